Background: an optimization exercise with open tools, aiming at small area and a short achievable clock period. Do not read the settings as production practice. Where RTL was checked, it was by simulation tests only, not by an equivalence proof against the original. The runs stand in the order in which they began. Some may have run side by side, so a run need not build on the results above it, and the first need not be the original design. The series may have gaps, and a smaller design here may also do less where the tests do not look. Only the layout flow was run in run 3; the RTL was not checked for function there.

==> flow/design.v <==
module LMS (
    input Clk, Rst,
    input signed [15:0] x_in,  
    output signed [15:0] y_out,  
    output signed [15:0] w0, w1, w2, w3,  
    output signed [15:0] err  
);
  parameter signed [15:0] gamma = 16'b0000001100110011;  
reg signed [15:0] wn[0:3], x[0:3] ;
wire signed [15:0] wn_u[0:3];
wire signed [15:0] fir_out, m1,m2,m3,m4, m12,m22,m32,m42;
wire signed [31:0] m11,m21,m31,m41, m13,m23,m33,m43, y_out1;
reg signed [15:0] d_in;
FIR_Filter fir(
    .Clk(Clk),
    .Rst(Rst),
    .x(x_in),
    .d(fir_out)
  );
  always@(*)
    begin
      if(Rst)
        d_in <= 0;
      else
        d_in <= fir_out;
    end
always@(posedge Clk or posedge Rst)
    if(Rst)
    begin
        x[3]<=16'b0;
        x[2]<=16'b0;
        x[1]<=16'b0;
        x[0]<=16'b0;
    end
    else
    begin
        x[3]<=x[2]; 
        x[2]<=x[1];
        x[1]<=x[0];
        x[0]<=x_in;
    end
    assign y_out1 = $signed(wn[0])*$signed(x[0]) + $signed(wn[1])*$signed(x[1]) + $signed(wn[2])*$signed(x[2]) + $signed(wn[3])*$signed(x[3]);
    assign y_out = y_out1[27:12];
assign m11 = $signed(err)*$signed(x[0]);
assign m12 = m11[27:12];
assign m13 = $signed(gamma)*$signed(m12);
assign m1 = m13[27:12];
assign m21 = $signed(err)*$signed(x[1]);
assign m22 = m21[27:12];
assign m23 = $signed(gamma)*$signed(m22);
assign m2 = m23[27:12];
assign m31 = $signed(err)*$signed(x[2]);
assign m32 = m31[27:12];
assign m33 = $signed(gamma)*$signed(m32);
assign m3 = m33[27:12];
assign m41 = $signed(err)*$signed(x[3]);
assign m42 = m41[27:12];
assign m43 = $signed(gamma)*$signed(m42);
assign m4 = m43[27:12];
assign wn_u[0] = wn[0] + m1;
assign wn_u[1] = wn[1] + m2;
assign wn_u[2] = wn[2] + m3;
assign wn_u[3] = wn[3] + m4;
always@( posedge Clk or posedge Rst)
    begin
    if(Rst)
        begin
         wn[0] <= 16'b0000000000000000;
         wn[1] <= 16'b0000000000000000;
         wn[2] <= 16'b0000000000000000;
         wn[3] <= 16'b0000000000000000;
        end
     else
        begin	
         wn[0] <= wn_u[0];
         wn[1] <= wn_u[1];
         wn[2] <= wn_u[2];
         wn[3] <= wn_u[3];  
        end
    end
    assign w0 = wn[0];
    assign w1 = wn[1];
    assign w2 = wn[2];
    assign w3 = wn[3];
    assign err = d_in - y_out;
endmodule
module FIR_Filter (
  input Clk,
  input Rst,
  input signed [15:0] x,
  output signed [15:0] d
);
  localparam signed [15:0] w0 = 16'b0000100000000000;
  localparam signed [15:0] w1 = 16'b0000100000000000;
  localparam signed [15:0] w2 = 16'b0000100000000000;
  localparam signed [15:0] w3 = 16'b0000100000000000;
  reg signed [15:0] xn_0, xn_1, xn_2, xn_3;
  reg signed [31:0] d1;
  always @(posedge Clk) 
  begin
    if (Rst) 
	    begin
	      xn_0 <= 0;
	      xn_1 <= 0;
	      xn_2 <= 0;
	      xn_3 <= 0;
	      d1 <= 0;
	    end 
    else 
	    begin
	      xn_3 <= xn_2;
	      xn_2 <= xn_1;
	      xn_1 <= xn_0;
	      xn_0 <= x;
	      d1 <= w0*xn_0 + w1*xn_1 + w2*xn_2 + w3*xn_3;
	    end
  end
  assign d = d1[27:12];
endmodule
==> flow/run.sh <==
#!/bin/bash
# synth_recipe.tcl (not shown) runs the flow's synth.tcl, then flattens the netlist and writes it again
# the make line also repeats each setting of config.mk as NAME=value (left out here)
make -C /OpenROAD-flow-scripts/flow DESIGN_CONFIG=/design/flow/config.mk WORK_HOME=/design/flow/orfs CLKGATE_MAP_FILE= SYNTH_SCRIPT=/design/flow/synth_recipe.tcl finish
==> flow/config.mk <==
export PLATFORM = sky130hd
export DESIGN_NAME = LMS
export DESIGN_NICKNAME = LMS
export VERILOG_FILES = /design/flow/design.v
export SDC_FILE = /design/flow/constraint.sdc
export NUM_CORES = 4
export LEC_CHECK = 0
export CAP_MARGIN = 20
export CORE_MARGIN = 2
export CORE_UTILIZATION = 40
export SLEW_MARGIN = 20
==> flow/constraint.sdc <==
create_clock -name core_clock -period 22.0 [get_ports {Clk}]
set_input_delay 4.4000 -clock core_clock [delete_from_list [all_inputs] [get_ports {Clk}]]
set_output_delay 4.4000 -clock core_clock [all_outputs]
set_load 0.01 [all_outputs]
==> results of run 1 <==
-- worst max-delay path: cells and delay by family, from the launching register on --
kind,cells,cell delay [ps]
DFF,1,630
xor gates and xnor gates,6,1660
buffers and inverters,9,740
adders and majority gates,24,11100
and+or+nand+nor,12,2060
AOI/OAI and AO/OA,24,4840
-- metal layers --
layer  wire length [um]  vias up  track usage, %
met1             110300    32190           32.29
met2             119900     1832           38.10
li1                   -    27020               -
met5                 29        -               0
met4               7626        4           5.915
met3              18330      294           3.912
-- flip-flops by register name, summed over array words and instances, names as in the netlist --
register  count
fir.xn_2     16
fir.xn_1     16
fir.d1       16
wn           64
fir.xn_3     16
x            64
fir.xn_0     16
-- how the worst max path moves through the flow --
| stage | end | slack, ps | depth (start not counted) |
|---|---|---|---|
| detailed placement | wn[2][15] | -500 | 85 |
| global route | wn[3][15] | -90 | 87 |
| global placement | wn[2][15] | -120 | 85 |
| CTS | wn[2][15] | -2 | 82 |
| finish | wn[3][15] | 820 | 75 |
| floorplan | wn[3][15] | 1410 | 84 |
-- cell usage after synthesis (4+ instances only) --
cell type	instances	area share, %
sky130_fd_sc_hd__o22ai_1	4	0.028
sky130_fd_sc_hd__o21a_1	38	0.32
sky130_fd_sc_hd__a21oi_1	150	0.84
sky130_fd_sc_hd__or2_2	4	0.028
sky130_fd_sc_hd__fa_1	2199	49
sky130_fd_sc_hd__o31a_1	6	0.059
sky130_fd_sc_hd__buf_1	7	0.029
sky130_fd_sc_hd__inv_1	2225	9.4
sky130_fd_sc_hd__nor2_1	195	0.82
sky130_fd_sc_hd__clkbuf_1	358	1.5
sky130_fd_sc_hd__a31o_2	7	0.069
sky130_fd_sc_hd__mux2i_1	10	0.11
sky130_fd_sc_hd__nor2b_1	200	1.4
sky130_fd_sc_hd__nand2b_1	51	0.36
sky130_fd_sc_hd__xnor2_1	322	3.2
sky130_fd_sc_hd__nand2_1	907	3.8
sky130_fd_sc_hd__dfrtp_1	128	3.6
sky130_fd_sc_hd__nand3_1	20	0.11
sky130_fd_sc_hd__a211oi_1	8	0.067
sky130_fd_sc_hd__or3_1	6	0.042
sky130_fd_sc_hd__a2111oi_0	4	0.039
sky130_fd_sc_hd__dfxtp_1	80	1.8
sky130_fd_sc_hd__ha_1	882	12
sky130_fd_sc_hd__a41o_1	5	0.056
sky130_fd_sc_hd__a21o_1	71	0.60
sky130_fd_sc_hd__o21ai_0	65	0.36
sky130_fd_sc_hd__o211ai_1	8	0.067
sky130_fd_sc_hd__buf_2	4	0.022
sky130_fd_sc_hd__o31ai_1	10	0.084
sky130_fd_sc_hd__a31oi_1	7	0.049
sky130_fd_sc_hd__o21bai_1	42	0.35
sky130_fd_sc_hd__a21boi_0	6	0.051
sky130_fd_sc_hd__and3_1	18	0.13
sky130_fd_sc_hd__xor2_1	117	1.1
sky130_fd_sc_hd__nor4_1	5	0.035
sky130_fd_sc_hd__nor3_1	37	0.21
sky130_fd_sc_hd__nand4_1	11	0.077
sky130_fd_sc_hd__and2_1	975	6.8
-- timing repair --
action / CTS / global route
gates resized for setup: 19 / 168
buffers inserted: 1 / 24
endpoints found under the hold margin: 0 / 0
pin swaps: 1 / 33
cloned: 0 / 1
setup endpoints to repair: 7 / 35
-- cells by family (layout without fill, tap and decap cells) --
kind of cell | after synthesis | after routing | share of synthesized area, %
DFF | 208 | 208 | 5.387
and+or+nand+nor | 2439 | 2439 | 13.96
xor gates and xnor gates | 445 | 445 | 4.464
AOI/OAI and AO/OA | 459 | 459 | 3.371
muxes | 12 | 12 | 0.1375
other | 0 | 6 | 0
buffers and inverters | 2599 | 2711 | 10.95
adders and majority gates | 3081 | 3081 | 61.73
-- through the flow --
stage,setup slack [ps],instances,util (%)
after floorplan,1412,9243,-
after global placement,-124.4,12250,42.83
after detailed placement,-496.1,12250,42.83
after CTS,-1.638,12310,43.35
after global routing,-89.29,12330,43.70
final,823.7,12340,43.71
-- cell type report --
type                    instances  area share, %
diodes                          6        0.01548
clock buffers                  41         0.9122
clock inverters                17         0.1922
inverters                    2229          8.633
multi-input cells            6436          77.59
flip-flops and latches        208          5.024
well taps                    2975          3.838
repair buffers                424          3.791
==> flow_summary.yaml, run 1 <==
worst_setup_path:
  cp_data_arrival_time_ps: 21730
  worst_path_max_delay_cell: "sky130_fd_sc_hd__fa_1"
  timing.setup.critical_path_class: "flop to flop"
  r2r_end: "wn[3][15]"
  worst_ep_required_time_ps: 22560
  r2r_cells: 75
  setup.worst_path.start_class: "flop"
  endpoint_kind: "flop"
  r2r_setup_slack_ps: 820
  critPathMaxFanout: 9
  worstReg2RegStart: "x[3][0]"
  critical_path.startpoint: "x[3][0]"
  cp_common_cell: "sky130_fd_sc_hd__fa_1"
  crit_path_max_incr_delay_ps: 640
timing:
  finalSetupViolations: 0
  relSlewSlack_pct: 36.98
  fin_crit_ps: 21180
  period_share_pct: 96.26
  hold_viol: 0
  finalMaxSlewViolations: 0
  setup_tns_ps: 0
  finalHoldWorstSlack_ps: 467.6
  maxClockFrequency_mhz: 47.22
  worst_pin_slew_ps: 938.6
  skew_ps: 35.98
routing:
  overall_via_count_from_detail_route: 61340
  first_pass_iters: 6
  via_density: 4.972
  antenna_left: 0
  wl_per_cell_um: 20.77
  drt_iter0_markers: 3933
  route.detailed.drc: 0
  finalWirelength_um: 256200
logic_synthesis:
  synth_top_flop_cell: "sky130_fd_sc_hd__dfrtp_1"
  number_of_flops_mapped_to_enable_cells_by_yosys: 0
  post_synth_inst_count: 9243
  yosys_register_bits: 208
  syn_area_um2: 89190
  syn_nets: 12340
  yosysUniqueCellTypes: 74
  postSynthAreaPerCell_um2: 9.649
  synth-warning-count: 4
  synth_async_sr_flop_share_pct: 61.54
  ys_seq_area_share_pct: 5.387
cts:
  clock-root-buffer: "sky130_fd_sc_hd__clkbuf_16"
  numCtsBuffers: 31
  clkLatencyLatePin_ps: 670
  clock_path_buffers: 3
  cts.sinks: 208
  postCtsHoldBufs: 0
  cts_tree: "done"
  htreeDepth: 1
  clk_pin_slew_ps: 70
grt:
  grt.total_usage_pct: 23.35
  wire_length_of_the_first_global_routing_pass_um: 408200
  antenna_found_initial: 8
  grt_pass1_vias: 69010
  grt-ovfl-total: 0
  grt_max_degree: 50
finish:
  final_layout_size_suffix_gt1_share_pct: 5.783
  final_cell_area_um2: 96980
  commonest_cells_after_routing_fill_and_taps_aside: "sky130_fd_sc_hd__inv_1, sky130_fd_sc_hd__fa_1, sky130_fd_sc_hd__and2_1"
  area_taken_by_flip_flops_and_latches_um2: 4872
  number_of_filler_cells_placed_in_the_layout: 21320
  multiInputGateArea_um2: 75250
  commonest_non_fill_non_tap_cell_in_the_layout: "sky130_fd_sc_hd__inv_1"
  design.final.nets: 12430
  layout-area-overhead-vs-synth_pct: 8.736
placement:
  io_buffers: 113
  placed_standard_cell_area_um2: 95030
  finalWeightedCongestion: 0.9512
  dp_hpwl_um: 216600
floorplan:
  placeableCoreArea_um2: 221900
  rows: 173
  io_count: 114
  die_height_um: 476.2
  starting_density_of_the_core_pct: 40.20
  die_w_um: 476.2
  die_area_um2: 226800
flow_run:
  max-cap-violations: 0
hold_path:
  holdCritPathClass: "flop to flop"
  min_delay_worst_endpoint: "fir.xn_1[0]"
  min-delay-start: "fir.xn_0[0]"
  min_path_cells: 1
outcome:
  outcome: "timing/DRC/antenna clean"
Power of run 1 is not shown: default switching activity piles up to over one toggle a cycle in this logic, so the estimate is an artifact.
--- run 2: outline of the changes from run 1 ---
flow/design.v: 119 -> 7730 lines; modules unchanged: 0
  LMS: edited, 86 -> 7730 lines, shown in part
  removed: FIR_Filter
==> module LMS, changes in run 2, first 63 of 7813 lines <==
@@ -1,86 +1,7730 @@
 module LMS (
     input Clk, Rst,
-    input signed [15:0] x_in,  
-    output signed [15:0] y_out,  
-    output signed [15:0] w0, w1, w2, w3,  
-    output signed [15:0] err  
+    input signed [15:0] x_in,
+    output signed [15:0] y_out,
+    output signed [15:0] w0, w1, w2, w3,
+    output signed [15:0] err
 );
-  parameter signed [15:0] gamma = 16'b0000001100110011;  
-reg signed [15:0] wn[0:3], x[0:3] ;
-wire signed [15:0] wn_u[0:3];
-wire signed [15:0] fir_out, m1,m2,m3,m4, m12,m22,m32,m42;
-wire signed [31:0] m11,m21,m31,m41, m13,m23,m33,m43, y_out1;
-reg signed [15:0] d_in;
-FIR_Filter fir(
-    .Clk(Clk),
-    .Rst(Rst),
-    .x(x_in),
-    .d(fir_out)
-  );
-  always@(*)
-    begin
-      if(Rst)
-        d_in <= 0;
-      else
-        d_in <= fir_out;
-    end
-always@(posedge Clk or posedge Rst)
-    if(Rst)
-    begin
-        x[3]<=16'b0;
-        x[2]<=16'b0;
-        x[1]<=16'b0;
-        x[0]<=16'b0;
-    end
-    else
-    begin
-        x[3]<=x[2]; 
-        x[2]<=x[1];
-        x[1]<=x[0];
-        x[0]<=x_in;
-    end
-    assign y_out1 = $signed(wn[0])*$signed(x[0]) + $signed(wn[1])*$signed(x[1]) + $signed(wn[2])*$signed(x[2]) + $signed(wn[3])*$signed(x[3]);
-    assign y_out = y_out1[27:12];
-assign m11 = $signed(err)*$signed(x[0]);
-assign m12 = m11[27:12];
-assign m13 = $signed(gamma)*$signed(m12);
-assign m1 = m13[27:12];
-assign m21 = $signed(err)*$signed(x[1]);
-assign m22 = m21[27:12];
-assign m23 = $signed(gamma)*$signed(m22);
-assign m2 = m23[27:12];
-assign m31 = $signed(err)*$signed(x[2]);
-assign m32 = m31[27:12];
-assign m33 = $signed(gamma)*$signed(m32);
-assign m3 = m33[27:12];
-assign m41 = $signed(err)*$signed(x[3]);
-assign m42 = m41[27:12];
-assign m43 = $signed(gamma)*$signed(m42);
--- a/flow/config.mk
+++ b/flow/config.mk
@@ -6,4 +6,5 @@
 export NUM_CORES = 4
 export LEC_CHECK = 0
+export ABC_AREA = 1
 export CAP_MARGIN = 20
 export CORE_MARGIN = 2
==> run 2 against run 1 <==
Compared with the run above: highest routed layer unchanged; fmax rose by 10%; global-route usage rose by 8.3 points; hold slack improved by 7.7 ps; final area fell by 32%; core utilization fell by 0.72 points; cell count fell by 26%; synthesized cell count fell by 21%.
==> flow_summary.yaml, run 2 <==
finish:
  layout-area-overhead-vs-synth_pct: 6.435
  commonest_cells_after_routing_fill_and_taps_aside: "sky130_fd_sc_hd__inv_1, sky130_fd_sc_hd__xor2_1, sky130_fd_sc_hd__fa_1"
  number_of_filler_cells_placed_in_the_layout: 15240
  commonest_non_fill_non_tap_cell_in_the_layout: "sky130_fd_sc_hd__inv_1"
  finish.cell_count_without_fillers: 9179
  design.final.nets: 8665
  final_layout_size_suffix_gt1_share_pct: 4.338
cts:
  cts_repair_resize_count: 0
  clkLatencyLatePin_ps: 560
  clock-root-buffer: "sky130_fd_sc_hd__clkbuf_16"
  cts_tree: "done"
  numCtsBuffers: 17
  htreeDepth: 4
  post_cts_buffers: 0
  clock_path_buffers: 2
  postCtsHoldBufs: 0
  clk_pin_slew_ps: 90
  cts.sinks: 144
logic_synthesis:
  ys_seq_area_share_pct: 5.852
  synth.area.top_cells: "sky130_fd_sc_hd__fa_1, sky130_fd_sc_hd__xor2_1, sky130_fd_sc_hd__o22ai_1, sky130_fd_sc_hd__ha_1, sky130_fd_sc_hd__inv_1"
  postSynthAreaPerCell_um2: 8.435
  syn_area_um2: 61580
  yosysUniqueCellTypes: 60
  synth-adder-area-share_pct: 43.76
  synth_top_family_by_area: "adder cells"
  syn_nets: 8831
  yosys-top-cells-count: "sky130_fd_sc_hd__inv_1, sky130_fd_sc_hd__xor2_1, sky130_fd_sc_hd__fa_1, sky130_fd_sc_hd__o22ai_1, sky130_fd_sc_hd__nand2_1"
  post-synth-top-area-fraction_pct: 34.66
  synth-warning-count: 1
  number_of_flops_mapped_to_enable_cells_by_yosys: 0
  post_synth_inst_count: 7300
  synth_async_sr_flop_share_pct: 100.0
  synth-xor-area-share_pct: 16.89
  synthSimpleGateAreaFrac_pct: 7.046
  synth_top_flop_cell: "sky130_fd_sc_hd__dfrtp_1"
  yosys_register_bits: 144
  synth_largest_area_cell: "sky130_fd_sc_hd__fa_1"
  synth_compound_area_share_pct: 14.32
  synth_mux_area_share_pct: 0
  yosysMostFrequentCell: "sky130_fd_sc_hd__inv_1"
floorplan:
  die_area_um2: 157100
  die_height_um: 396.4
  io_count: 114
  starting_density_of_the_core_pct: 40.40
  die_w_um: 396.4
  rows: 143
  placeableCoreArea_um2: 152400
grt:
  grt_max_degree: 90
  grt_pass1_vias: 54230
  grt.total_usage_pct: 31.64
  antenna_found_initial: 13
  grt-ovfl-total: 0
  wire_length_of_the_first_global_routing_pass_um: 366700
placement:
  placedCellCount: 9145
  dp_hpwl_um: 193500
  finalWeightedCongestion: 1.085
  io_buffers: 113
flow_run:
  max-cap-violations: 0
routing:
  first_pass_iters: 6
  via_density: 5.843
  wl_per_cell_um: 27.21
  drt_iter0_markers: 6889
  finalWirelength_um: 249800
  overall_via_count_from_detail_route: 53630
  route.detailed.drc: 0
  antenna_left: 0
worst_setup_path:
  setup.worst_path.start_class: "flop"
  critPathMaxFanout: 24
  r2r_end: "wn0[15]"
  r2r_cells: 68
  endpoint_kind: "flop"
  cp_data_arrival_time_ps: 19600
  setup.worst_path.end: "wn0[15]"
  timing.setup.critical_path_class: "flop to flop"
  cp_common_cell: "sky130_fd_sc_hd__fa_1"
  worstReg2RegStart: "x1[11]"
  worst_path_max_delay_cell: "sky130_fd_sc_hd__nand2_2"
  critical_path.startpoint: "x1[11]"
  worst_ep_required_time_ps: 22420
  crit_path_max_incr_delay_ps: 780
  r2r_setup_slack_ps: 2820
hold_path:
  holdCritPathClass: "flop to flop"
  min_path_cells: 0
timing:
  finalMaxSlewViolations: 0
  finalHoldWorstSlack_ps: 475.2
  fin_crit_ps: 19180
  grt_setup_unrepaired: "false"
  maxClockFrequency_mhz: 52.13
  setup_tns_ps: 0
  hold_viol: 0
  worst_pin_slew_ps: 1125
  skew_ps: 33.26
  relSlewSlack_pct: 24.97
  period_share_pct: 87.19
  finalSetupViolations: 0
outcome:
  outcome: "timing/DRC/antenna clean"
==> run 2: cell type report <==
| type | instances | area [um^2] | share of cell area [%] |
|---|---|---|---|
| multi-input cells | 5193 | 50680 | 77.33 |
| inverters | 1493 | 5617 | 8.570 |
| flip-flops and latches | 144 | 3606 | 5.502 |
| well taps | 2030 | 2540 | 3.875 |
| repair buffers | 285 | 2472 | 3.772 |
| clock buffers | 18 | 429.2 | 0.6548 |
| clock inverters | 13 | 186.4 | 0.2844 |
| diodes | 3 | 7.507 | 0.01145 |
==> run 2: critical path: cells and delay by family (launching register included) <==
kind            cells  cell delay [ps]
flops               1              750
xor+xnor            5             1320
simple gates       18             3010
fa+ha+maj          19             9030
compound gates     14             2770
buf+inv            12             2110
==> run 2: worst min path at each step <==
stage | from | to | slack [ps]
after floorplan | x0[1] | x1[1] | 410
after global placement | x1[5] | x2[5] | 430
after detailed placement | x1[5] | x2[5] | 450
after CTS | x1[5] | x2[5] | 470
after global routing | x1[5] | x2[5] | 480
final | x1[5] | x2[5] | 480
==> run 2: routing by layer <==
metal	wire length [um]	GRT usage (%)
met5	68	0
met1	100100	42.42
met4	13460	14.18
met2	106700	47.03
met3	29480	9.361
==> run 2: cells by family after synthesis <==
| logic type | Yosys count |
|---|---|
| compound gates | 1457 |
| xor+xnor | 1186 |
| fa+ha+maj | 1514 |
| buf+inv | 1963 |
| flops | 144 |
| simple gates | 1036 |
==> run 2: per-stage QoR <==
step           area [um^2]  setup WS (ps)  util (%)
6_report             65540           2818     42.99
2_1_floorplan        61580           5674         -
3_5_place_dp         64900           3118     42.58
3_3_place_gp         64900           3165     42.58
5_1_grt              65530           1959     42.99
4_1_cts              65520           3076     42.98
Power of run 2 is left out for the same reason.
--- run 3: outline of the changes from run 2 ---
flow/design.v: 7730 -> 6614 lines; modules unchanged: 0
  LMS: edited, 7730 -> 6614 lines, shown in part
==> module LMS, changes in run 3, first 26 of 3633 lines <==
@@ -4515,1060 +4515,560 @@
 assign y3pp_639 = ((y3one_621 & wn3[15]) | (y3two_622 & wn3[14])) ^ y3neg_623;
 assign y3pp_640 = ((y3one_621 & wn3[15]) | (y3two_622 & wn3[15])) ^ y3neg_623;
-assign ys_641 = y0neg_123 ^ y1neg_283 ^ y2neg_443;
-assign yc_642 = (y0neg_123 & y1neg_283) | (y0neg_123 & y2neg_443) | (y1neg_283 & y2neg_443);
-assign ys_643 = y3neg_603 ^ y0pp_16 ^ y0pp_34;
-assign yc_644 = (y3neg_603 & y0pp_16) | (y3neg_603 & y0pp_34) | (y0pp_16 & y0pp_34);
-assign ys_645 = y0pp_17 ^ y0pp_35 ^ y0pp_53;
-assign yc_646 = (y0pp_17 & y0pp_35) | (y0pp_17 & y0pp_53) | (y0pp_35 & y0pp_53);
-assign ys_647 = y0neg_143 ^ y1neg_303 ^ y2neg_463;
-assign yc_648 = (y0neg_143 & y1neg_303) | (y0neg_143 & y2neg_463) | (y1neg_303 & y2neg_463);
-assign ys_649 = y3neg_623 ^ y0pp_18 ^ y0pp_36;
-assign yc_650 = (y3neg_623 & y0pp_18) | (y3neg_623 & y0pp_36) | (y0pp_18 & y0pp_36);
-assign ys_651 = y0pp_54 ^ y0pp_72 ^ y0pp_90;
-assign yc_652 = (y0pp_54 & y0pp_72) | (y0pp_54 & y0pp_90) | (y0pp_72 & y0pp_90);
-assign ys_653 = y0pp_108 ^ y0pp_126 ^ y0pp_144;
-assign yc_654 = (y0pp_108 & y0pp_126) | (y0pp_108 & y0pp_144) | (y0pp_126 & y0pp_144);
+assign {yc_642, ys_641} = {1'b0, y0neg_123} + {1'b0, y1neg_283} + {1'b0, y2neg_443};
+assign {yc_644, ys_643} = {1'b0, y3neg_603} + {1'b0, y0pp_16} + {1'b0, y0pp_34};
+assign {yc_646, ys_645} = {1'b0, y0pp_17} + {1'b0, y0pp_35} + {1'b0, y0pp_53};
+assign {yc_648, ys_647} = {1'b0, y0neg_143} + {1'b0, y1neg_303} + {1'b0, y2neg_463};
+assign {yc_650, ys_649} = {1'b0, y3neg_623} + {1'b0, y0pp_18} + {1'b0, y0pp_36};
+assign {yc_652, ys_651} = {1'b0, y0pp_54} + {1'b0, y0pp_72} + {1'b0, y0pp_90};
+assign {yc_654, ys_653} = {1'b0, y0pp_108} + {1'b0, y0pp_126} + {1'b0, y0pp_144};
 assign ys_655 = y1pp_178 ^ y1pp_196;
 assign yc_656 = y1pp_178 & y1pp_196;
--- a/flow/config.mk
+++ b/flow/config.mk
@@ -9,4 +9,5 @@
 export CAP_MARGIN = 20
 export CORE_MARGIN = 2
-export CORE_UTILIZATION = 40
+export CORE_UTILIZATION = 50
+export SETUP_SLACK_MARGIN = 5
 export SLEW_MARGIN = 20
==> run 3 against run 2 <==
Compared with the run above: global-route usage is 8.4 points higher; clock skew is 5.6 ps lower; flip-flop and latch count stayed put; hold slack better by 7.5 ps; via count is 4.8% higher; critical path depth is 7 lower; synthesized cell count is 3.5% higher; core utilization is 11 points higher; setup slack better by 2700 ps; final area is 3.6% higher; die area is 18% lower; first-iteration DRC count is 4.5% higher.
==> flow_summary.yaml, run 3 <==
logic_synthesis:
  yosys_register_bits: 144
  synth.area.top_cells: "sky130_fd_sc_hd__fa_1, sky130_fd_sc_hd__xor2_1, sky130_fd_sc_hd__ha_1, sky130_fd_sc_hd__o22ai_1, sky130_fd_sc_hd__inv_1"
  yosysUniqueCellTypes: 58
  synth-warning-count: 1
  number_of_flops_mapped_to_enable_cells_by_yosys: 0
  yosysMostFrequentCell: "sky130_fd_sc_hd__inv_1"
  synth_top_flop_cell: "sky130_fd_sc_hd__dfrtp_1"
  syn_nets: 9097
  synth_async_sr_flop_share_pct: 100.0
  ys_seq_area_share_pct: 5.740
  syn_area_um2: 62780
  synth_largest_area_cell: "sky130_fd_sc_hd__fa_1"
  postSynthAreaPerCell_um2: 8.313
  post-synth-top-area-fraction_pct: 34.82
  post_synth_inst_count: 7552
  yosys-top-cells-count: "sky130_fd_sc_hd__inv_1, sky130_fd_sc_hd__fa_1, sky130_fd_sc_hd__xor2_1, sky130_fd_sc_hd__nand2_1, sky130_fd_sc_hd__o22ai_1"
floorplan:
  io_count: 114
  die_area_um2: 128400
  starting_density_of_the_core_pct: 50.19
  die_height_um: 358.4
  placeableCoreArea_um2: 125100
  rows: 130
  die_w_um: 358.4
cts:
  clock_path_buffers: 2
  clock-root-buffer: "sky130_fd_sc_hd__clkbuf_16"
  cts_tree: "done"
  numCtsBuffers: 17
  clkLatencyLatePin_ps: 570
  clk_pin_slew_ps: 80
  cts.sinks: 144
  htreeDepth: 4
  postCtsHoldBufs: 0
worst_setup_path:
  setup.worst_path.end: "wn2[11]"
  setup.worst_path.start_class: "flop"
  critPathTopFamily: "adder cells"
  worstReg2RegStart: "wn1[9]"
  r2r_cells: 61
  critPathMaxFanout: 17
  worstPathBufferInverterCount: 10
  worst_ep_required_time_ps: 22470
  cp_num_cells: 61
  endpoint_kind: "flop"
  r2r_setup_slack_ps: 5470
  cp_common_cell: "sky130_fd_sc_hd__fa_1"
  r2r_end: "wn2[11]"
  worst_path_max_delay_cell: "sky130_fd_sc_hd__clkinv_1"
  timing.setup.critical_path_class: "flop to flop"
  crit_path_max_incr_delay_ps: 740
  cp_data_arrival_time_ps: 17000
  critical_path.startpoint: "wn1[9]"
timing:
  maxClockFrequency_mhz: 60.51
  setup_slack_ps: 5473
  relSlewSlack_pct: 32.75
  finalHoldWorstSlack_ps: 482.7
  finalSetupViolations: 0
  setup_tns_ps: 0
  grt_setup_unrepaired: "false"
  skew_ps: 27.66
  fin_crit_ps: 16530
  finalMaxSlewViolations: 0
  worst_pin_slew_ps: 1008
  hold_viol: 0
  period_share_pct: 75.12
finish:
  final_layout_size_suffix_gt1_share_pct: 7.377
  design.final.nets: 9001
  final_cell_area_um2: 67890
  commonest_non_fill_non_tap_cell_in_the_layout: "sky130_fd_sc_hd__inv_1"
  commonest_cells_after_routing_fill_and_taps_aside: "sky130_fd_sc_hd__inv_1, sky130_fd_sc_hd__fa_1, sky130_fd_sc_hd__xor2_1"
  layout-area-overhead-vs-synth_pct: 8.139
routing:
  overall_via_count_from_detail_route: 56230
  finalWirelength_um: 256500
  drt_iter0_markers: 7201
  via_density: 6.160
  antenna_left: 0
  wl_per_cell_um: 28.10
  first_pass_iters: 9
  route.detailed.drc: 0
grt:
  wire_length_of_the_first_global_routing_pass_um: 375900
  grt_max_degree: 59
  grt.total_usage_pct: 40.04
  global_route.usage.met3_pct: 13.61
  groute.layer.met2.usage_pct: 57.88
  most_used_routing_layer: "met2"
  met1_usage_in_global_routing_pct: 52.92
  antenna_found_initial: 11
  grt-ovfl-total: 0
  grt_pass1_vias: 56050
placement:
  worst_slack_after_detailed_placement_ps: 4027
  placed_standard_cell_area_um2: 65420
  dp_hpwl_um: 195600
  io_buffers: 113
  finalWeightedCongestion: 1.072
outcome:
  outcome: "timing/DRC/antenna clean"
flow_run:
  max-cap-violations: 0
hold_path:
  holdCritPathClass: "flop to flop"
  min_path_cells: 0
[run 3: cell types whose count changed in the layout (fill, tap and decap cells not counted), moves of 35 or more]
cell,delta
sky130_fd_sc_hd__nand2_1,+253
sky130_fd_sc_hd__inv_1,-168
sky130_fd_sc_hd__o21ai_0,+77
sky130_fd_sc_hd__o22ai_1,-76
sky130_fd_sc_hd__xor2_1,-74
sky130_fd_sc_hd__nor2_1,+53
sky130_fd_sc_hd__buf_6,+35
[run 3: timing repair]
item / CTS / global route
pin swaps: 4 / 23
buffers inserted: 10 / 64
endpoints found under the setup margin: 56 / 60
cloned: 4 / 3
hold endpoints to repair: 0 / 0
resized for setup: 82 / 241
[run 3: cell families (layout without fill, tap and decap cells)]
kind of cell	Yosys count	in the layout	share of synthesized area (%)
buffers and inverters	1841	1756	11.34
AOI/OAI and AO/OA	1536	1538	14.75
adders and majority gates	1527	1527	43.49
and+or+nand+nor	1386	1386	9.082
xor gates and xnor gates	1118	1118	15.60
DFF	144	144	5.740
other	0	9	0
[run 3: worst min path at each step]
stage | startpoint | to | slack, ps
2_1_floorplan | x2[15] | x3[15] | 390
3_3_place_gp | x1[12] | x2[12] | 530
3_5_place_dp | x1[12] | x2[12] | 550
4_1_cts | x1[12] | x2[12] | 560
5_1_grt | x0[11] | x1[11] | 500
6_report | x0[11] | x1[11] | 480
[run 3: through the flow]
step	util [%]	cells
after global placement	52.30	9006
final	54.28	9128
after detailed placement	52.30	9006
after global routing	54.26	9120
after CTS	53.13	9052
after floorplan	-	7552
[run 3: metal layers]
metal  wire, um  vias up
met5         83        -
li1           -    24030
met4      16610       12
met2     106700     3700
met3      33250      836
met1      99890    27660
[run 3: final cells by class]
type,instances,area (um^2)
clock buffer,17,425.4
sequential,144,3638
inverter,1370,5296
antenna,9,22.52
clock inverter,15,187.7
tap,1650,2064
multi-input combinational,5569,52830
timing repair buffer,352,3416
timing repair inverter,2,10.01
fill,11880,57190
Power of run 3 is left out for the same reason.
--- run 4: outline of the changes from run 3 ---
flow/design.v: 6614 -> 6253 lines; modules unchanged: 0
  LMS: edited, 6614 -> 6253 lines, shown in part
==> module LMS, changes in run 4, first 32 of 9686 lines <==
@@ -6,10 +6,25 @@
     output signed [15:0] err
 );
-reg [15:0] x0, x1, x2, x3;      
 reg [15:0] wn0, wn1, wn2, wn3;  
 reg [15:0] d;                   
-wire y0one_1;
-wire y0two_2;
-wire y0neg_3;
+reg [7:0] xneg0, xneg1, xneg2, xneg3;
+reg [7:0] xone0, xone1, xone2, xone3;
+reg [7:0] xtwo0, xtwo1, xtwo2, xtwo3;
+wire [15:0] x0, x1, x2, x3;    
+assign x0 = {xneg0[7], xone0[7] ^ xneg0[6], xneg0[6], xone0[6] ^ xneg0[5], xneg0[5], xone0[5] ^ xneg0[4], xneg0[4], xone0[4] ^ xneg0[3], xneg0[3], xone0[3] ^ xneg0[2], xneg0[2], xone0[2] ^ xneg0[1], xneg0[1], xone0[1] ^ xneg0[0], xneg0[0], xone0[0]};
+assign x1 = {xneg1[7], xone1[7] ^ xneg1[6], xneg1[6], xone1[6] ^ xneg1[5], xneg1[5], xone1[5] ^ xneg1[4], xneg1[4], xone1[4] ^ xneg1[3], xneg1[3], xone1[3] ^ xneg1[2], xneg1[2], xone1[2] ^ xneg1[1], xneg1[1], xone1[1] ^ xneg1[0], xneg1[0], xone1[0]};
+assign x2 = {xneg2[7], xone2[7] ^ xneg2[6], xneg2[6], xone2[6] ^ xneg2[5], xneg2[5], xone2[5] ^ xneg2[4], xneg2[4], xone2[4] ^ xneg2[3], xneg2[3], xone2[3] ^ xneg2[2], xneg2[2], xone2[2] ^ xneg2[1], xneg2[1], xone2[1] ^ xneg2[0], xneg2[0], xone2[0]};
+assign x3 = {xneg3[7], xone3[7] ^ xneg3[6], xneg3[6], xone3[6] ^ xneg3[5], xneg3[5], xone3[5] ^ xneg3[4], xneg3[4], xone3[4] ^ xneg3[3], xneg3[3], xone3[3] ^ xneg3[2], xneg3[2], xone3[2] ^ xneg3[1], xneg3[1], xone3[1] ^ xneg3[0], xneg3[0], xone3[0]};
+wire [16:0] xie = {x_in, 1'b0};
+wire [7:0] ineg, ione, itwo;
+genvar gj;
+generate for (gj = 0; gj < 8; gj = gj + 1) begin : enc
+  assign ineg[gj] = xie[2*gj+2];
+  assign ione[gj] = xie[2*gj+1] ^ xie[2*gj];
+  assign itwo[gj] = (xie[2*gj+2] & ~xie[2*gj+1] & ~xie[2*gj]) | (~xie[2*gj+2] & xie[2*gj+1] & xie[2*gj]);
+end endgenerate
+wire y0pp_1;
+wire y0pp_2;
+wire y0pp_3;
 wire y0pp_4;
 wire y0pp_5;
@@ -29,7 +44,7 @@
 wire y0pp_19;
removed: flow/run.sh
==> flow/flow/run.sh (new file) <==
#!/bin/bash
set -euo pipefail
bash standard.sh SYNTH_ARGS=-noabc SETUP_SLACK_MARGIN=6 finish > standard_flow.log 2>&1
==> flow/standard.sh (new file) <==
#!/bin/bash
# synth_recipe.tcl (not shown) runs the flow's synth.tcl, then flattens the netlist and writes it again
# the make line also repeats each setting of config.mk as NAME=value (left out here)
make -C /OpenROAD-flow-scripts/flow DESIGN_CONFIG=/design/flow/config.mk WORK_HOME=/design/flow/orfs CLKGATE_MAP_FILE= SYNTH_SCRIPT=/design/flow/synth_recipe.tcl "${@:-finish}"
--- a/flow/config.mk
+++ b/flow/config.mk
@@ -9,5 +9,4 @@
 export CAP_MARGIN = 20
 export CORE_MARGIN = 2
-export CORE_UTILIZATION = 50
-export SETUP_SLACK_MARGIN = 5
+export CORE_UTILIZATION = 40
 export SLEW_MARGIN = 20
==> run 4 against run 3 <==
Compared with the run above: still clean on timing, DRC and antenna; non-clock buffer count rose by 41; sequential share of layout area rose by 1.3 points; critical path depth fell by 4; hold slack got worse by 3.3 ps; critical endpoint is now wn1[11]; highest routed layer unchanged.
==> flow_summary.yaml, run 4 <==
outcome:
  outcome: "timing/DRC/antenna clean"
timing:
  finalMaxSlewViolations: 0
  setup_tns_ps: 0
  period_share_pct: 70.60
  fin_crit_ps: 15530
  maxClockFrequency_mhz: 64.38
  worst_pin_slew_ps: 1054
  skew_ps: 30.38
  relSlewSlack_pct: 29.66
  grt_setup_unrepaired: "true"
  finalSetupViolations: 0
  hold_viol: 0
grt:
  grt_max_degree: 82
  wire_length_of_the_first_global_routing_pass_um: 362800
  grt-ovfl-total: 0
  antenna_found_initial: 3
  grt_pass1_vias: 54430
  grt.total_usage_pct: 31.11
placement:
  dp_hpwl_um: 187700
  finalWeightedCongestion: 1.113
  io_buffers: 113
floorplan:
  starting_density_of_the_core_pct: 40.41
  die_w_um: 396.2
  die_area_um2: 157000
  die_height_um: 396.2
  io_count: 114
  placeableCoreArea_um2: 152300
  rows: 143
logic_synthesis:
  synth_largest_area_cell: "sky130_fd_sc_hd__fa_1"
  post-synth-top-area-fraction_pct: 35.59
  yosys-top-cells-count: "sky130_fd_sc_hd__xor2_1, sky130_fd_sc_hd__fa_1, sky130_fd_sc_hd__nand2_1, sky130_fd_sc_hd__o22ai_1, sky130_fd_sc_hd__inv_1"
  ys_seq_area_share_pct: 7.158
  synth.area.top_cells: "sky130_fd_sc_hd__fa_1, sky130_fd_sc_hd__xor2_1, sky130_fd_sc_hd__ha_1, sky130_fd_sc_hd__o22ai_1, sky130_fd_sc_hd__dfrtp_1"
  synth_top_flop_cell: "sky130_fd_sc_hd__dfrtp_1"
  synth_async_sr_flop_share_pct: 100.0
  yosysMostFrequentCell: "sky130_fd_sc_hd__xor2_1"
  yosys_register_bits: 176
  number_of_flops_mapped_to_enable_cells_by_yosys: 0
  syn_nets: 8522
  syn_area_um2: 61530
  postSynthAreaPerCell_um2: 8.843
  synth-warning-count: 1
  yosysUniqueCellTypes: 52
  post_synth_inst_count: 6958
cts:
  htreeDepth: 4
  postCtsHoldBufs: 0
  cts_tree: "done"
  clock_path_buffers: 2
  clkLatencyLatePin_ps: 600
  clk_pin_slew_ps: 110
  numCtsBuffers: 17
  cts.sinks: 176
  clock-root-buffer: "sky130_fd_sc_hd__clkbuf_16"
finish:
  commonest_non_fill_non_tap_cell_in_the_layout: "sky130_fd_sc_hd__xor2_1"
  multiInputGateArea_um2: 52930
  number_of_filler_cells_placed_in_the_layout: 14770
  design.final.nets: 8470
  commonest_cells_after_routing_fill_and_taps_aside: "sky130_fd_sc_hd__xor2_1, sky130_fd_sc_hd__fa_1, sky130_fd_sc_hd__nand2_1"
  final_layout_size_suffix_gt1_share_pct: 8.917
  area_taken_by_flip_flops_and_latches_um2: 4489
  layout-area-overhead-vs-synth_pct: 9.425
  fin_util_pct: 44.22
hold_path:
  holdCritPathClass: "flop to flop"
worst_setup_path:
  worst_ep_required_time_ps: 22510
  crit_path_max_incr_delay_ps: 730
  endpoint_kind: "flop"
  setup.worst_path.start_class: "flop"
  worstPathBufferInverterCount: 10
  worst_path_max_delay_cell: "sky130_fd_sc_hd__fa_1"
  critPathMaxFanout: 36
  critPathTopFamily: "adder cells"
  cp_data_arrival_time_ps: 16040
  cp_common_cell: "sky130_fd_sc_hd__fa_1"
  timing.setup.critical_path_class: "flop to flop"
routing:
  via_density: 6.077
  first_pass_iters: 9
  finalWirelength_um: 248300
  wl_per_cell_um: 27.73
  antenna_left: 0
  route.detailed.drc: 0
  overall_via_count_from_detail_route: 54410
  drt_iter0_markers: 7096
flow_run:
  max-cap-violations: 0
[run 4: cell types whose count changed after synthesis, moves of 30 or more]
| cell | previous run | this run |
|---|---|---|
| sky130_fd_sc_hd__inv_1 | 1287 | 659 |
| sky130_fd_sc_hd__xor2_1 | 1077 | 1151 |
| sky130_fd_sc_hd__nor2_1 | 233 | 192 |
| sky130_fd_sc_hd__dfrtp_1 | 144 | 176 |
| sky130_fd_sc_hd__buf_1 | 78 | 108 |
[run 4: worst paths after layout]
kind                            slack, ps  depth (start not counted)     start        to
worst max-delay path                 6470                         57  xone3[3]   wn1[11]
worst min-delay path                  480                          0  xtwo0[6]  xtwo1[6]
worst max register to register       6470                         57  xone3[3]   wn1[11]
worst min register to register        480                          0  xtwo0[6]  xtwo1[6]
max in group asynchronous           16240                          3       Rst  xone2[5]
min in group asynchronous            4340                          2       Rst  xneg0[6]
[run 4: area by class of cell]
| class | instances | area share [%] |
|---|---|---|
| Multi-Input combinational cell | 5584 | 78.62 |
| Clock buffer | 17 | 0.6318 |
| Tap cell | 2030 | 3.772 |
| Clock inverter | 15 | 0.2137 |
| Antenna cell | 4 | 0.01487 |
| Timing Repair Buffer | 393 | 5.513 |
| Sequential cell | 176 | 6.667 |
| Inverter | 726 | 4.512 |
| Timing Repair inverter | 8 | 0.05946 |
[run 4: through the flow]
step / hold WS [ps] / setup slack [ps] / std cells / area, um^2
global route: 482.8 / 5958 / 8949 / 67320
floorplan: 348.7 / 7463 / 6958 / 61530
CTS: 481.4 / 6005 / 8810 / 65320
global placement: 458.5 / 4484 / 8753 / 64290
detailed placement: 465.1 / 4495 / 8753 / 64290
finish: 479.5 / 6468 / 8953 / 67330
[run 4: timing repair]
item | 4_1_cts | 5_1_grt
pin swaps | 1 | 6
setup buffers | 21 | 133
resized for setup | 83 | 205
gates cloned | 4 | 6
setup endpoints to repair | 64 | 64
[run 4: logic make-up after synthesis]
logic type      count (synthesis)  share of synthesized area, %
compound gates               1494                         14.57
xor+xnor                     1183                         16.84
fa+ha+maj                    1546                         44.78
buf+inv                      1198                         7.578
flops                         176                         7.158
mux                             7                        0.1281
simple gates                 1354                         8.943
[run 4: layer usage]
layer | part of all wire (%) | up-vias | track usage [%]
met5 | 0.035 | - | 0
met4 | 6.7 | 12 | 17.48
met3 | 12 | 741 | 8.421
met2 | 43 | 3577 | 46.20
met1 | 39 | 27170 | 40.90
li1 | - | 22910 | -
[run 4: worst register-to-register path, delay by kind of cell, from the launching register on]
| family | cells | cell delay (ps) |
|---|---|---|
| compound gates | 5 | 720 |
| buf+inv | 10 | 1650 |
| flops | 1 | 590 |
| simple gates | 20 | 2730 |
| fa+ha+maj | 19 | 9270 |
| xor+xnor | 3 | 510 |
Power of run 4 is left out for the same reason.
==> run 5: changes to the inputs <==
==> flow/flow/run.sh (replaced) <==
#!/bin/bash
set -euo pipefail
bash standard.sh SYNTH_ARGS=-noabc SETUP_SLACK_MARGIN=5.5 finish > standard_flow.log 2>&1
==> run 5 against run 4 <==
Compared with the run above: critical endpoint is now wn2[13]; sequential share of layout area increased by 0.070 points; critical path type unchanged; synthesized area unchanged; setup slack worse by 400 ps; non-clock buffer count decreased by 49; flip-flop and latch count is the same; cell count shrank 0.52%; hold slack better by 4.4 ps; fmax fell by 2.5%; final area shrank 1.5%; first-iteration DRC count decreased by 5.9%.
==> flow_summary.yaml, run 5 <==
outcome:
  outcome: "timing/DRC/antenna clean"
worst_setup_path:
  critPathMaxFanout: 36
  worstReg2RegStart: "xneg2[4]"
  worst_ep_required_time_ps: 22480
  r2r_cells: 51
  cp_common_cell: "sky130_fd_sc_hd__fa_1"
  worstPathBufferInverterCount: 4
  worst_path_max_delay_cell: "sky130_fd_sc_hd__xor2_1"
  crit_path_max_incr_delay_ps: 690
  r2r_end: "wn2[13]"
  critPathTopFamily: "adder cells"
  critical_path.startpoint: "xneg2[4]"
  r2r_setup_slack_ps: 6070
  timing.setup.critical_path_class: "flop to flop"
  endpoint_kind: "flop"
  cp_data_arrival_time_ps: 16410
  setup.worst_path.start_class: "flop"
logic_synthesis:
  yosys-top-cells-count: "sky130_fd_sc_hd__xor2_1, sky130_fd_sc_hd__fa_1, sky130_fd_sc_hd__nand2_1, sky130_fd_sc_hd__o22ai_1, sky130_fd_sc_hd__inv_1"
  post-synth-top-area-fraction_pct: 35.59
  number_of_flops_mapped_to_enable_cells_by_yosys: 0
  synth_top_flop_cell: "sky130_fd_sc_hd__dfrtp_1"
  yosysMostFrequentCell: "sky130_fd_sc_hd__xor2_1"
  synth_largest_area_cell: "sky130_fd_sc_hd__fa_1"
  synth-warning-count: 1
  ys_seq_area_share_pct: 7.158
  postSynthAreaPerCell_um2: 8.843
  synth.area.top_cells: "sky130_fd_sc_hd__fa_1, sky130_fd_sc_hd__xor2_1, sky130_fd_sc_hd__ha_1, sky130_fd_sc_hd__o22ai_1, sky130_fd_sc_hd__dfrtp_1"
  post_synth_inst_count: 6958
  syn_nets: 8522
  syn_area_um2: 61530
  yosysUniqueCellTypes: 52
  synth_async_sr_flop_share_pct: 100.0
  yosys_register_bits: 176
routing:
  route.detailed.drc: 0
  via_density: 6.061
  drt_iter0_markers: 6676
  wl_per_cell_um: 27.56
  first_pass_iters: 8
  overall_via_count_from_detail_route: 53980
  antenna_left: 0
  finalWirelength_um: 245400
finish:
  design.final.nets: 8419
  final_layout_size_suffix_gt1_share_pct: 7.251
  commonest_non_fill_non_tap_cell_in_the_layout: "sky130_fd_sc_hd__xor2_1"
  layout-area-overhead-vs-synth_pct: 7.833
  commonest_cells_after_routing_fill_and_taps_aside: "sky130_fd_sc_hd__xor2_1, sky130_fd_sc_hd__fa_1, sky130_fd_sc_hd__nand2_1"
grt:
  grt-ovfl-total: 0
  antenna_found_initial: 4
  grt_pass1_vias: 54180
  grt_max_degree: 82
  grt.total_usage_pct: 31.05
  wire_length_of_the_first_global_routing_pass_um: 362300
hold_path:
  min-delay-start: "xtwo2[5]"
  holdCritPathClass: "flop to flop"
  min_path_cells: 0
  min_delay_worst_endpoint: "xtwo3[5]"
cts:
  numCtsBuffers: 17
  clkLatencyLatePin_ps: 600
  cts.sinks: 176
  clk_pin_slew_ps: 80
  clock-root-buffer: "sky130_fd_sc_hd__clkbuf_16"
  clock_path_buffers: 2
  cts_tree: "done"
  postCtsHoldBufs: 0
  htreeDepth: 4
floorplan:
  io_count: 114
  die_area_um2: 157000
  die_w_um: 396.2
  placeableCoreArea_um2: 152300
  die_height_um: 396.2
  starting_density_of_the_core_pct: 40.41
  rows: 143
timing:
  finalMaxSlewViolations: 0
  relSlewSlack_pct: 31.14
  grt_setup_unrepaired: "false"
  hold_viol: 0
  finalSetupViolations: 0
  setup_tns_ps: 0
  period_share_pct: 72.42
  fin_crit_ps: 15930
  maxClockFrequency_mhz: 62.76
  skew_ps: 31.40
  worst_pin_slew_ps: 1032
placement:
  finalWeightedCongestion: 1.113
  io_buffers: 113
  dp_hpwl_um: 187700
flow_run:
  max-cap-violations: 0
==> run 5: cell counts after synthesis <==
Identical to the previous run, type by type.
==> run 5: cell type report <==
class                           instances  area (um^2)
Antenna cell                            8        20.02
Clock buffer                           17        425.4
Clock inverter                         15        143.9
Fill cell                           14840        85910
Inverter                              726         2945
Multi-Input combinational cell       5584        52700
Sequential cell                       176         4471
Tap cell                             2030         2540
Timing Repair Buffer                  344         3079
Timing Repair inverter                  6        30.03
==> run 5: cell families (layout without fill, tap and decap cells) <==
| logic type | after synthesis | count (layout) | synth area share, % |
|---|---|---|---|
| xor gates and xnor gates | 1183 | 1183 | 16.84 |
| buffers and inverters | 1198 | 1108 | 7.578 |
| AOI/OAI and AO/OA | 1494 | 1494 | 14.57 |
| DFF | 176 | 176 | 7.158 |
| and+or+nand+nor | 1354 | 1354 | 8.943 |
| adders and majority gates | 1546 | 1546 | 44.78 |
| muxes | 7 | 7 | 0.1281 |
| other | 0 | 8 | 0 |
==> run 5: metrics by stage <==
stage	hold slack [ps]	instances	utilization (%)	area, um^2	setup slack, ps
floorplan	348.7	6958	-	61530	7463
global placement	458.5	8753	42.23	64290	4484
detailed placement	465.1	8753	42.23	64290	4495
CTS	481.4	8789	42.70	65010	5502
global route	494.8	8898	43.56	66330	5459
finish	483.9	8906	43.58	66350	6067
==> run 5: worst max-delay path by stage <==
stage	slack [ps]	cells past startpoint	to
finish	6070	51	wn2[13]
global route	5460	57	wn1[15]
CTS	5500	60	wn1[15]
detailed placement	4500	57	wn1[14]
global placement	4480	58	wn1[14]
floorplan	7460	51	wn3[15]
==> run 5: per-layer routing <==
layer | GRT usage (%) | wire length (um) | vias up
li1 | - | - | 22820
met1 | 41.03 | 95990 | 26950
met2 | 45.73 | 104700 | 3463
met3 | 8.273 | 27580 | 744
met4 | 17.94 | 17120 | 4
met5 | 0 | 26 | -
==> run 5: timing repair <==
| action | in CTS | in global routing |
|---|---|---|
| pin swaps | 0 | 3 |
| gates cloned | 3 | 3 |
| gates resized for setup | 35 | 122 |
| setup buffers | 1 | 105 |
| endpoints found under the hold margin | 0 | 0 |
| endpoints found under the setup margin | 62 | 64 |
Power of run 5 is left out for the same reason.
==> run 6: changes to the inputs <==
==> flow/flow/run.sh (replaced) <==
#!/bin/bash
set -euo pipefail
bash standard.sh SYNTH_ARGS=-noabc SETUP_SLACK_MARGIN=6 finish > standard_flow.log 2>&1
--- a/flow/config.mk
+++ b/flow/config.mk
@@ -10,3 +10,4 @@
 export CORE_MARGIN = 2
 export CORE_UTILIZATION = 40
+export PLACE_DENSITY = 0.7
 export SLEW_MARGIN = 20
==> run 6 against run 5 <==
Compared with the run above: routed wire length rose by 0.21%; critical path depth fell by 1; clock skew fell by 6.1 ps; synthesized area did not move; sequential share of layout area barely moved; cell count rose by 0.37%.
==> flow_summary.yaml, run 6 <==
timing:
  period_share_pct: 70.37
  finalMaxSlewViolations: 0
  relSlewSlack_pct: 19.74
  fin_crit_ps: 15480
  grt_setup_unrepaired: "false"
  skew_ps: 25.28
  finalSetupViolations: 0
  hold_viol: 0
  maxClockFrequency_mhz: 64.59
  setup_tns_ps: 0
  worst_pin_slew_ps: 1200
worst_setup_path:
  worst_ep_required_time_ps: 22430
  endpoint_kind: "flop"
  setup.worst_path.start_class: "flop"
  r2r_setup_slack_ps: 6520
  critical_path.startpoint: "xtwo1[3]"
  critPathMaxFanout: 38
  cp_common_cell: "sky130_fd_sc_hd__fa_1"
  crit_path_max_incr_delay_ps: 650
  worstReg2RegStart: "xtwo1[3]"
  cp_data_arrival_time_ps: 15920
  worst_path_max_delay_cell: "sky130_fd_sc_hd__xor2_1"
  timing.setup.critical_path_class: "flop to flop"
routing:
  route.detailed.drc: 0
  via_density: 6.171
  antenna_left: 0
  overall_via_count_from_detail_route: 55160
  drt_iter0_markers: 7170
  finalWirelength_um: 245900
  wl_per_cell_um: 27.51
  first_pass_iters: 7
grt:
  grt_pass1_vias: 55000
  antenna_found_initial: 7
  wire_length_of_the_first_global_routing_pass_um: 362100
  grt_max_degree: 71
  grt-ovfl-total: 0
  grt.total_usage_pct: 30.94
cts:
  numCtsBuffers: 17
  clock_path_buffers: 2
  htreeDepth: 4
  clkLatencyLatePin_ps: 570
  cts_tree: "done"
  clk_pin_slew_ps: 80
  clock-root-buffer: "sky130_fd_sc_hd__clkbuf_16"
  cts.sinks: 176
  postCtsHoldBufs: 0
placement:
  dp_hpwl_um: 188000
  io_buffers: 113
  finalWeightedCongestion: 1.113
floorplan:
  placeableCoreArea_um2: 152300
  die_height_um: 396.2
  die_w_um: 396.2
  io_count: 114
  rows: 143
  starting_density_of_the_core_pct: 40.41
  die_area_um2: 157000
finish:
  number_of_filler_cells_placed_in_the_layout: 14480
  final_layout_size_suffix_gt1_share_pct: 8.718
  layout-area-overhead-vs-synth_pct: 9.053
  commonest_non_fill_non_tap_cell_in_the_layout: "sky130_fd_sc_hd__xor2_1"
  fin_util_pct: 44.07
  commonest_cells_after_routing_fill_and_taps_aside: "sky130_fd_sc_hd__xor2_1, sky130_fd_sc_hd__fa_1, sky130_fd_sc_hd__nand2_1"
  design.final.nets: 8456
logic_synthesis:
  post-synth-top-area-fraction_pct: 35.59
  synth_top_flop_cell: "sky130_fd_sc_hd__dfrtp_1"
  synth.area.top_cells: "sky130_fd_sc_hd__fa_1, sky130_fd_sc_hd__xor2_1, sky130_fd_sc_hd__ha_1, sky130_fd_sc_hd__o22ai_1, sky130_fd_sc_hd__dfrtp_1"
  yosys_register_bits: 176
  synth_mux_area_share_pct: 0.1281
  synth_compound_area_share_pct: 14.57
  synth_top_family_by_area: "adder cells"
  synth-warning-count: 1
  synth_async_sr_flop_share_pct: 100.0
  synthSimpleGateAreaFrac_pct: 8.943
  postSynthAreaPerCell_um2: 8.843
  syn_area_um2: 61530
  synth-adder-area-share_pct: 44.78
  post_synth_inst_count: 6958
  ys_seq_area_share_pct: 7.158
  yosys-top-cells-count: "sky130_fd_sc_hd__xor2_1, sky130_fd_sc_hd__fa_1, sky130_fd_sc_hd__nand2_1, sky130_fd_sc_hd__o22ai_1, sky130_fd_sc_hd__inv_1"
  synth-xor-area-share_pct: 16.84
  number_of_flops_mapped_to_enable_cells_by_yosys: 0
  syn_nets: 8522
  yosysUniqueCellTypes: 52
  synth_largest_area_cell: "sky130_fd_sc_hd__fa_1"
  yosysMostFrequentCell: "sky130_fd_sc_hd__xor2_1"
hold_path:
  min-delay-start: "xtwo0[5]"
  holdCritPathClass: "flop to flop"
flow_run:
  max-cap-violations: 0
outcome:
  outcome: "timing/DRC/antenna clean"
[run 6: cell families after synthesis]
| logic type | Yosys count |
|---|---|
| and+or+nand+nor | 1354 |
| muxes | 7 |
| DFF | 176 |
| xor gates and xnor gates | 1183 |
| buffers and inverters | 1198 |
| adders and majority gates | 1546 |
| AOI/OAI and AO/OA | 1494 |
[run 6: area by class of cell]
type	count	area, um^2	share of cell area, %
inverter	726	3039	4.529
multi-input combinational	5584	52920	78.87
timing repair inverter	5	25.02	0.03729
timing repair buffer	382	3508	5.228
antenna	4	10.01	0.01492
tap	2030	2540	3.785
sequential	176	4497	6.701
clock inverter	14	120.1	0.1790
clock buffer	18	439.2	0.6545
[run 6: per-layer routing]
layer	global-route usage [%]	part of all wire [%]	vias up
met5	0	0.049	-
met4	20.70	8.4	12
met3	8.988	12	967
met2	45.71	42	4028
met1	39.21	37	27270
li1	-	-	22880
[run 6: final timing paths]
| check | endpoint | cells past startpoint |
|---|---|---|
| setup / recovery | wn0[15] | 50 |
| max in group asynchronous | xone2[4] | 4 |
| hold reg to reg | xtwo1[5] | 0 |
| setup reg to reg | wn0[15] | 50 |
| hold / removal | xtwo1[5] | 0 |
| min in group asynchronous | xtwo0[6] | 2 |
[run 6: what timing repair did]
action	in CTS	in global routing
setup endpoints to repair	64	64
gates resized for setup	69	217
pin swaps	2	5
buffers inserted	11	136
cloned	2	3
[run 6: per-stage QoR]
stage	area [um^2]	cells	setup WS, ps	hold slack (ps)
5_1_grt	67090	8935	5911	521.6
2_1_floorplan	61530	6958	7463	348.7
6_report	67100	8939	6518	507.8
3_3_place_gp	64280	8751	4671	461.4
4_1_cts	65150	8796	6007	478.1
3_5_place_dp	64280	8751	4437	462.8
[run 6: critical path: cells and delay by family, from the launching register on]
family                   cells  cell delay [ps]
flip-flops                   1              520
AND/OR/NAND/NOR             12             1570
adder cells (fa/ha/maj)     19             9170
buffers and inverters        5             1010
AO/OA/AOI/OAI               10             1750
XOR/XNOR                     4             1180
Power of run 6 is left out for the same reason.
==> run 7: changes to the inputs <==
==> flow/flow/run.sh (replaced) <==
#!/bin/bash
set -euo pipefail
bash standard.sh SYNTH_ARGS=-noabc SETUP_SLACK_MARGIN=7 finish > standard_flow.log 2>&1
--- a/flow/config.mk
+++ b/flow/config.mk
@@ -10,4 +10,4 @@
 export CORE_MARGIN = 2
 export CORE_UTILIZATION = 40
-export PLACE_DENSITY = 0.7
 export SLEW_MARGIN = 20
+export TNS_END_PERCENT = 5
==> run 7 against run 6 <==
Compared with the run above: count of clock-buffer cells in the layout shrank 1; still clean; via count grew 1.5%; hold slack got worse by 25 ps; final area rose by 6.1%; flip-flop and latch count unchanged; sequential share of layout area fell by 0.31 points; core utilization up 2.7 points.
==> flow_summary.yaml, run 7 <==
outcome:
  outcome: "timing/DRC/antenna clean"
flow_run:
  max-cap-violations: 0
cts:
  clock_path_buffers: 2
  cts.sinks: 176
  postCtsHoldBufs: 0
  clock-root-buffer: "sky130_fd_sc_hd__clkbuf_16"
  htreeDepth: 4
  clkLatencyLatePin_ps: 600
  numCtsBuffers: 17
  cts_tree: "done"
  clk_pin_slew_ps: 90
routing:
  finalWirelength_um: 259300
  antenna_left: 0
  first_pass_iters: 7
  via_density: 6.124
  wl_per_cell_um: 28.37
  overall_via_count_from_detail_route: 55960
  route.detailed.drc: 0
  drt_iter0_markers: 7072
worst_setup_path:
  worst_ep_required_time_ps: 22470
  timing.setup.critical_path_class: "flop to flop"
  crit_path_max_incr_delay_ps: 650
  endpoint_kind: "flop"
  cp_data_arrival_time_ps: 15320
  worst_path_max_delay_cell: "sky130_fd_sc_hd__fa_2"
  setup.worst_path.start_class: "flop"
  critPathMaxFanout: 14
  cp_common_cell: "sky130_fd_sc_hd__fa_1"
timing:
  fin_crit_ps: 14850
  skew_ps: 30.88
  relSlewSlack_pct: 23.18
  grt_setup_unrepaired: "true"
  period_share_pct: 67.52
  worst_pin_slew_ps: 1151
  hold_viol: 0
  setup_tns_ps: 0
  finalMaxSlewViolations: 0
  finalSetupViolations: 0
  maxClockFrequency_mhz: 67.32
floorplan:
  io_count: 114
  die_height_um: 396.2
  die_w_um: 396.2
  rows: 143
  starting_density_of_the_core_pct: 40.41
  die_area_um2: 157000
  placeableCoreArea_um2: 152300
finish:
  finish.cell_count_without_fillers: 9138
  commonest_non_fill_non_tap_cell_in_the_layout: "sky130_fd_sc_hd__xor2_1"
  number_of_filler_cells_placed_in_the_layout: 14410
  layout-area-overhead-vs-synth_pct: 15.73
  commonest_cells_after_routing_fill_and_taps_aside: "sky130_fd_sc_hd__xor2_1, sky130_fd_sc_hd__fa_1, sky130_fd_sc_hd__nand2_1"
  design.final.nets: 8654
  final_layout_size_suffix_gt1_share_pct: 15.28
logic_synthesis:
  syn_area_um2: 61530
  synth-warning-count: 1
  yosys-top-cells-count: "sky130_fd_sc_hd__xor2_1, sky130_fd_sc_hd__fa_1, sky130_fd_sc_hd__nand2_1, sky130_fd_sc_hd__o22ai_1, sky130_fd_sc_hd__inv_1"
  synth_async_sr_flop_share_pct: 100.0
  post-synth-top-area-fraction_pct: 35.59
  yosysUniqueCellTypes: 52
  post_synth_inst_count: 6958
  number_of_flops_mapped_to_enable_cells_by_yosys: 0
  yosysMostFrequentCell: "sky130_fd_sc_hd__xor2_1"
  synth.area.top_cells: "sky130_fd_sc_hd__fa_1, sky130_fd_sc_hd__xor2_1, sky130_fd_sc_hd__ha_1, sky130_fd_sc_hd__o22ai_1, sky130_fd_sc_hd__dfrtp_1"
  postSynthAreaPerCell_um2: 8.843
  yosys_register_bits: 176
  synth_top_flop_cell: "sky130_fd_sc_hd__dfrtp_1"
  syn_nets: 8522
  synth_largest_area_cell: "sky130_fd_sc_hd__fa_1"
  ys_seq_area_share_pct: 7.158
grt:
  grt-ovfl-total: 0
  grt.total_usage_pct: 31.94
  antenna_found_initial: 8
  grt_max_degree: 82
  grt_pass1_vias: 55660
  wire_length_of_the_first_global_routing_pass_um: 371900
hold_path:
  holdCritPathClass: "flop to flop"
placement:
  io_buffers: 113
  placedCellCount: 8753
  finalWeightedCongestion: 1.113
  dp_hpwl_um: 187700
## run 7: changes by cell type in the layout (fill, tap and decap cells not counted), sizes merged
cell,before,now
clkbuf,21,28
inv,655,631
buf,266,448
bufbuf,0,4
clkinv,21,31
nand2,926,928
diode,4,5
clkinvlp,69,86
## run 7: kinds of logic after synthesis
group	share of synthesized area, %
flip-flops	7.158
adder cells (fa/ha/maj)	44.78
multiplexers	0.1281
buffers and inverters	7.578
XOR/XNOR	16.84
AND/OR/NAND/NOR	8.943
AO/OA/AOI/OAI	14.57
## run 7: timing repair
item                                    4_1_cts  5_1_grt
pin swaps                                    13       91
gates cloned                                 11        9
buffers inserted                            174      154
gates resized for setup                     329      434
endpoints found under the setup margin       67       64
## run 7: final cells by class
type	count	area, um^2	area share (%)
diodes	5	12.51	0.01757
clock buffers	17	425.4	0.5974
clock inverters	15	143.9	0.2021
inverters	726	3196	4.487
multi-input cells	5586	54360	76.33
flip-flops and latches	176	4549	6.388
well taps	2030	2540	3.567
repair buffers	576	5954	8.361
repair inverters	7	35.03	0.04920
## run 7: per-stage QoR
stage / utilization [%] / instance area (um^2) / worst slack, ps / hold WS (ps)
detailed placement: 42.23 / 64290 / 4495 / 465.1
global route: 46.76 / 71200 / 6675 / 484.3
global placement: 42.23 / 64290 / 4484 / 458.5
finish: 46.77 / 71210 / 7145 / 482.8
CTS: 44.53 / 67800 / 7004 / 481.4
floorplan: - / 61530 / 7463 / 348.7
## run 7: path summary, 6_finish.rpt
kind,slack [ps],start,endpoint,depth (start not counted)
max,7150,xtwo3[4],wn3[15],56
min,480,xtwo0[6],xtwo1[6],0
max reg2reg,7150,xtwo3[4],wn3[15],56
min reg2reg,480,xtwo0[6],xtwo1[6],0
max in group asynchronous,16240,Rst,wn1[2],3
min in group asynchronous,4350,Rst,xneg0[6],2
## run 7: worst max-delay path, delay by kind of cell, from the launching register on
kind / cells / cell delay [ps]
AO/OA/AOI/OAI: 6 / 1240
XOR/XNOR: 3 / 530
adder cells (fa/ha/maj): 19 / 9110
buffers and inverters: 10 / 1190
flip-flops: 1 / 560
AND/OR/NAND/NOR: 18 / 2100
## run 7: layer usage
metal,GRT usage (%),routed length [um],up-vias
li1,-,-,23290
met1,41.23,97200,27780
met2,46.77,108700,3926
met3,9.991,33270,961
met4,19.16,19950,12
met5,0,84,-
Power of run 7 is left out for the same reason.
==> run 8: changes to the inputs <==
==> flow/run.sh (new file) <==
#!/bin/bash
# synth_recipe.tcl (not shown) runs the flow's synth.tcl, then flattens the netlist and writes it again
# the make line also repeats each setting of config.mk as NAME=value (left out here)
make -C /OpenROAD-flow-scripts/flow DESIGN_CONFIG=/design/flow/config.mk WORK_HOME=/design/flow/orfs CLKGATE_MAP_FILE= SYNTH_SCRIPT=/design/flow/synth_recipe.tcl finish
--- a/flow/config.mk
+++ b/flow/config.mk
@@ -10,4 +10,4 @@
 export CORE_MARGIN = 2
 export CORE_UTILIZATION = 40
+export SETUP_SLACK_MARGIN = 5
 export SLEW_MARGIN = 20
-export TNS_END_PERCENT = 5
removed: flow/flow/run.sh
removed: flow/standard.sh
==> run 8 against run 7 <==
Compared with the run above: still clean on timing, DRC and antenna; first-iteration DRC count shrank 1.6%; flip-flop and latch count did not move; register-to-register slack worse by 1600 ps; critical path type unchanged; largest cell class unchanged.
==> flow_summary.yaml, run 8 <==
floorplan:
  rows: 147
  io_count: 114
  die_height_um: 405.4
  starting_density_of_the_core_pct: 40.23
  placeableCoreArea_um2: 160200
  die_w_um: 405.4
  die_area_um2: 164300
cts:
  htreeDepth: 4
  clk_pin_slew_ps: 80
  cts.sinks: 176
  clock_path_buffers: 2
  clkLatencyLatePin_ps: 600
  postCtsHoldBufs: 0
  numCtsBuffers: 17
  cts_tree: "done"
  clock-root-buffer: "sky130_fd_sc_hd__clkbuf_16"
logic_synthesis:
  yosys_register_bits: 176
  synthSimpleGateAreaFrac_pct: 9.710
  post_synth_inst_count: 7804
  syn_area_um2: 64440
  yosysUniqueCellTypes: 52
  synth_async_sr_flop_share_pct: 100.0
  synth_top_family_by_area: "adder cells"
  synth_top_flop_cell: "sky130_fd_sc_hd__dfrtp_1"
  yosysMostFrequentCell: "sky130_fd_sc_hd__inv_1"
  post-synth-top-area-fraction_pct: 33.80
  synth-warning-count: 1
  synth-xor-area-share_pct: 15.14
  postSynthAreaPerCell_um2: 8.258
  synth_mux_area_share_pct: 0.1223
  syn_nets: 9344
  ys_seq_area_share_pct: 6.834
  number_of_flops_mapped_to_enable_cells_by_yosys: 0
  synth_largest_area_cell: "sky130_fd_sc_hd__fa_1"
  synth_compound_area_share_pct: 14.78
  synth.area.top_cells: "sky130_fd_sc_hd__fa_1, sky130_fd_sc_hd__xor2_1, sky130_fd_sc_hd__ha_1, sky130_fd_sc_hd__o22ai_1, sky130_fd_sc_hd__inv_1"
  yosys-top-cells-count: "sky130_fd_sc_hd__inv_1, sky130_fd_sc_hd__fa_1, sky130_fd_sc_hd__xor2_1, sky130_fd_sc_hd__nand2_1, sky130_fd_sc_hd__o22ai_1"
  synth-adder-area-share_pct: 42.23
routing:
  antenna_left: 0
  overall_via_count_from_detail_route: 57850
  via_density: 5.869
  drt_iter0_markers: 6959
  wl_per_cell_um: 27.11
  route.detailed.drc: 0
  post_route_met1_wirelength_um: 109100
  max_layer_used: "met5"
  routed-wl-met2_um: 109600
  first_pass_iters: 7
  finalWirelength_um: 267200
  dr_wl_met3_um: 34440
timing:
  period_share_pct: 74.85
  finalMaxSlewViolations: 0
  relSlewSlack_pct: 36.35
  hold_viol: 0
  fin_crit_ps: 16470
  worst_pin_slew_ps: 954.7
  finalSetupViolations: 0
  skew_ps: 30.29
  maxClockFrequency_mhz: 60.73
  grt_setup_unrepaired: "true"
  setup_tns_ps: 0
worst_setup_path:
  timing.setup.critical_path_class: "flop to flop"
  cp_common_cell: "sky130_fd_sc_hd__fa_1"
  crit_path_max_incr_delay_ps: 810
  worst_ep_required_time_ps: 22500
  setup.worst_path.start_class: "flop"
  critPathMaxFanout: 36
  endpoint_kind: "flop"
  worst_path_max_delay_cell: "sky130_fd_sc_hd__fa_1"
  cp_data_arrival_time_ps: 16970
placement:
  dp_hpwl_um: 206100
  finalWeightedCongestion: 1.062
  io_buffers: 113
finish:
  layout-area-overhead-vs-synth_pct: 7.694
  design.final.nets: 9219
  final_layout_size_suffix_gt1_share_pct: 5.967
  commonest_cells_after_routing_fill_and_taps_aside: "sky130_fd_sc_hd__inv_1, sky130_fd_sc_hd__fa_1, sky130_fd_sc_hd__xor2_1"
  commonest_non_fill_non_tap_cell_in_the_layout: "sky130_fd_sc_hd__inv_1"
outcome:
  outcome: "timing/DRC/antenna clean"
grt:
  wire_length_of_the_first_global_routing_pass_um: 388700
  grt.total_usage_pct: 32.21
  antenna_found_initial: 14
  grt-ovfl-total: 0
  grt_max_degree: 65
  grt_pass1_vias: 57050
hold_path:
  holdCritPathClass: "flop to flop"
flow_run:
  max-cap-violations: 0
[run 8: cell types whose count changed after synthesis, moves of 11 or more]
cell / previous run / this run
sky130_fd_sc_hd__ha_1: 452 / 434
sky130_fd_sc_hd__buf_1: 108 / 165
sky130_fd_sc_hd__xor2_1: 1151 / 1069
sky130_fd_sc_hd__nor2_1: 192 / 216
sky130_fd_sc_hd__o21ai_2: 23 / 0
sky130_fd_sc_hd__xnor2_1: 32 / 43
sky130_fd_sc_hd__nand3_1: 114 / 175
sky130_fd_sc_hd__o22ai_1: 839 / 861
sky130_fd_sc_hd__inv_1: 659 / 1310
sky130_fd_sc_hd__clkbuf_1: 308 / 268
sky130_fd_sc_hd__a21oi_1: 263 / 282
sky130_fd_sc_hd__o211ai_1: 9 / 72
sky130_fd_sc_hd__nand2_1: 922 / 1006
sky130_fd_sc_hd__buf_2: 31 / 45
[run 8: critical path: cells and delay by family (launching register included)]
family,cells,cell delay [ps]
DFF,1,590
AOI/OAI and AO/OA,9,1660
and+or+nand+nor,16,2180
buffers and inverters,8,1990
xor gates and xnor gates,3,520
adders and majority gates,18,9370
[run 8: cell type report]
| type | instances | area (um^2) |
|---|---|---|
| fillers | 16020 | 90800 |
| multi-input cells | 5750 | 53150 |
| inverters | 1385 | 5438 |
| flip-flops and latches | 176 | 4419 |
| repair buffers | 347 | 3057 |
| well taps | 2160 | 2703 |
| clock buffers | 19 | 442.9 |
| clock inverters | 13 | 171.4 |
| diodes | 5 | 12.51 |
| repair inverters | 2 | 10.01 |
[run 8: worst paths after layout]
kind                          start       end  slack (ps)  depth (start not counted)
hold reg to reg            xtwo1[1]  xtwo2[1]         460                          0
setup reg to reg           xone3[5]   wn2[14]        5530                         54
hold / removal             xtwo1[1]  xtwo2[1]         460                          0
setup / recovery           xone3[5]   wn2[14]        5530                         54
min in group asynchronous       Rst    wn1[0]        4280                          2
max in group asynchronous       Rst  xone0[0]       16240                          3
[run 8: cells by family (layout without fill, tap and decap cells)]
logic type	after synthesis	in the layout
flops	176	176
other cells	0	5
buf+inv	1882	1766
simple gates	1525	1529
xor+xnor	1113	1113
fa+ha+maj	1522	1522
mux	7	7
compound gates	1579	1579
[run 8: what timing repair did]
action / CTS / global route
gates cloned: 0 / 6
setup buffers: 0 / 78
endpoints found under the setup margin: 32 / 60
gates resized for setup: 13 / 149
endpoints found under the hold margin: 0 / 0
pin swaps: 0 / 8
[run 8: through the flow]
| step | worst slack, ps | util, % | hold slack (ps) | area, um^2 | cells |
|---|---|---|---|---|---|
| 2_1_floorplan | 6969 | - | 348.7 | 64440 | 7804 |
| 3_3_place_gp | 4550 | 42.13 | 420.8 | 67500 | 9736 |
| 3_5_place_dp | 4481 | 42.13 | 434.0 | 67500 | 9736 |
| 4_1_cts | 4997 | 42.55 | 454.7 | 68160 | 9768 |
| 5_1_grt | 4944 | 43.31 | 483.5 | 69390 | 9852 |
| 6_report | 5534 | 43.32 | 459.7 | 69400 | 9857 |
[run 8: layer usage]
layer	vias up	track usage [%]
met3	677	10.82
met1	28750	44.22
met4	22	13.83
li1	24850	-
met5	-	0
met2	3555	45.90
Power of run 8 is left out for the same reason.

[re-timing with driven ports]
How much do the figures lean on ideal ports? The routed layouts below were timed once more, with nothing changed but the port constraints.
Step 1 sets driving cells, clkbuf_16 on the clock port and buf_2 on the other inputs (assumed; they add their load-dependent delay and slew).
Step 2 also shifts input and output timing later by t, the mid clock arrival at the registers, as if the neighbouring blocks saw the same clock.
Three values: no drivers, after step 1, after step 2; two values: the first two.
| run | shift t [ns] | slack for setup (ns) | worst register clock-pin slew, ns |
|---|---|---|---|
| run 1 | 0.738 | 0.824 / 0.824 / 0.824 | 0.07 / 0.07 |
| run 2 | 0.615 | 2.818 / 2.818 / 2.818 | 0.10 / 0.10 |
| run 3 | 0.641 | 5.473 / 5.473 / 5.473 | 0.09 / 0.09 |
| run 4 | 0.665 | 6.468 / 6.468 / 6.468 | 0.11 / 0.11 |
| run 5 | 0.662 | 6.067 / 6.067 / 6.067 | 0.11 / 0.11 |
| run 6 | 0.631 | 6.518 / 6.518 / 6.518 | 0.10 / 0.10 |
| run 7 | 0.667 | 7.145 / 7.145 / 7.145 | 0.11 / 0.11 |
| run 8 | 0.668 | 5.534 / 5.534 / 5.534 | 0.11 / 0.11 |
After both steps every run listed still meets setup and hold.
